What follows belongs to an exercise in optimizing a design on an open flow for small area, a short achievable clock period and few clock cycles; a production flow would make more cautious choices.
Function was checked by simulation only, so behaviour that the tests miss may differ from the original.
Order is by start time. A run may have started before the one above it ended, and the first run may already hold edits.
Some runs may be left out. An edit can pass the tests and still lose a function that they never use.

--- flow/config.mk ---
export PLATFORM = sky130hd
export DESIGN_NAME = cpu_v32_5
export DESIGN_NICKNAME = cpu_v32_5
export VERILOG_FILES = /design/flow/design.v
export SDC_FILE = /design/flow/constraint.sdc
export NUM_CORES = 4
export LEC_CHECK = 0
export CAP_MARGIN = 40
export CORE_MARGIN = 2
export CORE_UTILIZATION = 32
export PLACE_DENSITY = 0.5
export SLEW_MARGIN = 30
--- flow/constraint.sdc ---
create_clock -name core_clock -period 70.0 [get_ports {wire_clock}]
set_input_delay 14.0000 -clock core_clock [delete_from_list [all_inputs] [get_ports {wire_clock}]]
set_output_delay 14.0000 -clock core_clock [all_outputs]
set_load 0.01 [all_outputs]
--- flow/design.v ---
module alu_v32_5(wire_clock, wire_reset, enable_alu, m2, m3, m4, opCode, FR_out,
                 useCarry, flagToShifthAndRot, dec, fr_load, fr_value);
   input  wire         wire_clock;
   input  wire         wire_reset;
   input  wire         enable_alu;
   output reg  [31:0]  m2;
   input  wire [31:0]  m3;
   input  wire [31:0]  m4;
   input  wire [5:0]   opCode;
   output reg  [15:0]  FR_out;
   input  wire         useCarry;
   input  wire [2:0]   flagToShifthAndRot;
   input  wire         dec;
   input  wire         fr_load;
   input  wire [15:0]  fr_value;
   wire        cin = useCarry & FR_out[11];
   wire [63:0] add_t = {32'h0, m3} + {32'h0, m4} + {63'h0, cin};
   wire [31:0] addInv = -m4;
   wire [63:0] sub_t = {32'h0, m3} + {32'h0, addInv} + {63'h0, cin};
   wire [31:0] sub_ref = m3 + {31'h0, cin};
   wire        sub_neg = (m4 > sub_ref);
   wire [63:0] mul_t = {32'h0, m3} * {32'h0, m4};
   wire        dz = (m4 == 32'h0);
   wire [31:0] div_q = m3 / m4;
   wire [31:0] div_r = m3 % m4;
   wire [31:0] div_res = dz ? m2 : div_q;
   wire [31:0] mod_res = dz ? m2 : div_r;
   wire [31:0] n = m4;
   reg  [31:0] sh_res;
   always @(*) begin
      casez (flagToShifthAndRot)
        3'b10?:  sh_res = ((m3 << n) & 32'h0000ffff) | (m3 >> (32'h0000000f - n));
        3'b11?:  sh_res = ((m3 >> (32'h00000010 - n)) | (m3 << n)) & 32'h0000ffff;
        3'b00?:  sh_res = m3 << n;
        default: sh_res = m3 >> n;
      endcase
   end
   always @(posedge wire_clock) begin
      if (wire_reset) begin
         m2     <= 32'h0;
         FR_out <= 16'h0;
      end else if (fr_load) begin
         FR_out <= fr_value;
      end else if (enable_alu) begin
         case (opCode)
           6'b100000: begin  
              m2         <= {16'h0, add_t[15:0]};
              FR_out[11] <= (add_t > 64'h000000000000ffff);
              FR_out[12] <= (add_t[15:0] == 16'h0);
           end
           6'b100001: begin  
              m2         <= sub_neg ? 32'h0 : {16'h0, sub_t[15:0]};
              FR_out[6]  <= sub_neg;
              FR_out[12] <= (sub_t[15:0] == 16'h0);
           end
           6'b100010: begin  
              m2         <= {16'h0, mul_t[15:0]};
              FR_out[10] <= (mul_t > 64'h000000000000ffff);
              FR_out[12] <= (mul_t[15:0] == 16'h0);
           end
           6'b100011: begin  
              m2         <= div_res;
              FR_out[9]  <= dz;
              FR_out[12] <= (div_res == 32'h0);
           end
           6'b100101: begin  
              m2         <= mod_res;
              FR_out[9]  <= dz;
              FR_out[12] <= (mod_res == 32'h0);
           end
           6'b100100: begin  
              m2 <= dec ? (m3 - 32'h1) : (m3 + 32'h1);
           end
           6'b010110: begin  
              if (m3 == m4)     FR_out[15:13] <= 3'b001;
              else if (m3 < m4) FR_out[15:13] <= 3'b010;
              else              FR_out[15:13] <= 3'b100;
           end
           6'b010010: begin  
              m2         <= m3 & m4;
              FR_out[12] <= ((m3 & m4) == 32'h0);
           end
           6'b010011: begin  
              m2         <= m3 | m4;
              FR_out[12] <= ((m3 | m4) == 32'h0);
           end
           6'b010100: begin  
              m2         <= m3 ^ m4;
              FR_out[12] <= ((m3 ^ m4) == 32'h0);
           end
           6'b010101: begin  
              m2         <= ~m3;
              FR_out[12] <= (~m3 == 32'h0);
           end
           6'b010000: begin  
              m2 <= sh_res;
           end
           default: ;
         endcase
      end
   end
endmodule
module control_unit_v(wire_clock, wire_reset, bus_RAM_DATA_IN, bus_RAM_DATA_OUT,
                      bus_RAM_ADDRESS, wire_RW, bus_keyboard, videoflag, bus_vga_pos,
                      bus_vga_char, enable_alu, FR_in_at_control, opcode, useCarry,
                      flagToShifthAndRot, useDec, m2, m3, m4, fr_load, fr_value);
   input  wire         wire_clock;
   input  wire         wire_reset;
   input  wire [31:0]  bus_RAM_DATA_IN;
   output reg  [31:0]  bus_RAM_DATA_OUT;
   output reg  [31:0]  bus_RAM_ADDRESS;
   output reg          wire_RW;
   input  wire [7:0]   bus_keyboard;
   output reg          videoflag;
   output reg  [15:0]  bus_vga_pos;
   output reg  [15:0]  bus_vga_char;
   output reg          enable_alu;
   input  wire [15:0]  FR_in_at_control;
   output reg  [5:0]   opcode;
   output reg          useCarry;
   output reg  [2:0]   flagToShifthAndRot;
   output reg          useDec;
   input  wire [31:0]  m2;
   output reg  [31:0]  m3;
   output reg  [31:0]  m4;
   output wire         fr_load;
   output wire [15:0]  fr_value;
   reg [7:0]   stage;
   reg         processing_instruction;
   reg [15:0]  IR;
   reg [15:0]  PC;
   reg [31:0]  Rn [0:7];
   reg [15:0]  END;
   reg [15:0]  SP;
   wire [15:0] FR = FR_in_at_control;
   wire [2:0]  rd = IR[9:7];
   wire [2:0]  rs = IR[6:4];
   wire [2:0]  rt = IR[3:1];
   reg cond;
   always @(*) begin
      case (IR[9:6])
        4'b0000: cond = 1'b1;
        4'b0001: cond = FR[13];
        4'b0010: cond = ~FR[13];
        4'b0011: cond = FR[12];
        4'b0100: cond = ~FR[12];
        4'b0101: cond = FR[11];
        4'b0110: cond = ~FR[11];
        4'b0111: cond = FR[15];
        4'b1000: cond = FR[14];
        4'b1001: cond = FR[15] | FR[13];
        4'b1010: cond = FR[14] | FR[13];
        4'b1011: cond = FR[10];
        4'b1100: cond = ~FR[10];
        4'b1101: cond = FR[6];
        4'b1110: cond = FR[9];
        default: cond = 1'b0;
      endcase
   end
   assign fr_load  = processing_instruction && (IR[15:10] == 6'b000110) && IR[6] && (stage == 8'h03);
   assign fr_value = bus_RAM_DATA_IN[15:0];
   wire [15:0] jmp_target = bus_RAM_DATA_IN[15:0] - 16'h0001;
   always @(posedge wire_clock) begin
      if (!wire_reset && processing_instruction) begin
         casez (IR[15:10])
           6'b110000: if (stage == 8'h04) Rn[rd] <= bus_RAM_DATA_IN;             
           6'b111100: if (stage == 8'h02) Rn[rd] <= bus_RAM_DATA_IN;             
           6'b111000: if (stage == 8'h02) Rn[rd] <= bus_RAM_DATA_IN;             
           6'b110011: if (stage == 8'h01) begin                                   
                         if (IR[0] == 1'b0)      Rn[rd] <= Rn[rs];
                         else if (IR[1] == 1'b0) Rn[rd] <= {16'h0, SP};
                      end
           6'b110101: if (stage == 8'h01) Rn[rd] <= {24'h0, bus_keyboard};      
           6'b000110: if (stage == 8'h03 && !IR[6]) Rn[rd] <= bus_RAM_DATA_IN;   
           6'b100000, 6'b100001, 6'b100010, 6'b100011, 6'b100101, 6'b100100,
           6'b010010, 6'b010011, 6'b010100, 6'b010101, 6'b010000:
                      if (stage == 8'h06) Rn[rd] <= m2;                           
           default: ;
         endcase
      end
   end
   always @(posedge wire_clock) begin
      if (wire_reset) begin
         stage                  <= 8'h01;
         processing_instruction <= 1'b0;
         PC                     <= 16'h0000;
         SP                     <= 16'h7ffc;
         bus_RAM_ADDRESS        <= 32'h0;
         wire_RW                <= 1'b0;
         videoflag              <= 1'b0;
         enable_alu             <= 1'b0;
      end else begin
         stage      <= stage + 8'h01;
         enable_alu <= 1'b0;
         if (!processing_instruction) begin
            case (stage)
              8'h01: bus_RAM_ADDRESS <= {16'h0, PC};
              8'h02: begin
                 IR                     <= bus_RAM_DATA_IN[15:0];
                 PC                     <= PC + 16'h0001;
                 processing_instruction <= 1'b1;
                 stage                  <= 8'h01;
              end
              default: ;
            endcase
         end else begin
            casez (IR[15:10])
              6'b110000: begin  
                 case (stage)
                   8'h01: bus_RAM_ADDRESS <= {16'h0, PC};
                   8'h02: END <= bus_RAM_DATA_IN[15:0];
                   8'h03: bus_RAM_ADDRESS <= {16'h0, END};
                   8'h04: begin
                      PC <= PC + 16'h0001;
                      processing_instruction <= 1'b0;
                      stage <= 8'h01;
                   end
                   default: ;
                 endcase
              end
              6'b110001: begin  
                 case (stage)
                   8'h01: bus_RAM_ADDRESS <= {16'h0, PC};
                   8'h02: END <= bus_RAM_DATA_IN[15:0];
                   8'h03: bus_RAM_ADDRESS <= {16'h0, END};
                   8'h04: begin
                      wire_RW <= 1'b1;
                      bus_RAM_DATA_OUT <= Rn[rd];
                   end
                   8'h05: begin
                      PC <= PC + 16'h0001;
                      wire_RW <= 1'b0;
                      processing_instruction <= 1'b0;
                      stage <= 8'h01;
                   end
                   default: ;
                 endcase
              end
              6'b111101: begin  
                 case (stage)
                   8'h01: bus_RAM_ADDRESS <= Rn[rd];
                   8'h02: begin
                      wire_RW <= 1'b1;
                      bus_RAM_DATA_OUT <= Rn[rs];
                   end
                   8'h03: begin
                      wire_RW <= 1'b0;
                      processing_instruction <= 1'b0;
                      stage <= 8'h01;
                   end
                   default: ;
                 endcase
              end
              6'b111100: begin  
                 case (stage)
                   8'h01: bus_RAM_ADDRESS <= Rn[rs];
                   8'h02: begin
                      processing_instruction <= 1'b0;
                      stage <= 8'h01;
                   end
                   default: ;
                 endcase
              end
              6'b111000: begin  
                 case (stage)
                   8'h01: bus_RAM_ADDRESS <= {16'h0, PC};
                   8'h02: begin
                      PC <= PC + 16'h0001;
                      processing_instruction <= 1'b0;
                      stage <= 8'h01;
                   end
                   default: ;
                 endcase
              end
              6'b110011: begin  
                 case (stage)
                   8'h01: if (IR[1:0] == 2'b11) SP <= Rn[rd][15:0];
                   8'h02: begin
                      processing_instruction <= 1'b0;
                      stage <= 8'h01;
                   end
                   default: ;
                 endcase
              end
              6'b110010: begin  
                 case (stage)
                   8'h01: begin
                      bus_vga_pos  <= Rn[rs][15:0];
                      bus_vga_char <= Rn[rd][15:0];
                   end
                   8'h02: begin
                      if (bus_vga_char[11:8] == 4'h0)
                        bus_vga_char <= Rn[rd][15:0] + 16'h0f00;
                      else if (bus_vga_char[11:8] == 4'hf)
                        bus_vga_char <= Rn[rd][15:0] - 16'h0f00;
                   end
                   8'h03: videoflag <= 1'b1;
                   8'h04: videoflag <= 1'b0;
                   8'h90: begin
                      processing_instruction <= 1'b0;
                      stage <= 8'h01;
                   end
                   default: ;
                 endcase
              end
              6'b110101: begin  
                 if (stage == 8'h02) begin
                    processing_instruction <= 1'b0;
                    stage <= 8'h01;
                 end
              end
              6'b000101: begin  
                 case (stage)
                   8'h01: bus_RAM_ADDRESS <= {16'h0, SP};
                   8'h02: begin
                      wire_RW <= 1'b1;
                      bus_RAM_DATA_OUT <= IR[6] ? {16'h0, FR} : Rn[rd];
                   end
                   8'h03: begin
                      wire_RW <= 1'b0;
                      SP <= SP - 16'h0001;
                      processing_instruction <= 1'b0;
                      stage <= 8'h01;
                   end
                   default: ;
                 endcase
              end
              6'b000110: begin  
                 case (stage)
                   8'h01: SP <= SP + 16'h0001;
                   8'h02: bus_RAM_ADDRESS <= {16'h0, SP};
                   8'h06: begin
                      processing_instruction <= 1'b0;
                      stage <= 8'h01;
                   end
                   default: ;
                 endcase
              end
              6'b000100: begin  
                 case (stage)
                   8'h01: SP <= SP + 16'h0001;
                   8'h02: bus_RAM_ADDRESS <= {16'h0, SP};
                   8'h03: PC <= bus_RAM_DATA_IN[15:0];
                   8'h04: begin
                      PC <= PC + 16'h0001;
                      processing_instruction <= 1'b0;
                      stage <= 8'h01;
                   end
                   default: ;
                 endcase
              end
              6'b100000, 6'b100001, 6'b100010, 6'b100011, 6'b100101,
              6'b010010, 6'b010011, 6'b010100: begin  
                 case (stage)
                   8'h01: begin
                      m3         <= Rn[rs];
                      m4         <= Rn[rt];
                      useCarry   <= IR[0];
                      opcode     <= IR[15:10];
                      enable_alu <= 1'b1;
                   end
                   8'h06: begin
                      processing_instruction <= 1'b0;
                      stage <= 8'h01;
                   end
                   default: ;
                 endcase
              end
              6'b100100: begin  
                 case (stage)
                   8'h01: begin
                      m3         <= Rn[rd];
                      useDec     <= IR[6];
                      opcode     <= IR[15:10];
                      enable_alu <= 1'b1;
                   end
                   8'h06: begin
                      processing_instruction <= 1'b0;
                      stage <= 8'h01;
                   end
                   default: ;
                 endcase
              end
              6'b010110: begin  
                 case (stage)
                   8'h01: begin
                      m3         <= Rn[rd];
                      m4         <= Rn[rs];
                      opcode     <= IR[15:10];
                      enable_alu <= 1'b1;
                   end
                   8'h06: begin
                      processing_instruction <= 1'b0;
                      stage <= 8'h01;
                   end
                   default: ;
                 endcase
              end
              6'b010101: begin  
                 case (stage)
                   8'h01: begin
                      m3         <= Rn[rs];
                      opcode     <= IR[15:10];
                      enable_alu <= 1'b1;
                   end
                   8'h06: begin
                      processing_instruction <= 1'b0;
                      stage <= 8'h01;
                   end
                   default: ;
                 endcase
              end
              6'b010000: begin  
                 case (stage)
                   8'h01: begin
                      m3                 <= Rn[rd];
                      m4                 <= {28'h0, IR[3:0]};
                      opcode             <= IR[15:10];
                      flagToShifthAndRot <= IR[6:4];
                      enable_alu         <= 1'b1;
                   end
                   8'h06: begin
                      processing_instruction <= 1'b0;
                      stage <= 8'h01;
                   end
                   default: ;
                 endcase
              end
              6'b000010: begin  
                 case (stage)
                   8'h01: bus_RAM_ADDRESS <= {16'h0, PC};
                   8'h02: if (cond) PC <= jmp_target;
                   8'h03: PC <= PC + 16'h0001;
                   8'h04: begin
                      processing_instruction <= 1'b0;
                      stage <= 8'h01;
                   end
                   default: ;
                 endcase
              end
              6'b000011: begin  
                 case (stage)
                   8'h01: bus_RAM_ADDRESS <= {16'h0, SP};
                   8'h02: begin
                      wire_RW <= 1'b1;
                      bus_RAM_DATA_OUT <= {16'h0, PC};
                   end
                   8'h03: wire_RW <= 1'b0;
                   8'h04: bus_RAM_ADDRESS <= {16'h0, PC};
                   8'h05: if (cond) begin
                      PC <= jmp_target;
                      SP <= SP - 16'h0001;
                   end
                   8'h06: PC <= PC + 16'h0001;
                   8'h07: begin
                      processing_instruction <= 1'b0;
                      stage <= 8'h01;
                   end
                   default: ;
                 endcase
              end
              default: begin  
                 if (stage == 8'h03) begin
                    processing_instruction <= 1'b0;
                    stage <= 8'h01;
                 end
              end
            endcase
         end
      end
   end
endmodule
module  cpu_v32_5(wire_clock, wire_reset, bus_RAM_DATA_IN, bus_RAM_DATA_OUT, bus_RAM_ADDRESS,
                  wire_RW, bus_keyboard, videoflag, bus_vga_pos, bus_vga_char);
   input  wire         wire_clock;
   input  wire         wire_reset;
   input  wire [31:0]  bus_RAM_DATA_IN;
   output wire [31:0]  bus_RAM_DATA_OUT;
   output wire [31:0]  bus_RAM_ADDRESS;
   output wire         wire_RW;
   input  wire [7:0]   bus_keyboard;
   output wire         videoflag;
   output wire [15:0]  bus_vga_pos;
   output wire [15:0]  bus_vga_char;
   wire [31:0]         m2;
   wire [31:0]         m3;
   wire [31:0]         m4;
   wire                enable_alu;
   wire [5:0]          opCode;
   wire                useCarry;
   wire                useDec;
   wire [15:0]         FR_in_at_control;
   wire [2:0]          flagToShifthAndRot;
   wire                fr_load;
   wire [15:0]         fr_value;
   alu_v32_5 alu_v_dut(wire_clock, wire_reset, enable_alu, m2, m3, m4, opCode, FR_in_at_control,
                       useCarry, flagToShifthAndRot, useDec, fr_load, fr_value);
   control_unit_v control_v_dut(wire_clock, wire_reset, bus_RAM_DATA_IN, bus_RAM_DATA_OUT,
                                bus_RAM_ADDRESS, wire_RW, bus_keyboard, videoflag, bus_vga_pos,
                                bus_vga_char, enable_alu, FR_in_at_control, opCode, useCarry,
                                flagToShifthAndRot, useDec, m2, m3, m4, fr_load, fr_value);
endmodule
--- flow/run.sh ---
#!/bin/bash
# synth_recipe.tcl (not shown) runs the flow's synth.tcl, then flattens the netlist and writes it again
# the make line also repeats each setting of config.mk as NAME=value (left out here)
make -C /OpenROAD-flow-scripts/flow DESIGN_CONFIG=/design/flow/config.mk WORK_HOME=/design/flow/orfs CLKGATE_MAP_FILE= SYNTH_SCRIPT=/design/flow/synth_recipe.tcl finish
==> impl_metrics.tcl, run 1 <==
set metrics [dict create \
    final_util_pct 37.5 \
    antenna_found_initial 38 \
    ys.warnings.count 2 \
    use_met3_pct 6.22 \
    fmaxAchievable_ghz 0.0148 \
    place.port_buffers 139 \
    finalWeightedCongestion 1.04 \
    cp_common_cell "ha_1" \
    viasPerCell 5.97 \
    netlist-cell-type-count 113 \
    skew_ns 0.102 \
    use_met1_pct 43.6 \
    synth_nets 15300 \
    drv_slew 0 \
    slowest_stage "a311oi_1" \
    numCtsBuffers 57 \
    synth_ff_type "edfxtp_1" \
    clk_latency_ns 0.71 \
    core_area_mm2 0.337 \
    synth_area_leader_cell "fa_1" \
    endpoint_kind "flip-flop" \
    die-area_mm2 0.343 \
    grt.busiest_layer "met2" \
    row_count 213 \
    grt.overflow.total 0 \
    hold_viol_final 0 \
    drv_cap 0 \
    tns_ns 0 \
    drtAntennaViolNets 0 \
    fin_area_mm2 0.126 \
    grt_pass1_wl_mm 803 \
    grt_usage_pct 32.5 \
    path_class "reg -> reg" \
    postPlaceCellArea_mm2 0.121 \
    layout.nets 16000 \
    clk_transition_reported_paths_ns 0.07 \
    syn_inst 13400 \
    firstDrtPassIters 8 \
    synth_top_area_share_pct 16.8 \
    max_stage_delay_ns 0.72 \
    worst_ep_required_time_ns 70.62 \
    post-route-drc-count 0 \
    async_flop_share_pct 0 \
    fin_crit_sh_pct 96.6 \
    drive_above_1_share_pct 15.1 \
    clock-sinks 559 \
    worstPathArrival_ns 68.24 \
    synth.area.top_cells "fa_1 17%, edfxtp_1 12%, ha_1 12%" \
    grt_use_met2_pct 50.3 \
    maxSlewHeadroom_pct 26.0 \
    place_ws_ns -3.75 \
    tightest_slew_ns 1.10 \
    io_pins 140 \
    min_period_ns 67.61 \
    cts_root_buf "clkbuf_16" \
    grt_pass1_vias 107000 \
    outcome "timing/DRC/antenna clean" \
    synth_edf_count 426 \
    vias 111000 \
    syn_to_final_growth_pct 16.7 \
    grt_max_degree 69 \
    clk_path_buf_depth 3 \
    seq_area_frac_synth_pct 14.3 \
    cts_tree "yes" \
    routedWlPerCell_um 30.8 \
    finalWorstSetupSlack_ns 2.39 \
    crit_fanout 20 \
    syn_area_mm2 0.108 \
    setup_viol 0 \
    initial_core_util_pct 32.1 \
    routed_wl_mm 572 \
    htreeDepth 2 \
    startpoint_type "flip-flop" \
    post-synth-top-count-cell "nand2_1" \
    synthTopCellsByCount "1692 x nand2_1, 1386 x nor2_1, 1268 x inv_1, 998 x ha_1, 910 x fa_1" \
    hpwl_mm 442 \
    detail_route.iter0.violations 12900 \
    min_path_type "reg -> reg" \
    die_h_um 585 \
    ys_seq_elements 559 \
    hold_buffers 0 \
    avgSynthCellArea_um2 8.10 \
    die_w_um 585 \
]
==> layout make-up <==
| class | instances | area (um^2) |
|---|---|---|
| Tap cell | 4515 | 5650 |
| Inverter | 1295 | 4870 |
| Clock inverter | 37 | 484 |
| Timing Repair Buffer | 1367 | 11000 |
| Antenna cell | 19 | 47.5 |
| Sequential cell | 559 | 15500 |
| Fill cell | 35000 | 210000 |
| Clock buffer | 71 | 1510 |
| Multi-Input combinational cell | 10700 | 87200 |
==> worst max-delay path, delay by kind of cell, from the launching register on <==
kind                     cells  cell delay (ns)
flip-flops                   1             0.53
XOR/XNOR                     2             0.61
AO/OA/AOI/OAI              156            34.54
AND/OR/NAND/NOR             75            15.16
buffers and inverters       37             6.03
adder cells (fa/ha/maj)     31             9.07
multiplexers                 6             1.48
==> cells by family (layout without fill, tap and decap cells) <==
group | after synthesis | count (layout) | synth area share (%)
flops | 559 | 559 | 14.3
compound gates | 3246 | 3247 | 19.7
fa+ha+maj | 1908 | 1908 | 28.4
simple gates | 4528 | 4528 | 18.7
buf+inv | 2056 | 2770 | 7.18
mux | 474 | 474 | 6.98
xor+xnor | 590 | 590 | 4.78
other cells | 0 | 19 | 0
==> layer usage <==
metal	wire length [um]	up-vias
met5	119	-
li1	-	48400
met2	248000	5958
met1	235000	55700
met3	56400	1146
met4	32600	12
==> final timing paths <==
kind	start	endpoint	slack (ns)	depth (start not counted)
setup / recovery	control_v_dut.m4[2]$_DFFE_PP_	alu_v_dut.FR_out[12]$_SDFFE_PP0P_	2.39	307
hold / removal	control_v_dut.IR[5]$_DFFE_PP_	control_v_dut.flagToShifthAndRot[1]$_DFFE_PP_	0.45	0
setup reg to reg	control_v_dut.m4[2]$_DFFE_PP_	alu_v_dut.FR_out[12]$_SDFFE_PP0P_	2.39	307
hold reg to reg	control_v_dut.IR[5]$_DFFE_PP_	control_v_dut.flagToShifthAndRot[1]$_DFFE_PP_	0.45	0
==> sequential cells by signal, indices dropped and copies added, names as in the netlist, 32 cells and up, named ones only <==
register and count:
control_v_dut.bus_RAM_DATA_OUT 32, control_v_dut.bus_RAM_ADDRESS 32, control_v_dut.m4 32, control_v_dut.Rn 256
control_v_dut.m3 32, alu_v_dut.m2 32
==> cell usage in the layout, fill, tap and decap left out, drive strengths merged, types with 51 or more instances in the layout <==
cell           synthesis  layout
nand2               1693    1693
nor2                1390    1390
inv                 1276    1278
buf                  200    1217
ha                   998     998
fa                   910     910
a21oi                873     873
o21ai                630     631
edfxtp               426     426
xnor2                395     395
nor3                 318     318
nand3                276     276
mux4                 219     219
a21o                 217     217
mux2i                206     206
xor2                 195     195
o21a                 163     163
clkdlybuf4s50          0     138
a31oi                137     137
o22ai                136     136
dfxtp                133     133
a211oi               125     125
nand4                123     123
o211ai               119     119
and3                 104     104
nor4                 102     102
a22oi                 87      87
nand2b                86      86
or3                   86      86
and2                  84      84
nor2b                 79      79
o21bai                78      78
clkbuf               561      78
or2                   66      66
a221oi                62      62
o31ai                 62      62
a2111oi               54      54
o221ai                53      53
a211o                 51      51
==> through the flow <==
stage	hold slack (ns)	instances
final	0.453	18600
after global routing	0.466	18600
after CTS	0.454	18500
after detailed placement	0.442	18400
after global placement	0.442	18300
after floorplan	0.422	13400
==> repair_timing <==
item | 4_1_cts | 5_1_grt
setup buffers | 17 | 97
pin swaps | 15 | 90
setup endpoints to repair | 33 | 33
resized for setup | 79 | 314
cloned | 1 | 3
Testbench counts, summed over its fixed seeds: cycles 320,860.
Power of run 1 is not shown: the default activity estimate is doubtful for this run.
==> run 2, diff against run 1 <==
==> flow/design.v (replaced) <==
module alu_v32_5(op, ir_lo, X, Y, FR, m2, W, div_active, cnt, kb, SP,
                 res, fr_new, wr_rd, wr_m2, div_stall, w_next, m2_next, cnt_next);
   input  wire [5:0]   op;           
   input  wire [9:0]   ir_lo;        
   input  wire [31:0]  X;
   input  wire [31:0]  Y;
   input  wire [15:0]  FR;
   input  wire [31:0]  m2;           
   input  wire [31:0]  W;            
   input  wire         div_active;
   input  wire [4:0]   cnt;
   input  wire [7:0]   kb;
   input  wire [15:0]  SP;
   output reg  [31:0]  res;          
   output reg  [15:0]  fr_new;
   output reg          wr_rd;        
   output reg          wr_m2;        
   output wire         div_stall;    
   output wire [31:0]  w_next;
   output wire [31:0]  m2_next;
   output wire [4:0]   cnt_next;
   localparam OP_ADD = 6'b100000, OP_SUB = 6'b100001, OP_MUL = 6'b100010,
              OP_DIV = 6'b100011, OP_MOD = 6'b100101, OP_INC = 6'b100100,
              OP_CMP = 6'b010110, OP_AND = 6'b010010, OP_OR  = 6'b010011,
              OP_XOR = 6'b010100, OP_NOT = 6'b010101, OP_SHF = 6'b010000,
              OP_MOV = 6'b110011, OP_INCH = 6'b110101;
   wire is_add = (op == OP_ADD);
   wire is_sub = (op == OP_SUB);
   wire is_cmp = (op == OP_CMP);
   wire is_inc = (op == OP_INC);
   wire is_div = (op == OP_DIV) | (op == OP_MOD);
   wire dec    = ir_lo[6];
   wire k      = ir_lo[0] & FR[11] & (is_add | is_sub);
   wire        b_inv = is_sub | is_cmp;
   wire [31:0] b_op  = is_inc ? {32{dec}} : (b_inv ? ~Y : Y);
   wire        c_in  = b_inv | (is_inc & ~dec);
   wire [33:0] sum   = {2'b0, X} + {2'b0, b_op} + {33'b0, c_in} + {33'b0, k};
   wire        x_ones  = &X;
   wire        sub_neg = ~(sum[32] | sum[33]) | (x_ones & k & (|Y));
   wire        add_c   = |sum[33:16];
   wire [16:0] p17 = X[15:0] * Y[15:0];
   wire [15:0] y_suf;    
   genvar gi;
   generate
      for (gi = 0; gi < 16; gi = gi + 1) begin : g_suf
         assign y_suf[gi] = |Y[15:gi];
      end
   endgenerate
   reg hipp;
   integer ii;
   always @(*) begin
      hipp = 1'b0;
      for (ii = 1; ii < 16; ii = ii + 1)
         hipp = hipp | (X[ii] & y_suf[16-ii]);
   end
   wire x_nz = |X;
   wire y_nz = |Y;
   wire mul_o = ((|X[31:16]) & y_nz) | ((|Y[31:16]) & x_nz) | hipp | p17[16];
   wire [3:0]  n    = ir_lo[3:0];
   wire [2:0]  mode = ir_lo[6:4];
   wire [4:0]  r_amt = (mode[2:1] == 2'b01) ? {1'b0, n} :
                       (mode[2:1] == 2'b10) ? (5'd15 - {1'b0, n}) : (5'd16 - {1'b0, n});
   wire [31:0] rsh = X >> r_amt;
   function [5:0] blen(input [31:0] v);
      integer j;
      begin
         blen = 6'd0;
         for (j = 0; j < 32; j = j + 1)
            if (v[j]) blen = j + 1;
      end
   endfunction
   wire [5:0]  bl_x  = blen(X);
   wire [5:0]  bl_y  = blen(Y);
   wire        q_any = (bl_x >= bl_y);           
   wire [5:0]  i0    = bl_x - bl_y;
   wire [4:0]  di    = div_active ? cnt : i0[4:0];
   wire        use_d = is_div;
   wire [31:0] l_in  = use_d ? Y : X;
   wire [4:0]  l_amt = use_d ? di : {1'b0, n};
   wire [31:0] lsh   = l_in << l_amt;
   reg [31:0] sh_res;
   always @(*) begin
      case (mode[2:1])
        2'b00: sh_res = lsh;
        2'b01: sh_res = rsh;
        2'b10: sh_res = {16'h0, lsh[15:0]} | rsh;
        default: sh_res = {16'h0, lsh[15:0] | rsh[15:0]};
      endcase
   end
   wire        dz    = ~y_nz;
   wire [31:0] r_cur = div_active ? W : X;
   wire [31:0] q_cur = div_active ? m2 : 32'h0;
   wire [32:0] dsub  = {1'b0, r_cur} - {1'b0, lsh};
   wire        q_bit = ~dsub[32];
   wire [31:0] r_nx  = q_bit ? dsub[31:0] : r_cur;
   wire [31:0] q_nx  = {q_cur[30:0], q_bit};
   wire        d_run = div_active | (~dz & q_any);    
   wire        d_last = (di == 5'd0);
   assign div_stall = is_div & d_run & ~d_last;
   assign w_next    = r_nx;
   assign m2_next   = q_nx;
   assign cnt_next  = di - 5'd1;
   wire [31:0] div_q = dz ? m2 : (d_run ? q_nx : 32'h0);
   wire [31:0] div_r = dz ? m2 : (d_run ? r_nx : X);
   reg [31:0] pre;
   always @(*) begin
      pre    = 32'h0;
      wr_rd  = 1'b0;
      wr_m2  = 1'b0;
      fr_new = FR;
      case (op)
        OP_ADD: begin pre = {16'h0, sum[15:0]}; wr_rd = 1'b1; wr_m2 = 1'b1; fr_new[11] = add_c; end
        OP_SUB: begin pre = {16'h0, sum[15:0]}; wr_rd = 1'b1; wr_m2 = 1'b1; fr_new[6] = sub_neg; end
        OP_MUL: begin pre = {16'h0, p17[15:0]}; wr_rd = 1'b1; wr_m2 = 1'b1; fr_new[10] = mul_o; end
        OP_DIV: begin pre = div_q; wr_rd = 1'b1; wr_m2 = 1'b1; fr_new[9] = dz; end
        OP_MOD: begin pre = div_r; wr_rd = 1'b1; wr_m2 = 1'b1; fr_new[9] = dz; end
        OP_INC: begin pre = sum[31:0]; wr_rd = 1'b1; wr_m2 = 1'b1; end
        OP_AND: begin pre = X & Y; wr_rd = 1'b1; wr_m2 = 1'b1; end
        OP_OR:  begin pre = X | Y; wr_rd = 1'b1; wr_m2 = 1'b1; end
        OP_XOR: begin pre = X ^ Y; wr_rd = 1'b1; wr_m2 = 1'b1; end
        OP_NOT: begin pre = ~X; wr_rd = 1'b1; wr_m2 = 1'b1; end
        OP_SHF: begin pre = sh_res; wr_rd = 1'b1; wr_m2 = 1'b1; end
        OP_CMP: begin
           fr_new[15:13] = (sum[31:0] == 32'h0) ? 3'b001 : (sum[32] ? 3'b100 : 3'b010);
        end
        OP_MOV: begin
           pre   = ir_lo[0] ? {16'h0, SP} : X;
           wr_rd = ~(ir_lo[0] & ir_lo[1]);
        end
        OP_INCH: begin pre = {24'h0, kb}; wr_rd = 1'b1; end
        default: ;
      endcase
      case (op)
        OP_ADD, OP_SUB, OP_MUL, OP_DIV, OP_MOD, OP_AND, OP_OR, OP_XOR, OP_NOT:
          fr_new[12] = (pre == 32'h0);
        default: ;
      endcase
      res = (is_sub & sub_neg) ? 32'h0 : pre;
   end
endmodule
module control_unit_v(wire_clock, wire_reset, bus_RAM_DATA_IN, bus_RAM_DATA_OUT,
                      bus_RAM_ADDRESS, wire_RW, bus_keyboard, videoflag, bus_vga_pos,
                      bus_vga_char);
   input  wire         wire_clock;
   input  wire         wire_reset;
   input  wire [31:0]  bus_RAM_DATA_IN;
   output reg  [31:0]  bus_RAM_DATA_OUT;
   output reg  [31:0]  bus_RAM_ADDRESS;
   output wire         wire_RW;
   input  wire [7:0]   bus_keyboard;
   output wire         videoflag;
   output wire [15:0]  bus_vga_pos;
   output wire [15:0]  bus_vga_char;
   localparam PH_F = 2'd0, PH_I = 2'd1, PH_D = 2'd2, PH_W = 2'd3;
   localparam OP_LOAD = 6'b110000, OP_STORE = 6'b110001, OP_LOADN = 6'b111000,
              OP_LOADI = 6'b111100, OP_STOREI = 6'b111101, OP_MOV = 6'b110011,
              OP_OUTC = 6'b110010, OP_PUSH = 6'b000101, OP_POP = 6'b000110,
              OP_JMP = 6'b000010, OP_CALL = 6'b000011, OP_RTS = 6'b000100;
   reg [1:0]   phase;
   reg         ex_valid;      
   reg [15:0]  IR;
   reg [15:0]  PC;
   reg [15:0]  SP;
   reg [15:0]  FR;
   reg [31:0]  m2;            
   reg [31:0]  W;             
   reg         div_active;
   reg [4:0]   cnt;
   reg [31:0]  Rn [0:7];
   wire [5:0]  op = IR[15:10];
   wire [2:0]  rd = IR[9:7];
   wire [2:0]  rs = IR[6:4];
   wire [2:0]  rt = IR[3:1];
   wire x_rd = (op == 6'b010110) | (op == 6'b100100) | (op == 6'b010000) |
               (op == OP_STORE) | (op == OP_PUSH) | ((op == OP_MOV) & IR[1] & IR[0]);
   wire alu2 = (op == 6'b100000) | (op == 6'b100001) | (op == 6'b100010) |
               (op == 6'b100011) | (op == 6'b100101) | (op == 6'b010010) |
               (op == 6'b010011) | (op == 6'b010100);
   wire [2:0]  xi = x_rd ? rd : rs;
   wire [2:0]  yi = alu2 ? rt : ((op == 6'b010110) ? rs : rd);
   wire [31:0] X = Rn[xi];
   wire [31:0] Y = Rn[yi];
   wire [31:0] res;
   wire [15:0] fr_new;
   wire        wr_rd, wr_m2, div_stall;
   wire [31:0] w_next, m2_next;
   wire [4:0]  cnt_next;
   alu_v32_5 alu(.op(op), .ir_lo(IR[9:0]), .X(X), .Y(Y), .FR(FR), .m2(m2), .W(W),
                 .div_active(div_active), .cnt(cnt), .kb(bus_keyboard), .SP(SP),
                 .res(res), .fr_new(fr_new), .wr_rd(wr_rd), .wr_m2(wr_m2),
                 .div_stall(div_stall), .w_next(w_next), .m2_next(m2_next),
                 .cnt_next(cnt_next));
   wire ex     = (phase == PH_F) & ex_valid;
   wire stall  = ex & div_stall;
   wire [15:0] fr_cur = ex ? fr_new : FR;    
   wire [15:0] din16 = bus_RAM_DATA_IN[15:0];
   function cond_f(input [3:0] c, input [15:0] f);
      case (c)
        4'b0000: cond_f = 1'b1;
        4'b0001: cond_f = f[13];
        4'b0010: cond_f = ~f[13];
        4'b0011: cond_f = f[12];
        4'b0100: cond_f = ~f[12];
        4'b0101: cond_f = f[11];
        4'b0110: cond_f = ~f[11];
        4'b0111: cond_f = f[15];
        4'b1000: cond_f = f[14];
        4'b1001: cond_f = f[15] | f[13];
        4'b1010: cond_f = f[14] | f[13];
        4'b1011: cond_f = f[10];
        4'b1100: cond_f = ~f[10];
        4'b1101: cond_f = f[6];
        4'b1110: cond_f = f[9];
        default: cond_f = 1'b0;
      endcase
   endfunction
   wire f_cond = cond_f(din16[9:6], fr_cur);
   wire c_cond = cond_f(IR[9:6], FR);
   wire [15:0] sp_inc = SP + 16'h0001;
   always @(*) begin
      case (phase)
        PH_D: case (op)
                 OP_LOAD:  bus_RAM_ADDRESS = {16'h0, W[15:0]};
                 OP_LOADI: bus_RAM_ADDRESS = X;
                 default:  bus_RAM_ADDRESS = {16'h0, sp_inc};
              endcase
        PH_W: case (op)
                 OP_STORE:  bus_RAM_ADDRESS = {16'h0, W[15:0]};
                 OP_STOREI: bus_RAM_ADDRESS = Y;
                 default:   bus_RAM_ADDRESS = {16'h0, SP};
              endcase
        default: bus_RAM_ADDRESS = {16'h0, PC};
      endcase
      case (op)
        OP_CALL: bus_RAM_DATA_OUT = {16'h0, PC};
        OP_PUSH: bus_RAM_DATA_OUT = IR[6] ? {16'h0, FR} : X;
        default: bus_RAM_DATA_OUT = X;
      endcase
   end
   assign wire_RW      = (phase == PH_W);
   assign videoflag    = ex & (op == OP_OUTC);
   assign bus_vga_pos  = X[15:0];
   assign bus_vga_char = {Y[15:12], Y[11:8] ^ {4{(Y[11:8] == 4'h0) | (Y[11:8] == 4'hf)}}, Y[7:0]};
   wire load_wr = ((phase == PH_I) & (op == OP_LOADN)) |
                  ((phase == PH_D) & ((op == OP_LOAD) | (op == OP_LOADI) |
                                      ((op == OP_POP) & ~IR[6])));
   always @(posedge wire_clock) begin
      if (!wire_reset) begin
         if (load_wr)                   Rn[rd] <= bus_RAM_DATA_IN;
         else if (ex & wr_rd & ~stall)  Rn[rd] <= res;
      end
   end
   wire [5:0] fop = din16[15:10];
   wire f_multi = (fop == OP_LOAD) | (fop == OP_STORE) | (fop == OP_LOADN) |
                  (fop == OP_LOADI) | (fop == OP_STOREI) | (fop == OP_PUSH) |
                  (fop == OP_POP) | (fop == OP_JMP) | (fop == OP_CALL) | (fop == OP_RTS);
   reg [1:0] f_phase;
   always @(*) begin
      case (fop)
        OP_LOAD, OP_STORE, OP_LOADN: f_phase = PH_I;
        OP_JMP:                      f_phase = f_cond ? PH_I : PH_F;
        OP_LOADI, OP_POP, OP_RTS:    f_phase = PH_D;
        OP_STOREI, OP_PUSH, OP_CALL: f_phase = PH_W;
        default:                     f_phase = PH_F;
      endcase
   end
   wire f_skip = (fop == OP_JMP) & ~f_cond;
   always @(posedge wire_clock) begin
      if (phase == PH_I) W <= bus_RAM_DATA_IN;
      else if (stall)    W <= w_next;
      if (stall) cnt <= cnt_next;
   end
   always @(posedge wire_clock) begin
      if (wire_reset) begin
         phase      <= PH_F;
         ex_valid   <= 1'b0;
         PC         <= 16'h0000;
         SP         <= 16'h7ffc;
         FR         <= 16'h0000;
         m2         <= 32'h0;
         div_active <= 1'b0;
      end else begin
         if (ex) begin
            FR <= fr_new;
            if (stall)      m2 <= m2_next;
            else if (wr_m2) m2 <= res;
            if (op == OP_MOV && IR[1] && IR[0]) SP <= X[15:0];
         end
         div_active <= stall;
         case (phase)
           PH_F: if (!stall) begin
              IR       <= din16;
              ex_valid <= ~f_multi;
              phase    <= f_phase;
              PC       <= PC + (f_skip ? 16'h0002 : 16'h0001);
           end
           PH_I: begin
              phase <= (op == OP_LOAD) ? PH_D : (op == OP_STORE) ? PH_W : PH_F;
              if (op == OP_JMP || op == OP_CALL) PC <= din16;
              else                                PC <= PC + 16'h0001;
           end
           PH_D: begin
              phase <= PH_F;
              if (op == OP_POP || op == OP_RTS) SP <= sp_inc;
              if (op == OP_POP && IR[6])        FR <= din16;
              if (op == OP_RTS)                 PC <= din16 + 16'h0001;
           end
           PH_W: begin
              phase <= PH_F;
              if (op == OP_PUSH) SP <= SP - 16'h0001;
              if (op == OP_CALL) begin
                 if (c_cond) begin
                    phase <= PH_I;
                    SP    <= SP - 16'h0001;
                 end else begin
                    PC <= PC + 16'h0001;
                 end
              end
           end
         endcase
      end
   end
endmodule
module  cpu_v32_5(wire_clock, wire_reset, bus_RAM_DATA_IN, bus_RAM_DATA_OUT, bus_RAM_ADDRESS,
                  wire_RW, bus_keyboard, videoflag, bus_vga_pos, bus_vga_char);
   input  wire         wire_clock;
   input  wire         wire_reset;
   input  wire [31:0]  bus_RAM_DATA_IN;
   output wire [31:0]  bus_RAM_DATA_OUT;
   output wire [31:0]  bus_RAM_ADDRESS;
   output wire         wire_RW;
   input  wire [7:0]   bus_keyboard;
   output wire         videoflag;
   output wire [15:0]  bus_vga_pos;
   output wire [15:0]  bus_vga_char;
   control_unit_v control_v_dut(wire_clock, wire_reset, bus_RAM_DATA_IN, bus_RAM_DATA_OUT,
                                bus_RAM_ADDRESS, wire_RW, bus_keyboard, videoflag, bus_vga_pos,
                                bus_vga_char);
endmodule
==> impl_metrics.tcl, run 2 <==
set metrics [dict create \
    outcome "timing/DRC/antenna clean" \
    cpLargestDelayFamily "buffers and inverters" \
    maxSlewHeadroom_pct 30.9 \
    async_flop_share_pct 0 \
    worst-path-buf-inv 4 \
    largest_reg_flops 256 \
    hold_buffers 0 \
    netlist-cell-type-count 116 \
    cts_tree "yes" \
    clk_path_buf_depth 3 \
    final_cell_mix "570 x nand2_1, 457 x nor2_1, 388 x o21ai_0, 309 x edfxtp_1, 285 x a21oi_1" \
    htreeDepth 2 \
    tns_ns 0 \
    syn_area_mm2 0.0423 \
    r2r_end "control_v_dut.PC[14]$_SDFFE_PP0P_" \
    numCtsBuffers 50 \
    io_pins 140 \
    row_count 133 \
    fmaxAchievable_ghz 0.0476 \
    synth_top_area_share_pct 21.9 \
    setup_viol 0 \
    synth_edf_count 309 \
    syn_inst 5221 \
    initial_core_util_pct 32.2 \
    die-area_mm2 0.135 \
    core_area_mm2 0.131 \
    top_regs "control_v_dut.Rn (256), control_v_dut.W (32), control_v_dut.m2 (32)" \
    synth.area.top_cells "edfxtp_1 22%, ha_1 6.6%, nand2_1 5.1%" \
    clk_latency_ns 0.69 \
    worstPathArrival_ns 7.00 \
    grt_max_degree 70 \
    post-route-drc-count 0 \
    vias 46600 \
    cp.depth 11 \
    place.port_buffers 139 \
    synthTopCellsByCount "571 x nand2_1, 465 x nor2_1, 408 x o21ai_0, 343 x clkbuf_1, 309 x edfxtp_1" \
    largest-register "control_v_dut.Rn" \
    avgSynthCellArea_um2 8.11 \
    drv_cap 0 \
    antenna_found_initial 17 \
    postCtsSetupBuffers 0 \
    grt_pass1_vias 42800 \
    hpwl_mm 189 \
    rsz0062_at_grt "no" \
    min_path_type "reg -> reg" \
    clk_transition_reported_paths_ns 0.06 \
    max_stage_delay_ns 0.84 \
    layout.nets 5594 \
    seq_area_frac_synth_pct 25.9 \
    detail_route.iter0.violations 7603 \
    rr_worst_depth 65 \
    synth_area_leader_cell "edfxtp_1" \
    grt_usage_pct 36.6 \
    ys_seq_elements 393 \
    hold_viol_final 0 \
    endpoint_kind "primary output" \
    ctsResizeCount 0 \
    crit_fanout 65 \
    skew_ns 0.0563 \
    grt.overflow.total 0 \
    crit_chain "xnor2_1, mux2i_1, nand4_4, nand3_4, buf_4, mux2i_1, a2111oi_4, buf_4, clkinv_1, o21ai_0, clkdlybuf4s50_1" \
    worst_ep_required_time_ns 56.00 \
    cts_root_buf "clkbuf_16" \
    drtAntennaViolNets 0 \
    clock-sinks 393 \
    fin_crit_sh_pct 30.0 \
    slowest_stage "nand3_4" \
    synth_nets 5586 \
    die_h_um 368 \
    routed_wl_mm 258 \
    routedWlPerCell_um 36.6 \
    die_w_um 368 \
    viasPerCell 6.63 \
    finalWeightedCongestion 1.07 \
    drv_slew 0 \
    post-synth-top-count-cell "nand2_1" \
    drive_above_1_share_pct 10.8 \
    mostFrequentLayoutCell "nand2_1" \
    rrSetupSlack_ns 50.21 \
    firstDrtPassIters 13 \
    synth_ff_type "edfxtp_1" \
    endpoint "bus_RAM_ADDRESS[15]" \
    grt_pass1_wl_mm 353 \
    min_period_ns 21.00 \
    ys.warnings.count 2 \
    tightest_slew_ns 1.03 \
    syn_to_final_growth_pct 14.0 \
    crit_path_start "control_v_dut.IR[10]$_DFFE_PP_" \
    path_class "reg -> out" \
    r2r_start "control_v_dut.IR[10]$_DFFE_PP_" \
    startpoint_type "flip-flop" \
]
run 2: how the worst min path moves through the flow:
stage	from	endpoint	depth (start not counted)	slack [ns]
4_1_cts	control_v_dut.FR[4]$_SDFFE_PP0P_	control_v_dut.FR[4]$_SDFFE_PP0P_	2	0.46
3_3_place_gp	control_v_dut.FR[7]$_SDFFE_PP0P_	control_v_dut.FR[7]$_SDFFE_PP0P_	2	0.44
2_1_floorplan	control_v_dut.FR[0]$_SDFFE_PP0P_	control_v_dut.FR[0]$_SDFFE_PP0P_	2	0.44
5_1_grt	control_v_dut.FR[5]$_SDFFE_PP0P_	control_v_dut.FR[5]$_SDFFE_PP0P_	2	0.48
3_5_place_dp	control_v_dut.FR[4]$_SDFFE_PP0P_	control_v_dut.FR[4]$_SDFFE_PP0P_	2	0.45
6_report	control_v_dut.FR[5]$_SDFFE_PP0P_	control_v_dut.FR[5]$_SDFFE_PP0P_	2	0.46
run 2: metal layers:
layer | up-vias | GRT usage [%] | part of all wire (%)
li1 | 19700 | - | -
met1 | 23100 | 49.4 | 41
met2 | 3245 | 52.6 | 41
met3 | 635 | 9.65 | 12
met4 | 8 | 20.7 | 6.7
met5 | - | 0 | 0.021
run 2: cell families (layout without fill, tap and decap cells):
kind of cell | count (synthesis) | in the layout | synth area share [%]
other cells | 0 | 5 | 0
buf+inv | 709 | 758 | 6.85
xor+xnor | 171 | 171 | 3.63
fa+ha+maj | 323 | 323 | 11.3
compound gates | 1684 | 1684 | 27.1
flops | 393 | 393 | 25.9
mux | 177 | 177 | 4.80
simple gates | 1764 | 1764 | 20.5
run 2: through the flow:
step | std cells | hold slack, ns | instance area (um^2) | utilization, % | setup WS [ns]
floorplan | 5221 | 0.437 | 42300 | - | 51.12
global placement | 6892 | 0.444 | 46100 | 35.1 | 49.34
detailed placement | 6919 | 0.449 | 46400 | 35.3 | 49.48
CTS | 7012 | 0.457 | 48100 | 36.6 | 49.02
global route | 7026 | 0.480 | 48200 | 36.7 | 48.77
finish | 7030 | 0.456 | 48300 | 36.7 | 49.00
run 2: final cells by class:
type                    instances  area, um^2
clock inverters                34         435
multi-input cells            4119       28900
repair buffers                407        3450
flip-flops and latches        393       11000
well taps                    1755        2200
inverters                     258         968
diodes                          5        12.5
clock buffers                  59        1280
fillers                     13700       83200
run 2: worst reg2reg max path, delay by kind of cell, from the launching register on:
kind | cells | cell delay (ns)
and+or+nand+nor | 19 | 6.34
adders and majority gates | 4 | 1.36
DFF | 1 | 0.74
AOI/OAI and AO/OA | 29 | 6.78
xor gates and xnor gates | 1 | 0.50
buffers and inverters | 8 | 2.65
muxes | 4 | 1.27
Testbench counts for the RTL of run 2, summed over its fixed seeds: cycles 68,759.
Power of run 2 is not shown: the default activity estimate is doubtful for this run.
==> run 3, diff against run 2 <==
--- a/flow/design.v
+++ b/flow/design.v
@@ -69,14 +69,18 @@
             if (v[j]) blen = j + 1;
       end
    endfunction
-   wire [5:0]  bl_x  = blen(X);
-   wire [5:0]  bl_y  = blen(Y);
-   wire        q_any = (bl_x >= bl_y);           
-   wire [5:0]  i0    = bl_x - bl_y;
-   wire [4:0]  di    = div_active ? cnt : i0[4:0];
+   reg [31:0] y_pre;    
+   integer jj;
+   always @(*) begin
+      y_pre[31] = Y[31];
+      for (jj = 30; jj >= 0; jj = jj - 1)
+         y_pre[jj] = y_pre[jj+1] | Y[jj];
+   end
+   wire        x_longer = |(X & ~y_pre);           
+   wire [5:0]  i0    = blen(X) - blen(Y);
    wire        use_d = is_div;
    wire [31:0] l_in  = use_d ? Y : X;
-   wire [4:0]  l_amt = use_d ? di : {1'b0, n};
+   wire [4:0]  l_amt = use_d ? cnt : {1'b0, n};
    wire [31:0] lsh   = l_in << l_amt;
    reg [31:0] sh_res;
    always @(*) begin
@@ -90,18 +94,17 @@
    wire        dz    = ~y_nz;
    wire [31:0] r_cur = div_active ? W : X;
    wire [31:0] q_cur = div_active ? m2 : 32'h0;
-   wire [32:0] dsub  = {1'b0, r_cur} - {1'b0, lsh};
+   wire [31:0] d_cur = div_active ? lsh : Y;
+   wire [32:0] dsub  = {1'b0, r_cur} - {1'b0, d_cur};
    wire        q_bit = ~dsub[32];
    wire [31:0] r_nx  = q_bit ? dsub[31:0] : r_cur;
    wire [31:0] q_nx  = {q_cur[30:0], q_bit};
-   wire        d_run = div_active | (~dz & q_any);    
-   wire        d_last = (di == 5'd0);
-   assign div_stall = is_div & d_run & ~d_last;
-   assign w_next    = r_nx;
-   assign m2_next   = q_nx;
-   assign cnt_next  = di - 5'd1;
-   wire [31:0] div_q = dz ? m2 : (d_run ? q_nx : 32'h0);
-   wire [31:0] div_r = dz ? m2 : (d_run ? r_nx : X);
+   assign div_stall = is_div & (div_active ? (cnt != 5'd0) : (~dz & x_longer));
+   assign w_next    = div_active ? r_nx : X;
+   assign m2_next   = div_active ? q_nx : 32'h0;
+   assign cnt_next  = div_active ? (cnt - 5'd1) : i0[4:0];
+   wire [31:0] div_q = dz ? m2 : q_nx;
+   wire [31:0] div_r = dz ? m2 : r_nx;
    reg [31:0] pre;
    always @(*) begin
       pre    = 32'h0;
@@ -171,13 +174,21 @@
    wire [2:0]  rd = IR[9:7];
    wire [2:0]  rs = IR[6:4];
    wire [2:0]  rt = IR[3:1];
-   wire x_rd = (op == 6'b010110) | (op == 6'b100100) | (op == 6'b010000) |
-               (op == OP_STORE) | (op == OP_PUSH) | ((op == OP_MOV) & IR[1] & IR[0]);
-   wire alu2 = (op == 6'b100000) | (op == 6'b100001) | (op == 6'b100010) |
-               (op == 6'b100011) | (op == 6'b100101) | (op == 6'b010010) |
-               (op == 6'b010011) | (op == 6'b010100);
-   wire [2:0]  xi = x_rd ? rd : rs;
-   wire [2:0]  yi = alu2 ? rt : ((op == 6'b010110) ? rs : rd);
+   function [5:0] port_sel(input [15:0] w);
+      reg [5:0] o;
+      reg x_rd, alu2;
+      begin
+         o = w[15:10];
+         x_rd = (o == 6'b010110) | (o == 6'b100100) | (o == 6'b010000) |
+                (o == OP_STORE) | (o == OP_PUSH) | ((o == OP_MOV) & w[1] & w[0]);
+         alu2 = (o == 6'b100000) | (o == 6'b100001) | (o == 6'b100010) |
+                (o == 6'b100011) | (o == 6'b100101) | (o == 6'b010010) |
+                (o == 6'b010011) | (o == 6'b010100);
+         port_sel[2:0] = x_rd ? w[9:7] : w[6:4];
+         port_sel[5:3] = alu2 ? w[3:1] : ((o == 6'b010110) ? w[6:4] : w[9:7]);
+      end
+   endfunction
+   reg  [2:0]  xi, yi;
    wire [31:0] X = Rn[xi];
    wire [31:0] Y = Rn[yi];
    wire [31:0] res;
@@ -192,7 +203,8 @@
                  .cnt_next(cnt_next));
    wire ex     = (phase == PH_F) & ex_valid;
    wire stall  = ex & div_stall;
-   wire [15:0] fr_cur = ex ? fr_new : FR;    
+   wire flags_late = ex & ((op == 6'b100010) | (op == 6'b100011) | (op == 6'b100101));
+   wire [15:0] fr_cur = ex ? fr_new : FR;
    wire [15:0] din16 = bus_RAM_DATA_IN[15:0];
    function cond_f(input [3:0] c, input [15:0] f);
       case (c)
@@ -258,13 +270,13 @@
    always @(*) begin
       case (fop)
         OP_LOAD, OP_STORE, OP_LOADN: f_phase = PH_I;
-        OP_JMP:                      f_phase = f_cond ? PH_I : PH_F;
+        OP_JMP:                      f_phase = (f_cond | flags_late) ? PH_I : PH_F;
         OP_LOADI, OP_POP, OP_RTS:    f_phase = PH_D;
         OP_STOREI, OP_PUSH, OP_CALL: f_phase = PH_W;
         default:                     f_phase = PH_F;
       endcase
    end
-   wire f_skip = (fop == OP_JMP) & ~f_cond;
+   wire f_skip = (fop == OP_JMP) & ~f_cond & ~flags_late;
    always @(posedge wire_clock) begin
       if (phase == PH_I) W <= bus_RAM_DATA_IN;
       else if (stall)    W <= w_next;
@@ -290,13 +302,14 @@
          case (phase)
            PH_F: if (!stall) begin
               IR       <= din16;
+              {yi, xi} <= port_sel(din16);
               ex_valid <= ~f_multi;
               phase    <= f_phase;
               PC       <= PC + (f_skip ? 16'h0002 : 16'h0001);
            end
            PH_I: begin
               phase <= (op == OP_LOAD) ? PH_D : (op == OP_STORE) ? PH_W : PH_F;
-              if (op == OP_JMP || op == OP_CALL) PC <= din16;
+              if (op == OP_CALL || (op == OP_JMP && c_cond)) PC <= din16;
               else                                PC <= PC + 16'h0001;
            end
            PH_D: begin
==> flow/config.mk (replaced) <==
export PLATFORM = sky130hd
export DESIGN_NAME = cpu_v32_5
export DESIGN_NICKNAME = cpu_v32_5
export VERILOG_FILES = /design/flow/design.v
export SDC_FILE = /design/flow/constraint.sdc
export NUM_CORES = 4
export LEC_CHECK = 0
export ABC_CLOCK_PERIOD_IN_PS = 14000
export CAP_MARGIN = 20
export CORE_MARGIN = 2
export CORE_UTILIZATION = 50
export PLACE_DENSITY = 0.6
export SLEW_MARGIN = 20
==> impl_metrics.tcl, run 3 <==
set metrics [dict create \
    synthTopCellsByCount "602 x nand2_1, 488 x nor2_1, 384 x a21oi_1, 340 x o21ai_0, 338 x clkbuf_1" \
    largest_reg_flops 256 \
    r2r_end "control_v_dut.PC[12]$_SDFFE_PP0P_" \
    skew_ns 0.0492 \
    drtAntennaViolNets 0 \
    slowest_stage "a2111oi_0" \
    synthSimpleGateAreaFrac_pct 17.7 \
    outcome "complete, but fails checks" \
    drv_cap 1 \
    drv_slew 3 \
    setup_viol 0 \
    synth_top_family_by_area "compound AO/OA/AOI/OAI gates" \
    synth_edf_count 314 \
    synth_area_leader_cell "edfxtp_1" \
    fin_crit_sh_pct 29.0 \
    clk_latency_ns 0.67 \
    hpwl_mm 175 \
    ys_seq_elements 404 \
    grt_pass1_wl_mm 329 \
    rrSetupSlack_ns 55.81 \
    tns_ns 0 \
    initial_core_util_pct 50.7 \
    ys.warnings.count 2 \
    core_area_mm2 0.0854 \
    synth_top_area_share_pct 21.8 \
    clk_path_buf_depth 3 \
    clk_transition_reported_paths_ns 0.06 \
    path_class "in -> reg" \
    die_h_um 298 \
    row_count 107 \
    rr_worst_depth 38 \
    synth.area.top_cells "edfxtp_1 22%, ha_1 6.4%, nand2_1 5.2%" \
    seq_area_frac_synth_pct 25.9 \
    grt.overflow.total 0 \
    numCtsBuffers 46 \
    async_flop_share_pct 0 \
    worstPathArrival_ns 20.88 \
    hold_buffers 0 \
    avgSynthCellArea_um2 8.25 \
    finalWeightedCongestion 1.14 \
    crit_chain "clkdlybuf4s50_1, a22oi_1, o211ai_1, a221o_1, a2111oi_0, and3_1, nor4b_1, and4b_1, nand4b_1, nor4_1, nand4_1, a2111oi_2, a311oi_2, nand2b_1, ha_1, inv_1, fa_1, or3_1, or2_2, nor2_1, a21oi_1, o311ai_0, a22oi_1, nor2_1" \
    io_pins 140 \
    final_cell_mix "601 x nand2_1, 479 x nor2_1, 379 x a21oi_1, 336 x o21ai_0, 314 x edfxtp_1" \
    firstDrtPassIters 12 \
    grt_usage_pct 51.8 \
    grt_max_degree 69 \
    worst-path-buf-inv 2 \
    maxSlewHeadroom_pct -2.98 \
    tightest_slew_ns 1.51 \
    largest-register "control_v_dut.Rn" \
    endpoint "control_v_dut.PC[12]$_SDFFE_PP0P_" \
    worst_ep_required_time_ns 70.58 \
    routedWlPerCell_um 37.1 \
    multi_input_area_mm2 0.0298 \
    rsz0062_at_grt "no" \
    yosys.area_share.adder_pct 11.1 \
    place.port_buffers 139 \
    syn_inst 5246 \
    so_faults "capacitance limit, slew limit" \
    die_w_um 298 \
    routed_wl_mm 238 \
    synth_mux_area_share_pct 11.3 \
    max_stage_delay_ns 1.17 \
    final_util_pct 56.3 \
    startpoint_type "input port" \
    syn_to_final_growth_pct 11.1 \
    fmaxAchievable_ghz 0.0493 \
    postCtsSetupBuffers 0 \
    vias 48200 \
    clock-sinks 404 \
    n_fill_cell 7846 \
    antenna_found_initial 23 \
    synth-xor-area-share_pct 3.63 \
    cp.depth 24 \
    endpoint_kind "flip-flop" \
    drive_above_1_share_pct 10.9 \
    top_regs "control_v_dut.Rn (256), control_v_dut.W (32), control_v_dut.m2 (32)" \
    synth_ff_type "edfxtp_1" \
    min_path_type "reg -> reg" \
    netlist-cell-type-count 100 \
    detail_route.iter0.violations 8881 \
    min_period_ns 20.30 \
    htreeDepth 2 \
    synth_compound_area_share_pct 24.2 \
    ctsResizeCount 0 \
    syn_area_mm2 0.0433 \
    post-route-drc-count 0 \
    cpLargestDelayFamily "simple AND/OR/NAND/NOR gates" \
    layout.nets 5584 \
    hold_viol_final 0 \
    crit_fanout 4 \
    post-synth-top-count-cell "nand2_1" \
    synth_nets 5610 \
    cts_root_buf "clkbuf_16" \
    crit_path_start "bus_keyboard[6]" \
    mostFrequentLayoutCell "nand2_1" \
    viasPerCell 7.50 \
    regArea_mm2 0.0113 \
    die-area_mm2 0.0889 \
    grt_pass1_vias 43200 \
    cts_tree "yes" \
]
## run 3: worst min-delay path by stage
stage	start	endpoint	slack (ns)	depth (start not counted)
floorplan	control_v_dut.FR[0]$_SDFFE_PP0P_	control_v_dut.FR[0]$_SDFFE_PP0P_	0.44	2
global placement	control_v_dut.FR[7]$_SDFFE_PP0P_	control_v_dut.FR[7]$_SDFFE_PP0P_	0.44	2
detailed placement	control_v_dut.FR[0]$_SDFFE_PP0P_	control_v_dut.FR[0]$_SDFFE_PP0P_	0.45	2
CTS	control_v_dut.FR[0]$_SDFFE_PP0P_	control_v_dut.FR[0]$_SDFFE_PP0P_	0.45	2
global route	control_v_dut.FR[8]$_SDFFE_PP0P_	control_v_dut.FR[8]$_SDFFE_PP0P_	0.48	2
finish	control_v_dut.FR[0]$_SDFFE_PP0P_	control_v_dut.FR[0]$_SDFFE_PP0P_	0.45	2
## run 3: metal layers
metal  routed length, um  vias to the layer above  share of wire (%)  track usage (%)
met1               86100                    23000                 36             65.9
met3               41300                     1111                 17             25.0
met2               91800                     4525                 38             69.3
met5                 163                        -              0.068            0.812
met4               19000                       10                8.0             32.6
li1                    -                    19500                  -                -
## run 3: cell type report
cell class	count	area share (%)
antenna	22	0.114
clock buffer	53	2.45
clock inverter	32	0.827
inverter	263	2.05
multi-input combinational	4153	62.0
sequential	404	23.4
tap	1144	2.98
timing repair buffer	352	6.21
## run 3: worst register-to-register path, delay by kind of cell, from the launching register on
kind	cells	cell delay, ns
AOI/OAI and AO/OA	13	4.69
buffers and inverters	6	2.69
muxes	3	1.41
adders and majority gates	3	1.06
and+or+nand+nor	13	3.79
DFF	1	0.50
## run 3: kinds of logic (layout without fill, tap and decap cells)
logic type               Yosys count  count (layout)
AO/OA/AOI/OAI                   1588            1588
XOR/XNOR                         178             178
adder cells (fa/ha/maj)          324             324
buffers and inverters            689             700
flip-flops                       404             404
multiplexers                     366             366
other                              0              22
AND/OR/NAND/NOR                 1697            1697
## run 3: stage by stage
step                setup WS, ns  std cells  hold WS [ns]  cell area, um^2
finish                     49.70       6423         0.453            48100
global route               49.73       6403         0.476            48100
CTS                        50.17       6401         0.454            48000
detailed placement         49.55       6316         0.446            46400
global placement           49.59       6316         0.442            46400
floorplan                  51.49       5246         0.436            43300
Testbench counts for the RTL of run 3, summed over its fixed seeds: cycles 69,166.
Power of run 3 is not shown: the default activity estimate is doubtful for this run.
==> run 4, diff against run 3 <==
--- a/flow/design.v
+++ b/flow/design.v
@@ -106,39 +106,36 @@
    wire [31:0] div_q = dz ? m2 : q_nx;
    wire [31:0] div_r = dz ? m2 : r_nx;
    reg [31:0] pre;
+   reg        zf;
    always @(*) begin
       pre    = 32'h0;
+      zf     = 1'b0;
       wr_rd  = 1'b0;
       wr_m2  = 1'b0;
       fr_new = FR;
       case (op)
-        OP_ADD: begin pre = {16'h0, sum[15:0]}; wr_rd = 1'b1; wr_m2 = 1'b1; fr_new[11] = add_c; end
-        OP_SUB: begin pre = {16'h0, sum[15:0]}; wr_rd = 1'b1; wr_m2 = 1'b1; fr_new[6] = sub_neg; end
-        OP_MUL: begin pre = {16'h0, p17[15:0]}; wr_rd = 1'b1; wr_m2 = 1'b1; fr_new[10] = mul_o; end
-        OP_DIV: begin pre = div_q; wr_rd = 1'b1; wr_m2 = 1'b1; fr_new[9] = dz; end
-        OP_MOD: begin pre = div_r; wr_rd = 1'b1; wr_m2 = 1'b1; fr_new[9] = dz; end
+        OP_ADD: begin pre = {16'h0, sum[15:0]}; wr_rd = 1'b1; wr_m2 = 1'b1; fr_new[11] = add_c; zf = 1'b1; end
+        OP_SUB: begin pre = {16'h0, sum[15:0]}; wr_rd = 1'b1; wr_m2 = 1'b1; fr_new[6] = sub_neg; zf = 1'b1; end
+        OP_MUL: begin pre = {16'h0, p17[15:0]}; wr_rd = 1'b1; wr_m2 = 1'b1; fr_new[10] = mul_o; zf = 1'b1; end
+        OP_DIV: begin pre = div_q; wr_rd = 1'b1; wr_m2 = 1'b1; fr_new[9] = dz; zf = 1'b1; end
+        OP_MOD: begin pre = div_r; wr_rd = 1'b1; wr_m2 = 1'b1; fr_new[9] = dz; zf = 1'b1; end
         OP_INC: begin pre = sum[31:0]; wr_rd = 1'b1; wr_m2 = 1'b1; end
-        OP_AND: begin pre = X & Y; wr_rd = 1'b1; wr_m2 = 1'b1; end
-        OP_OR:  begin pre = X | Y; wr_rd = 1'b1; wr_m2 = 1'b1; end
-        OP_XOR: begin pre = X ^ Y; wr_rd = 1'b1; wr_m2 = 1'b1; end
-        OP_NOT: begin pre = ~X; wr_rd = 1'b1; wr_m2 = 1'b1; end
+        OP_AND: begin pre = X & Y; wr_rd = 1'b1; wr_m2 = 1'b1; zf = 1'b1; end
+        OP_OR:  begin pre = X | Y; wr_rd = 1'b1; wr_m2 = 1'b1; zf = 1'b1; end
+        OP_XOR: begin pre = X ^ Y; wr_rd = 1'b1; wr_m2 = 1'b1; zf = 1'b1; end
+        OP_NOT: begin pre = ~X; wr_rd = 1'b1; wr_m2 = 1'b1; zf = 1'b1; end
         OP_SHF: begin pre = sh_res; wr_rd = 1'b1; wr_m2 = 1'b1; end
         OP_CMP: begin
            fr_new[15:13] = (sum[31:0] == 32'h0) ? 3'b001 : (sum[32] ? 3'b100 : 3'b010);
         end
-        OP_MOV: begin
-           pre   = ir_lo[0] ? {16'h0, SP} : X;
-           wr_rd = ~(ir_lo[0] & ir_lo[1]);
-        end
-        OP_INCH: begin pre = {24'h0, kb}; wr_rd = 1'b1; end
-        default: ;
-      endcase
-      case (op)
-        OP_ADD, OP_SUB, OP_MUL, OP_DIV, OP_MOD, OP_AND, OP_OR, OP_XOR, OP_NOT:
-          fr_new[12] = (pre == 32'h0);
+        OP_MOV: wr_rd = ~(ir_lo[0] & ir_lo[1]);
+        OP_INCH: wr_rd = 1'b1;
         default: ;
       endcase
-      res = (is_sub & sub_neg) ? 32'h0 : pre;
+      if (zf) fr_new[12] = (pre == 32'h0);
+      if (op == OP_MOV)       res = ir_lo[0] ? {16'h0, SP} : X;
+      else if (op == OP_INCH) res = {24'h0, kb};
+      else                    res = (is_sub & sub_neg) ? 32'h0 : pre;
    end
 endmodule
 module control_unit_v(wire_clock, wire_reset, bus_RAM_DATA_IN, bus_RAM_DATA_OUT,
@@ -147,33 +144,40 @@
    input  wire         wire_clock;
    input  wire         wire_reset;
    input  wire [31:0]  bus_RAM_DATA_IN;
-   output reg  [31:0]  bus_RAM_DATA_OUT;
-   output reg  [31:0]  bus_RAM_ADDRESS;
+   output wire [31:0]  bus_RAM_DATA_OUT;
+   output wire [31:0]  bus_RAM_ADDRESS;
    output wire         wire_RW;
    input  wire [7:0]   bus_keyboard;
    output wire         videoflag;
    output wire [15:0]  bus_vga_pos;
    output wire [15:0]  bus_vga_char;
-   localparam PH_F = 2'd0, PH_I = 2'd1, PH_D = 2'd2, PH_W = 2'd3;
+   localparam PH_F = 3'd0, PH_I = 3'd1, PH_D = 3'd2, PH_W = 3'd3, PH_A = 3'd4;
    localparam OP_LOAD = 6'b110000, OP_STORE = 6'b110001, OP_LOADN = 6'b111000,
               OP_LOADI = 6'b111100, OP_STOREI = 6'b111101, OP_MOV = 6'b110011,
               OP_OUTC = 6'b110010, OP_PUSH = 6'b000101, OP_POP = 6'b000110,
               OP_JMP = 6'b000010, OP_CALL = 6'b000011, OP_RTS = 6'b000100;
-   reg [1:0]   phase;
+   reg [2:0]   phase;
    reg         ex_valid;      
    reg [15:0]  IR;
-   reg [15:0]  PC;
+   reg [15:0]  PC;            
    reg [15:0]  SP;
    reg [15:0]  FR;
    reg [31:0]  m2;            
-   reg [31:0]  W;             
+   reg [31:0]  ADDR;
+   reg [31:0]  DOUT;          
+   reg         RW;
+   reg         VF;
    reg         div_active;
    reg [4:0]   cnt;
    reg [31:0]  Rn [0:7];
+   assign bus_RAM_ADDRESS  = ADDR;
+   assign bus_RAM_DATA_OUT = DOUT;
+   assign wire_RW          = RW;
+   assign videoflag        = VF;
+   assign bus_vga_pos      = DOUT[15:0];
+   assign bus_vga_char     = DOUT[31:16];
    wire [5:0]  op = IR[15:10];
    wire [2:0]  rd = IR[9:7];
-   wire [2:0]  rs = IR[6:4];
-   wire [2:0]  rt = IR[3:1];
    function [5:0] port_sel(input [15:0] w);
       reg [5:0] o;
       reg x_rd, alu2;
@@ -196,16 +200,17 @@
    wire        wr_rd, wr_m2, div_stall;
    wire [31:0] w_next, m2_next;
    wire [4:0]  cnt_next;
-   alu_v32_5 alu(.op(op), .ir_lo(IR[9:0]), .X(X), .Y(Y), .FR(FR), .m2(m2), .W(W),
+   alu_v32_5 alu(.op(op), .ir_lo(IR[9:0]), .X(X), .Y(Y), .FR(FR), .m2(m2), .W(DOUT),
                  .div_active(div_active), .cnt(cnt), .kb(bus_keyboard), .SP(SP),
                  .res(res), .fr_new(fr_new), .wr_rd(wr_rd), .wr_m2(wr_m2),
                  .div_stall(div_stall), .w_next(w_next), .m2_next(m2_next),
                  .cnt_next(cnt_next));
    wire ex     = (phase == PH_F) & ex_valid;
    wire stall  = ex & div_stall;
+   wire ex_outc  = ex & (op == OP_OUTC);
+   wire ex_movsp = ex & (op == OP_MOV) & IR[1] & IR[0];
    wire flags_late = ex & ((op == 6'b100010) | (op == 6'b100011) | (op == 6'b100101));
    wire [15:0] fr_cur = ex ? fr_new : FR;
-   wire [15:0] din16 = bus_RAM_DATA_IN[15:0];
    function cond_f(input [3:0] c, input [15:0] f);
       case (c)
         4'b0000: cond_f = 1'b1;
@@ -226,61 +231,38 @@
         default: cond_f = 1'b0;
       endcase
    endfunction
+   wire [15:0] din16 = bus_RAM_DATA_IN[15:0];
+   wire [5:0]  fop   = din16[15:10];
    wire f_cond = cond_f(din16[9:6], fr_cur);
    wire c_cond = cond_f(IR[9:6], FR);
-   wire [15:0] sp_inc = SP + 16'h0001;
-   always @(*) begin
-      case (phase)
-        PH_D: case (op)
-                 OP_LOAD:  bus_RAM_ADDRESS = {16'h0, W[15:0]};
-                 OP_LOADI: bus_RAM_ADDRESS = X;
-                 default:  bus_RAM_ADDRESS = {16'h0, sp_inc};
-              endcase
-        PH_W: case (op)
-                 OP_STORE:  bus_RAM_ADDRESS = {16'h0, W[15:0]};
-                 OP_STOREI: bus_RAM_ADDRESS = Y;
-                 default:   bus_RAM_ADDRESS = {16'h0, SP};
-              endcase
-        default: bus_RAM_ADDRESS = {16'h0, PC};
-      endcase
-      case (op)
-        OP_CALL: bus_RAM_DATA_OUT = {16'h0, PC};
-        OP_PUSH: bus_RAM_DATA_OUT = IR[6] ? {16'h0, FR} : X;
-        default: bus_RAM_DATA_OUT = X;
-      endcase
-   end
-   assign wire_RW      = (phase == PH_W);
-   assign videoflag    = ex & (op == OP_OUTC);
-   assign bus_vga_pos  = X[15:0];
-   assign bus_vga_char = {Y[15:12], Y[11:8] ^ {4{(Y[11:8] == 4'h0) | (Y[11:8] == 4'hf)}}, Y[7:0]};
+   wire [15:0] pc_inc  = PC + 16'h0001;
+   wire [15:0] pc_inc2 = PC + 16'h0002;
+   wire [15:0] sp_inc  = SP + 16'h0001;
+   wire [15:0] sp_dec  = SP - 16'h0001;
+   wire [15:0] sp_now     = ex_movsp ? X[15:0] : SP;
+   wire [15:0] sp_now_inc = ex_movsp ? (X[15:0] + 16'h0001) : sp_inc;
    wire load_wr = ((phase == PH_I) & (op == OP_LOADN)) |
                   ((phase == PH_D) & ((op == OP_LOAD) | (op == OP_LOADI) |
                                       ((op == OP_POP) & ~IR[6])));
    always @(posedge wire_clock) begin
-      if (!wire_reset) begin
-         if (load_wr)                   Rn[rd] <= bus_RAM_DATA_IN;
-         else if (ex & wr_rd & ~stall)  Rn[rd] <= res;
-      end
-   end
-   wire [5:0] fop = din16[15:10];
-   wire f_multi = (fop == OP_LOAD) | (fop == OP_STORE) | (fop == OP_LOADN) |
-                  (fop == OP_LOADI) | (fop == OP_STOREI) | (fop == OP_PUSH) |
-                  (fop == OP_POP) | (fop == OP_JMP) | (fop == OP_CALL) | (fop == OP_RTS);
-   reg [1:0] f_phase;
-   always @(*) begin
-      case (fop)
-        OP_LOAD, OP_STORE, OP_LOADN: f_phase = PH_I;
-        OP_JMP:                      f_phase = (f_cond | flags_late) ? PH_I : PH_F;
-        OP_LOADI, OP_POP, OP_RTS:    f_phase = PH_D;
-        OP_STOREI, OP_PUSH, OP_CALL: f_phase = PH_W;
-        default:                     f_phase = PH_F;
-      endcase
+      if (load_wr)                   Rn[rd] <= bus_RAM_DATA_IN;
+      else if (ex & wr_rd & ~stall)  Rn[rd] <= res;
    end
-   wire f_skip = (fop == OP_JMP) & ~f_cond & ~flags_late;
+   wire [15:0] ch = Y[15:0];
+   wire [15:0] ch_adj = {ch[15:12], ch[11:8] ^ {4{(ch[11:8] == 4'h0) | (ch[11:8] == 4'hf)}}, ch[7:0]};
    always @(posedge wire_clock) begin
-      if (phase == PH_I) W <= bus_RAM_DATA_IN;
-      else if (stall)    W <= w_next;
       if (stall) cnt <= cnt_next;
+      if (ex_outc)
+         DOUT <= {ch_adj, X[15:0]};
+      else if (stall)
+         DOUT <= w_next;
+      else if (phase == PH_F)
+         DOUT <= {16'h0, pc_inc};                         
+      else if (phase == PH_A)
+         DOUT <= (op == OP_CALL) ? {16'h0, PC} :
+                 (op == OP_PUSH && IR[6]) ? {16'h0, FR} : X;
+      else if (phase == PH_I)
+         DOUT <= X;                                        
    end
    always @(posedge wire_clock) begin
       if (wire_reset) begin
@@ -291,45 +273,113 @@
          FR         <= 16'h0000;
          m2         <= 32'h0;
          div_active <= 1'b0;
+         ADDR       <= 32'h0;
+         RW         <= 1'b0;
+         VF         <= 1'b0;
       end else begin
          if (ex) begin
             FR <= fr_new;
             if (stall)      m2 <= m2_next;
             else if (wr_m2) m2 <= res;
-            if (op == OP_MOV && IR[1] && IR[0]) SP <= X[15:0];
+            if (ex_movsp)   SP <= X[15:0];
          end
          div_active <= stall;
+         VF <= ex_outc;
+         RW <= 1'b0;
          case (phase)
            PH_F: if (!stall) begin
               IR       <= din16;
               {yi, xi} <= port_sel(din16);
-              ex_valid <= ~f_multi;
-              phase    <= f_phase;
-              PC       <= PC + (f_skip ? 16'h0002 : 16'h0001);
+              ex_valid <= 1'b0;
+              PC       <= pc_inc;
+              ADDR     <= {16'h0, pc_inc};
+              case (fop)
+                OP_LOAD, OP_STORE, OP_LOADN: phase <= PH_I;
+                OP_JMP:
+                   if (f_cond | flags_late) phase <= PH_I;
+                   else begin
+                      PC   <= pc_inc2;
+                      ADDR <= {16'h0, pc_inc2};
+                   end
+                OP_LOADI, OP_STOREI, OP_PUSH: phase <= PH_A;
+                OP_POP, OP_RTS: begin
+                   phase <= PH_D;
+                   ADDR  <= {16'h0, sp_now_inc};
+                end
+                OP_CALL:
+                   if (ex_outc) phase <= PH_A;      
+                   else begin
+                      phase <= PH_W;
+                      ADDR  <= {16'h0, sp_now};
+                      RW    <= 1'b1;
+                   end
+                default: ex_valid <= 1'b1;
+              endcase
            end
            PH_I: begin
-              phase <= (op == OP_LOAD) ? PH_D : (op == OP_STORE) ? PH_W : PH_F;
-              if (op == OP_CALL || (op == OP_JMP && c_cond)) PC <= din16;
-              else                                PC <= PC + 16'h0001;
+              phase <= PH_F;
+              PC    <= pc_inc;
+              ADDR  <= {16'h0, pc_inc};
+              case (op)
+                OP_LOAD: begin
+                   phase <= PH_D;
+                   ADDR  <= {16'h0, din16};
+                end
+                OP_STORE: begin
+                   phase <= PH_W;
+                   ADDR  <= {16'h0, din16};
+                   RW    <= 1'b1;
+                end
+                OP_JMP, OP_CALL:
+                   if (op == OP_CALL || c_cond) begin
+                      PC   <= din16;
+                      ADDR <= {16'h0, din16};
+                   end
+                default: ;
+              endcase
            end
            PH_D: begin
               phase <= PH_F;
+              ADDR  <= {16'h0, PC};
               if (op == OP_POP || op == OP_RTS) SP <= sp_inc;
               if (op == OP_POP && IR[6])        FR <= din16;
-              if (op == OP_RTS)                 PC <= din16 + 16'h0001;
+              if (op == OP_RTS) begin
+                 PC   <= din16 + 16'h0001;
+                 ADDR <= {16'h0, din16 + 16'h0001};
+              end
            end
            PH_W: begin
               phase <= PH_F;
-              if (op == OP_PUSH) SP <= SP - 16'h0001;
+              ADDR  <= {16'h0, PC};
+              if (op == OP_PUSH) SP <= sp_dec;
               if (op == OP_CALL) begin
                  if (c_cond) begin
                     phase <= PH_I;
-                    SP    <= SP - 16'h0001;
+                    SP    <= sp_dec;
                  end else begin
-                    PC <= PC + 16'h0001;
+                    PC   <= pc_inc;
+                    ADDR <= {16'h0, pc_inc};
                  end
               end
            end
+           default: begin  
+              case (op)
+                OP_LOADI: begin
+                   phase <= PH_D;
+                   ADDR  <= X;
+                end
+                OP_STOREI: begin
+                   phase <= PH_W;
+                   ADDR  <= Y;
+                   RW    <= 1'b1;
+                end
+                default: begin  
+                   phase <= PH_W;
+                   ADDR  <= {16'h0, SP};
+                   RW    <= 1'b1;
+                end
+              endcase
+           end
          endcase
       end
    end
==> impl_metrics.tcl, run 4 <==
set metrics [dict create \
    die-area_mm2 0.0946 \
    clk_path_buf_depth 3 \
    hpwl_mm 187 \
    vias 51700 \
    setup_viol 0 \
    largest-register "control_v_dut.Rn" \
    ys.warnings.count 2 \
    synth_edf_count 314 \
    postPlaceCellArea_mm2 0.0488 \
    antenna_found_initial 21 \
    path_class "in -> reg" \
    rsz0062_at_grt "no" \
    avgSynthCellArea_um2 8.22 \
    worst_ep_required_time_ns 70.58 \
    detail_route.iter0.violations 10400 \
    seq_area_frac_synth_pct 25.9 \
    endpoint_kind "flip-flop" \
    syn_inst 5602 \
    crit_path_start "bus_RAM_DATA_IN[7]" \
    async_flop_share_pct 0 \
    rrSetupSlack_ns 56.11 \
    drv_slew 0 \
    grt_pass1_wl_mm 363 \
    syn_area_mm2 0.0461 \
    largest_reg_flops 256 \
    drive_above_1_share_pct 10.8 \
    fin_crit_sh_pct 25.7 \
    synth.area.top_cells "edfxtp_1 20%, ha_1 6.1%, dfxtp_1 5.4%" \
    grt_pass1_vias 47400 \
    worstPathArrival_ns 18.57 \
    post-route-drc-count 0 \
    die_h_um 308 \
    initial_core_util_pct 50.3 \
    synth_ff_type "edfxtp_1" \
    n_fill_cell 8361 \
    cts_root_buf "clkbuf_16" \
    netlist-cell-type-count 106 \
    routed_wl_mm 264 \
    hold_buffers 0 \
    rr_worst_depth 36 \
    synthTopCellsByCount "646 x nand2_1, 485 x nor2_1, 474 x a21oi_1, 392 x o21ai_0, 389 x clkbuf_1" \
    firstDrtPassIters 13 \
    final_util_pct 55.2 \
    synth_nets 5965 \
    clk_transition_reported_paths_ns 0.06 \
    layout.nets 5863 \
    min_period_ns 18.00 \
    ys_seq_elements 439 \
    hold_viol_final 0 \
    hp-start "control_v_dut.xi[2]$_DFFE_PP_" \
    ctsResizeCount 0 \
    synth_top_area_share_pct 20.5 \
    htreeDepth 2 \
    viasPerCell 7.67 \
    clock-sinks 439 \
    synth_area_leader_cell "edfxtp_1" \
    tightest_slew_ns 1.38 \
    drtAntennaViolNets 0 \
    place.port_buffers 139 \
    grt_max_degree 68 \
    outcome "timing/DRC/antenna clean" \
    crit_fanout 22 \
    fmaxAchievable_ghz 0.0556 \
    io_pins 140 \
    postCtsSetupBuffers 0 \
    die_w_um 308 \
    min_path_type "reg -> reg" \
    clk_latency_ns 0.68 \
    regArea_mm2 0.0119 \
    grt_usage_pct 54.2 \
    r2r_end "control_v_dut.PC[6]$_SDFFE_PP0P_" \
    routedWlPerCell_um 39.1 \
    fin_area_mm2 0.0505 \
    numCtsBuffers 50 \
    maxSlewHeadroom_pct 7.56 \
    mostFrequentLayoutCell "nand2_1" \
    multi_input_area_mm2 0.0315 \
    core_area_mm2 0.0915 \
    cts_tree "yes" \
    finalWeightedCongestion 1.13 \
    min_path_cells 2 \
    syn_to_final_growth_pct 9.73 \
    tns_ns 0 \
    post-synth-top-count-cell "nand2_1" \
    grt.overflow.total 0 \
    final_cell_mix "646 x nand2_1, 472 x nor2_1, 471 x a21oi_1, 390 x o21ai_0, 314 x edfxtp_1" \
    drv_cap 0 \
    row_count 111 \
    startpoint_type "input port" \
    skew_ns 0.0213 \
]
## run 4: changes by cell type in the layout (fill, tap and decap cells not counted), moves of 17 or more
cell	delta
a311oi_1	-19
dfxtp_1	+38
a21oi_1	+92
nand3_1	-54
o22ai_1	+40
xnor2_1	+35
o21ai_0	+54
inv_1	-17
nand2_1	+45
## run 4: critical path: stages
cell,delay (ns)
clkdlybuf4s50_1,0.94
or3_1,0.21
a21oi_1,0.07
nor3_1,0.20
nand2_1,0.08
a31oi_1,0.14
o311ai_1,0.13
a211o_1,0.29
a211oi_1,0.56
nand2_2,0.56
nor2_4,0.44
mux2_1,0.39
a32o_1,0.27
a221oi_1,0.28
## run 4: layout make-up
cell class              count  share of cell area [%]
multi-input cells        4407                    62.2
flip-flops and latches    439                    23.6
repair buffers            351                    5.89
well taps                1186                    2.94
clock buffers              61                    2.56
inverters                 251                    1.86
clock inverters            32                   0.804
diodes                     17                  0.0842
## run 4: cell families (layout without fill, tap and decap cells)
family / count (synthesis) / in the layout / synth area share, %
multiplexers: 370 / 370 / 11.1
AO/OA/AOI/OAI: 1792 / 1792 / 25.1
adder cells (fa/ha/maj): 322 / 322 / 10.3
buffers and inverters: 756 / 695 / 6.69
other: 0 / 17 / 0
AND/OR/NAND/NOR: 1708 / 1708 / 16.8
flip-flops: 439 / 439 / 25.9
XOR/XNOR: 215 / 215 / 4.09
## run 4: per-layer routing
layer / part of all wire, % / wire length (um) / global-route usage [%]
met3: 17 / 44000 / 23.9
met2: 39 / 102000 / 73.9
met1: 35 / 92700 / 68.0
met5: 0.093 / 246 / 1.03
met4: 9.3 / 24500 / 38.1
## run 4: through the flow
step / setup slack (ns) / std cells / hold slack (ns)
after detailed placement: 51.39 / 6634 / 0.436
after global placement: 51.53 / 6633 / 0.428
after global routing: 51.85 / 6729 / 0.479
final: 52.00 / 6744 / 0.447
after CTS: 52.12 / 6727 / 0.448
after floorplan: 53.21 / 5602 / 0.415
## run 4: how the worst max path moves through the flow
stage,end,slack [ns],cells after the start
5_1_grt,control_v_dut.PC[6]$_SDFFE_PP0P_,51.85,14
4_1_cts,control_v_dut.PC[6]$_SDFFE_PP0P_,52.12,14
3_5_place_dp,control_v_dut.PC[6]$_SDFFE_PP0P_,51.39,14
6_report,control_v_dut.PC[6]$_SDFFE_PP0P_,52.00,14
3_3_place_gp,control_v_dut.PC[6]$_SDFFE_PP0P_,51.53,14
2_1_floorplan,control_v_dut.PC[6]$_SDFFE_PP0P_,53.21,14
Testbench counts for the RTL of run 4, summed over its fixed seeds: cycles 72,207.
Power of run 4 is not shown: the default activity estimate is doubtful for this run.
==> run 5, diff against run 4 <==
--- a/flow/design.v
+++ b/flow/design.v
@@ -31,10 +31,13 @@
    wire is_div = (op == OP_DIV) | (op == OP_MOD);
    wire dec    = ir_lo[6];
    wire k      = ir_lo[0] & FR[11] & (is_add | is_sub);
-   wire        b_inv = is_sub | is_cmp;
-   wire [31:0] b_op  = is_inc ? {32{dec}} : (b_inv ? ~Y : Y);
+   wire        d_it  = is_div & div_active;           
+   wire [31:0] lsh;
+   wire        b_inv = is_sub | is_cmp | is_div;
+   wire [31:0] a_op  = d_it ? W : X;
+   wire [31:0] b_op  = is_inc ? {32{dec}} : (b_inv ? ~(d_it ? lsh : Y) : Y);
    wire        c_in  = b_inv | (is_inc & ~dec);
-   wire [33:0] sum   = {2'b0, X} + {2'b0, b_op} + {33'b0, c_in} + {33'b0, k};
+   wire [33:0] sum   = {2'b0, a_op} + {2'b0, b_op} + {33'b0, c_in} + {33'b0, k};
    wire        x_ones  = &X;
    wire        sub_neg = ~(sum[32] | sum[33]) | (x_ones & k & (|Y));
    wire        add_c   = |sum[33:16];
@@ -81,7 +84,7 @@
    wire        use_d = is_div;
    wire [31:0] l_in  = use_d ? Y : X;
    wire [4:0]  l_amt = use_d ? cnt : {1'b0, n};
-   wire [31:0] lsh   = l_in << l_amt;
+   assign      lsh   = l_in << l_amt;
    reg [31:0] sh_res;
    always @(*) begin
       case (mode[2:1])
@@ -92,12 +95,9 @@
       endcase
    end
    wire        dz    = ~y_nz;
-   wire [31:0] r_cur = div_active ? W : X;
    wire [31:0] q_cur = div_active ? m2 : 32'h0;
-   wire [31:0] d_cur = div_active ? lsh : Y;
-   wire [32:0] dsub  = {1'b0, r_cur} - {1'b0, d_cur};
-   wire        q_bit = ~dsub[32];
-   wire [31:0] r_nx  = q_bit ? dsub[31:0] : r_cur;
+   wire        q_bit = sum[32];                          
+   wire [31:0] r_nx  = q_bit ? sum[31:0] : a_op;
    wire [31:0] q_nx  = {q_cur[30:0], q_bit};
    assign div_stall = is_div & (div_active ? (cnt != 5'd0) : (~dz & x_longer));
    assign w_next    = div_active ? r_nx : X;
@@ -151,7 +151,8 @@
    output wire         videoflag;
    output wire [15:0]  bus_vga_pos;
    output wire [15:0]  bus_vga_char;
-   localparam PH_F = 3'd0, PH_I = 3'd1, PH_D = 3'd2, PH_W = 3'd3, PH_A = 3'd4;
+   localparam PH_F = 3'd0, PH_I = 3'd1, PH_D = 3'd2, PH_W = 3'd3, PH_A = 3'd4,
+              PH_FA = 3'd5, PH_DA = 3'd6, PH_WA = 3'd7;
    localparam OP_LOAD = 6'b110000, OP_STORE = 6'b110001, OP_LOADN = 6'b111000,
               OP_LOADI = 6'b111100, OP_STOREI = 6'b111101, OP_MOV = 6'b110011,
               OP_OUTC = 6'b110010, OP_PUSH = 6'b000101, OP_POP = 6'b000110,
@@ -168,6 +169,8 @@
    reg         RW;
    reg         VF;
    reg         div_active;
+   reg [2:0]   pend;          
+   reg [2:0]   ld_rd;         
    reg [4:0]   cnt;
    reg [31:0]  Rn [0:7];
    assign bus_RAM_ADDRESS  = ADDR;
@@ -192,9 +195,17 @@
          port_sel[5:3] = alu2 ? w[3:1] : ((o == 6'b010110) ? w[6:4] : w[9:7]);
       end
    endfunction
-   reg  [2:0]  xi, yi;
-   wire [31:0] X = Rn[xi];
-   wire [31:0] Y = Rn[yi];
+   reg  [7:0]  xs, ys;        
+   reg  [31:0] X, Y;
+   integer ri;
+   always @(*) begin
+      X = 32'h0;
+      Y = 32'h0;
+      for (ri = 0; ri < 8; ri = ri + 1) begin
+         X = X | (Rn[ri] & {32{xs[ri]}});
+         Y = Y | (Rn[ri] & {32{ys[ri]}});
+      end
+   end
    wire [31:0] res;
    wire [15:0] fr_new;
    wire        wr_rd, wr_m2, div_stall;
@@ -233,7 +244,13 @@
    endfunction
    wire [15:0] din16 = bus_RAM_DATA_IN[15:0];
    wire [5:0]  fop   = din16[15:10];
-   wire f_cond = cond_f(din16[9:6], fr_cur);
+   wire [5:0]  psel  = port_sel(din16);
+   reg [15:0] cv;
+   integer ci;
+   always @(*)
+      for (ci = 0; ci < 16; ci = ci + 1)
+         cv[ci] = cond_f(ci[3:0], fr_cur) | flags_late;
+   wire f_cond = cv[din16[9:6]];
    wire c_cond = cond_f(IR[9:6], FR);
    wire [15:0] pc_inc  = PC + 16'h0001;
    wire [15:0] pc_inc2 = PC + 16'h0002;
@@ -241,39 +258,119 @@
    wire [15:0] sp_dec  = SP - 16'h0001;
    wire [15:0] sp_now     = ex_movsp ? X[15:0] : SP;
    wire [15:0] sp_now_inc = ex_movsp ? (X[15:0] + 16'h0001) : sp_inc;
+   wire ph_f  = (phase == PH_F);
+   wire ph_fa = (phase == PH_FA);
+   wire ph_da = (phase == PH_DA);
+   wire ph_wa = (phase == PH_WA);
+   wire ph_ax = ph_da | ph_wa;
+   wire fa_hazard = ((op == OP_PUSH) & (SP == PC)) |
+                    ((op == OP_STOREI) & (Y == {16'h0, PC}));
+   wire f_go  = ph_f & ~stall;                  
+   wire fa_go = ph_fa & ~fa_hazard;             
+   wire fetch = f_go | fa_go;
    wire load_wr = ((phase == PH_I) & (op == OP_LOADN)) |
-                  ((phase == PH_D) & ((op == OP_LOAD) | (op == OP_LOADI) |
-                                      ((op == OP_POP) & ~IR[6])));
+                  ((phase == PH_D) & ((op == OP_LOAD) | ((op == OP_POP) & ~IR[6]))) |
+                  ph_da;
+   wire [2:0] wr_idx = ph_da ? ld_rd : rd;
    always @(posedge wire_clock) begin
-      if (load_wr)                   Rn[rd] <= bus_RAM_DATA_IN;
+      if (load_wr)                   Rn[wr_idx] <= bus_RAM_DATA_IN;
       else if (ex & wr_rd & ~stall)  Rn[rd] <= res;
    end
    wire [15:0] ch = Y[15:0];
    wire [15:0] ch_adj = {ch[15:12], ch[11:8] ^ {4{(ch[11:8] == 4'h0) | (ch[11:8] == 4'hf)}}, ch[7:0]};
+   wire d_jmp     = (fop == OP_JMP);
+   wire d_poprts  = (fop == OP_POP) | (fop == OP_RTS);
+   wire d_call    = (fop == OP_CALL);
+   wire d_ahead   = (fop == OP_LOADI) | (fop == OP_STOREI) | (fop == OP_PUSH);
+   wire d_callw   = d_call & ~ex_outc;                 
+   wire f_skip    = d_jmp & ~f_cond;
+   reg  [2:0] f_phase;                                  
+   always @(*) begin
+      case (fop)
+        OP_LOAD, OP_STORE, OP_LOADN: f_phase = PH_I;
+        OP_JMP:                      f_phase = f_skip ? PH_F : PH_I;
+        OP_LOADI, OP_STOREI, OP_PUSH: f_phase = PH_FA;
+        OP_POP, OP_RTS:              f_phase = PH_D;
+        OP_CALL:                     f_phase = ex_outc ? PH_A : PH_W;
+        default:                     f_phase = PH_F;
+      endcase
+   end
+   wire f_multi = (fop == OP_LOAD) | (fop == OP_STORE) | (fop == OP_LOADN) | d_jmp |
+                  d_ahead | d_poprts | d_call;
    always @(posedge wire_clock) begin
       if (stall) cnt <= cnt_next;
+      if (fetch) begin
+         IR       <= din16;
+         {ys, xs} <= {8'h1 << psel[5:3], 8'h1 << psel[2:0]};
+      end
+      if (ph_fa) ld_rd <= rd;
       if (ex_outc)
          DOUT <= {ch_adj, X[15:0]};
       else if (stall)
          DOUT <= w_next;
-      else if (phase == PH_F)
+      else if (ph_f)
          DOUT <= {16'h0, pc_inc};                         
-      else if (phase == PH_A)
-         DOUT <= (op == OP_CALL) ? {16'h0, PC} :
-                 (op == OP_PUSH && IR[6]) ? {16'h0, FR} : X;
+      else if (ph_fa)
+         DOUT <= (op == OP_PUSH && IR[6]) ? {16'h0, FR} : X;
+      else if (phase == PH_A || ph_ax)
+         DOUT <= {16'h0, PC};                             
       else if (phase == PH_I)
          DOUT <= X;                                        
    end
+   wire i_din     = (op == OP_LOAD) | (op == OP_STORE) | (op == OP_CALL) | ((op == OP_JMP) & c_cond);
+   wire [15:0] din_inc = din16 + 16'h0001;
+   reg  [31:0] addr_slow;
+   reg  [15:0] pc_slow;
+   always @(*) begin
+      addr_slow = {16'h0, PC};
+      pc_slow   = PC;
+      case (phase)
+        PH_I: begin
+           addr_slow = {16'h0, i_din ? din16 : pc_inc};
+           pc_slow   = ((op == OP_CALL) | ((op == OP_JMP) & c_cond)) ? din16 : pc_inc;
+        end
+        PH_D:
+           if (op == OP_RTS) begin
+              addr_slow = {16'h0, din_inc};
+              pc_slow   = din_inc;
+           end
+        PH_W:
+           if (op == OP_CALL && !c_cond) begin
+              addr_slow = {16'h0, pc_inc};
+              pc_slow   = pc_inc;
+           end
+        PH_A:
+           addr_slow = {16'h0, SP};
+        PH_FA:
+           addr_slow = (op == OP_LOADI) ? X : (op == OP_STOREI) ? Y : {16'h0, SP};
+        PH_DA, PH_WA:
+           addr_slow = {16'h0, (pend == PH_D) ? sp_inc : (pend == PH_W) ? SP : PC};
+        default: ;
+      endcase
+   end
+   wire [15:0] a_base = d_poprts ? sp_now_inc : (d_callw ? sp_now : pc_inc);
+   wire [15:0] a_jmp  = f_cond ? pc_inc : pc_inc2;
+   wire [15:0] a_f    = d_jmp ? a_jmp : a_base;
+   wire [31:0] addr_next = f_go ? {16'h0, a_f} : addr_slow;
+   wire [15:0] pc_f      = d_jmp ? a_jmp : pc_inc;
+   wire [15:0] pc_next   = fetch ? pc_f : pc_slow;
+   always @(posedge wire_clock) begin
+      if (wire_reset) begin
+         ADDR <= 32'h0;
+         PC   <= 16'h0000;
+      end else begin
+         ADDR <= addr_next;
+         PC   <= pc_next;
+      end
+   end
    always @(posedge wire_clock) begin
       if (wire_reset) begin
          phase      <= PH_F;
          ex_valid   <= 1'b0;
-         PC         <= 16'h0000;
          SP         <= 16'h7ffc;
          FR         <= 16'h0000;
          m2         <= 32'h0;
          div_active <= 1'b0;
-         ADDR       <= 32'h0;
          RW         <= 1'b0;
          VF         <= 1'b0;
       end else begin
@@ -286,99 +383,47 @@
          div_active <= stall;
          VF <= ex_outc;
          RW <= 1'b0;
+         if (fetch) ex_valid <= ~f_multi;
          case (phase)
            PH_F: if (!stall) begin
-              IR       <= din16;
-              {yi, xi} <= port_sel(din16);
-              ex_valid <= 1'b0;
-              PC       <= pc_inc;
-              ADDR     <= {16'h0, pc_inc};
-              case (fop)
-                OP_LOAD, OP_STORE, OP_LOADN: phase <= PH_I;
-                OP_JMP:
-                   if (f_cond | flags_late) phase <= PH_I;
-                   else begin
-                      PC   <= pc_inc2;
-                      ADDR <= {16'h0, pc_inc2};
-                   end
-                OP_LOADI, OP_STOREI, OP_PUSH: phase <= PH_A;
-                OP_POP, OP_RTS: begin
-                   phase <= PH_D;
-                   ADDR  <= {16'h0, sp_now_inc};
-                end
-                OP_CALL:
-                   if (ex_outc) phase <= PH_A;      
-                   else begin
-                      phase <= PH_W;
-                      ADDR  <= {16'h0, sp_now};
-                      RW    <= 1'b1;
-                   end
-                default: ex_valid <= 1'b1;
-              endcase
+              phase <= f_phase;
+              RW    <= d_callw;
            end
            PH_I: begin
               phase <= PH_F;
-              PC    <= pc_inc;
-              ADDR  <= {16'h0, pc_inc};
-              case (op)
-                OP_LOAD: begin
-                   phase <= PH_D;
-                   ADDR  <= {16'h0, din16};
-                end
-                OP_STORE: begin
-                   phase <= PH_W;
-                   ADDR  <= {16'h0, din16};
-                   RW    <= 1'b1;
-                end
-                OP_JMP, OP_CALL:
-                   if (op == OP_CALL || c_cond) begin
-                      PC   <= din16;
-                      ADDR <= {16'h0, din16};
-                   end
-                default: ;
-              endcase
+              if (op == OP_LOAD) phase <= PH_D;
+              if (op == OP_STORE) begin
+                 phase <= PH_W;
+                 RW    <= 1'b1;
+              end
            end
            PH_D: begin
               phase <= PH_F;
-              ADDR  <= {16'h0, PC};
               if (op == OP_POP || op == OP_RTS) SP <= sp_inc;
               if (op == OP_POP && IR[6])        FR <= din16;
-              if (op == OP_RTS) begin
-                 PC   <= din16 + 16'h0001;
-                 ADDR <= {16'h0, din16 + 16'h0001};
-              end
            end
            PH_W: begin
               phase <= PH_F;
-              ADDR  <= {16'h0, PC};
               if (op == OP_PUSH) SP <= sp_dec;
-              if (op == OP_CALL) begin
-                 if (c_cond) begin
-                    phase <= PH_I;
-                    SP    <= sp_dec;
-                 end else begin
-                    PC   <= pc_inc;
-                    ADDR <= {16'h0, pc_inc};
-                 end
+              if (op == OP_CALL && c_cond) begin
+                 phase <= PH_I;
+                 SP    <= sp_dec;
               end
            end
+           PH_A: begin  
+              phase <= PH_W;
+              RW    <= 1'b1;
+           end
+           PH_FA: begin
+              phase <= (op == OP_LOADI) ? PH_DA : PH_WA;
+              RW    <= (op != OP_LOADI);
+              pend  <= fa_hazard ? PH_F : ((f_phase == PH_A) ? PH_W : f_phase);
+              if (fa_hazard) ex_valid <= 1'b0;
+              if (op == OP_PUSH) SP <= sp_dec;
+           end
            default: begin  
-              case (op)
-                OP_LOADI: begin
-                   phase <= PH_D;
-                   ADDR  <= X;
-                end
-                OP_STOREI: begin
-                   phase <= PH_W;
-                   ADDR  <= Y;
-                   RW    <= 1'b1;
-                end
-                default: begin  
-                   phase <= PH_W;
-                   ADDR  <= {16'h0, SP};
-                   RW    <= 1'b1;
-                end
-              endcase
+              phase <= pend;
+              RW    <= (pend == PH_W);
            end
          endcase
       end
==> flow/flow/run.sh (new file) <==
#!/bin/bash
# Layout: the standard flow (standard.sh, unchanged synthesis), with
# repair_timing asked to keep a setup margin so that it also shortens the
# paths that already meet the 70 ns clock; the I/O ports keep their buffers.
set -euo pipefail
cd "$(dirname "$0")/.."
bash standard.sh SETUP_SLACK_MARGIN=54.5 finish > orfs_make.log 2>&1
==> flow/standard.sh (new file) <==
#!/bin/bash
# synth_recipe.tcl (not shown) runs the flow's synth.tcl, then flattens the netlist and writes it again
# the make line also repeats each setting of config.mk as NAME=value (left out here)
make -C /OpenROAD-flow-scripts/flow DESIGN_CONFIG=/design/flow/config.mk WORK_HOME=/design/flow/orfs CLKGATE_MAP_FILE= SYNTH_SCRIPT=/design/flow/synth_recipe.tcl "${@:-finish}"
==> flow/config.mk (replaced) <==
export PLATFORM = sky130hd
export DESIGN_NAME = cpu_v32_5
export DESIGN_NICKNAME = cpu_v32_5
export VERILOG_FILES = /design/flow/design.v
export SDC_FILE = /design/flow/constraint.sdc
export NUM_CORES = 4
export LEC_CHECK = 0
export CAP_MARGIN = 40
export CORE_MARGIN = 2
export CORE_UTILIZATION = 35
export PLACE_DENSITY = 0.5
export SLEW_MARGIN = 30
removed: flow/run.sh
==> impl_metrics.tcl, run 5 <==
set metrics [dict create \
    outcome "timing/DRC/antenna clean" \
    fin_crit_sh_pct 22.4 \
    viasPerCell 6.95 \
    routedWlPerCell_um 37.8 \
    tightest_slew_ns 1.14 \
    initial_core_util_pct 35.4 \
    rsz0062_at_grt "yes" \
    grt_max_degree 66 \
    die_w_um 355 \
    rrSetupSlack_ns 58.34 \
    worst_ep_required_time_ns 70.58 \
    min_period_ns 15.68 \
    die_h_um 355 \
    dp_cells 6824 \
    yosys.area_share.adder_pct 10.1 \
    grt_pass1_wl_mm 364 \
    largest_reg_flops 256 \
    synth_compound_area_share_pct 29.4 \
    drv_cap 0 \
    synthSimpleGateAreaFrac_pct 18.0 \
    async_flop_share_pct 0 \
    startpoint_type "input port" \
    clk_latency_ns 0.70 \
    grt_usage_pct 40.5 \
    layout.cells.non_filler 7036 \
    ys.warnings.count 2 \
    vias 48900 \
    netlist-cell-type-count 118 \
    min_path_cells 2 \
    maxSlewHeadroom_pct 24.1 \
    tns_ns 0 \
    mostFrequentLayoutCell "nor2_1" \
    cts_root_buf "clkbuf_16" \
    grt.overflow.total 0 \
    row_count 128 \
    finalWeightedCongestion 1.08 \
    synth_nets 5619 \
    ys_seq_elements 449 \
    crit_fanout 8 \
    max_stage_delay_ns 0.36 \
    crit_chain "buf_12, nand2b_4, buf_4, buf_4, nor4b_2, or3b_4, o211ai_4, buf_12, a21oi_4, buf_6, a221oi_2, a21boi_2, a211oi_2" \
    fmaxAchievable_ghz 0.0638 \
    syn_area_mm2 0.0432 \
    skew_ns 0.0555 \
    drive_above_1_share_pct 14.7 \
    cts_tree "yes" \
    synth_top_area_share_pct 22.9 \
    min_path_type "reg -> reg" \
    io_pins 140 \
    synth-xor-area-share_pct 3.55 \
    hold_viol_final 0 \
    routed_wl_mm 266 \
    layout.nets 5691 \
    endpoint_kind "flip-flop" \
    numCtsBuffers 54 \
    firstDrtPassIters 9 \
    clock-sinks 449 \
    avgSynthCellArea_um2 8.17 \
    synth.area.top_cells "edfxtp_1 23%, a22oi_1 5.6%, ha_1 5.6%" \
    slowest_stage "a211oi_2" \
    drv_slew 0 \
    seq_area_frac_synth_pct 28.4 \
    cpLargestDelayFamily "compound AO/OA/AOI/OAI gates" \
    setup_viol 0 \
    hpwl_mm 188 \
    synthTopCellsByCount "576 x nor2_1, 433 x nand2_1, 364 x o21ai_0, 348 x a21oi_1, 336 x clkbuf_1" \
    htreeDepth 2 \
    hold_buffers 0 \
    core_area_mm2 0.122 \
    clk_transition_reported_paths_ns 0.06 \
    place.port_buffers 139 \
    die-area_mm2 0.126 \
    worst-path-buf-inv 5 \
    largest-register "control_v_dut.Rn" \
    rr_worst_depth 30 \
    synth_edf_count 330 \
    drtAntennaViolNets 0 \
    hp-start "control_v_dut.FR[3]$_SDFFE_PP0P_" \
    r2r_end "control_v_dut.PC[14]$_SDFFE_PP0P_" \
    synth_top_family_by_area "compound AO/OA/AOI/OAI gates" \
    grt_pass1_vias 45000 \
    r2r_start "control_v_dut.IR[14]$_DFFE_PN_" \
    syn_to_final_growth_pct 16.3 \
    post-synth-top-count-cell "nor2_1" \
    detail_route.iter0.violations 8775 \
    syn_inst 5287 \
    clk_path_buf_depth 3 \
    synth_mux_area_share_pct 3.15 \
    final_cell_mix "556 x nor2_1, 429 x nand2_1, 350 x o21ai_0, 336 x a21oi_1, 331 x buf_4" \
    min_to "control_v_dut.FR[3]$_SDFFE_PP0P_" \
    post-route-drc-count 0 \
    path_class "in -> reg" \
    antenna_found_initial 16 \
    synth_ff_type "edfxtp_1" \
    synth_area_leader_cell "edfxtp_1" \
    worstPathArrival_ns 16.26 \
]
## run 5: cell count changes in the layout (fill, tap and decap cells not counted), sizes merged, moves of 83 or more
cell | before | now
mux4 | 98 | 15
clkdlybuf4s50 | 138 | 24
mux2i | 216 | 41
nor2 | 487 | 578
a21oi | 474 | 354
nand2 | 648 | 435
a22oi | 135 | 337
buf | 213 | 391
## run 5: kinds of logic (layout without fill, tap and decap cells)
group,after synthesis,after routing
mux,110,110
buf+inv,758,873
simple gates,1641,1641
xor+xnor,175,175
fa+ha+maj,291,291
other cells,0,9
flops,449,449
compound gates,1863,1863
## run 5: how the worst max path moves through the flow
stage | start | to | slack (ns) | depth (start not counted)
6_report | bus_RAM_DATA_IN[8] | control_v_dut.ADDR[0]$_SDFF_PP0_ | 54.32 | 13
2_1_floorplan | bus_RAM_DATA_IN[8] | control_v_dut.ADDR[8]$_SDFF_PP0_ | 53.97 | 11
3_5_place_dp | bus_RAM_DATA_IN[0] | control_v_dut.ADDR[14]$_SDFF_PP0_ | 52.49 | 14
3_3_place_gp | bus_RAM_DATA_IN[0] | control_v_dut.ADDR[10]$_SDFF_PP0_ | 52.58 | 12
4_1_cts | bus_RAM_DATA_IN[5] | control_v_dut.ADDR[14]$_SDFF_PP0_ | 54.29 | 14
5_1_grt | bus_RAM_DATA_IN[7] | control_v_dut.ADDR[14]$_SDFF_PP0_ | 54.26 | 11
## run 5: per-stage QoR
step                      instance area [um^2]  worst slack [ns]  hold slack (ns)  util (%)
after floorplan                          43500             53.97            0.424         -
after global placement                   46700             52.58            0.473      38.2
after detailed placement                 47000             52.49            0.472      38.4
after CTS                                49500             54.29            0.480      40.5
after global routing                     50200             54.26            0.504      41.1
final                                    50300             54.32            0.485      41.1
## run 5: metal layers
layer | up-vias | track usage, % | routed length (um)
met5 | - | 0.0377 | 61
met4 | 10 | 22.6 | 17600
met3 | 947 | 14.1 | 35900
met2 | 3895 | 57.7 | 108000
met1 | 24000 | 53.2 | 104000
li1 | 20100 | - | -
## run 5: layout make-up
class / instances / area, um^2
clock inverter: 31 / 370
multi-input combinational: 4080 / 28700
sequential: 449 / 12300
tap: 1625 / 2030
timing repair buffer: 516 / 4290
fill: 12400 / 71900
inverter: 258 / 973
antenna: 9 / 22.5
clock buffer: 68 / 1530
## run 5: what timing repair did
action | in CTS | in global routing
buffers inserted | 52 | 36
gates resized for setup | 296 | 81
endpoints found under the setup margin | 151 | 59
gates cloned | 1 | 1
pin swaps | 30 | 48
## run 5: worst register-to-register path, delay by kind of cell (launching register included)
kind            cells  cell delay, ns
simple gates       11            5.03
compound gates     13            4.01
fa+ha+maj           2            0.71
mux                 2            0.66
flops               1            0.61
buf+inv             2            0.55
Testbench counts for the RTL of run 5, summed over its fixed seeds: cycles 69,172.
Power of run 5 is not shown: the default activity estimate is doubtful for this run.
==> run 6, diff against run 5 <==
==> flow/flow/run.sh (replaced) <==
#!/bin/bash
# Layout: the standard flow (standard.sh, unchanged synthesis), with
# repair_timing asked to keep a setup margin so that it also shortens the
# paths that already meet the 70 ns clock. The I/O ports keep their
# buffers (a plain buffer cell instead of the default delay cell).
set -euo pipefail
cd "$(dirname "$0")/.."
bash standard.sh SETUP_SLACK_MARGIN=55 "BUFFER_PORTS_ARGS=-buffer_cell sky130_fd_sc_hd__buf_2" finish > orfs_make.log 2>&1
--- a/flow/config.mk
+++ b/flow/config.mk
@@ -8,5 +8,6 @@
 export CAP_MARGIN = 40
 export CORE_MARGIN = 2
 export CORE_UTILIZATION = 35
+export CTS_BUF_LIST = sky130_fd_sc_hd__clkbuf_4 sky130_fd_sc_hd__clkbuf_8
 export PLACE_DENSITY = 0.5
 export SLEW_MARGIN = 30
==> impl_metrics.tcl, run 6 <==
set metrics [dict create \
    outcome "timing/DRC/antenna clean" \
    synthTopCellsByCount "576 x nor2_1, 433 x nand2_1, 364 x o21ai_0, 348 x a21oi_1, 336 x clkbuf_1" \
    drtAntennaViolNets 0 \
    mostFrequentLayoutCell "nor2_1" \
    synth.area.top_cells "edfxtp_1 23%, a22oi_1 5.6%, ha_1 5.6%" \
    fmaxAchievable_ghz 0.0642 \
    largest-register "control_v_dut.Rn" \
    netlist-cell-type-count 118 \
    grt_usage_pct 39.3 \
    drv_cap 0 \
    vias 49200 \
    io_pins 140 \
    maxSlewHeadroom_pct 25.7 \
    place.port_buffers 139 \
    cts_tree "yes" \
    largest_reg_flops 256 \
    cpLargestDelayFamily "flip-flops" \
    drv_slew 0 \
    layout.cells.non_filler 7035 \
    die-area_mm2 0.126 \
    synth_top_area_share_pct 22.9 \
    numCtsBuffers 86 \
    whs_ns 0.496 \
    route.met3.wl_mm 36.1 \
    min_path_type "reg -> reg" \
    synth_edf_count 330 \
    hold_viol_final 0 \
    clock-sinks 449 \
    hold_buffers 0 \
    worstPathArrival_ns 1.58 \
    layout.nets 5669 \
    crit_fanout 3 \
    slowest_stage "edfxtp_1" \
    r2r_start "control_v_dut.IR[14]$_DFFE_PN_" \
    crit_path_start "control_v_dut.DOUT[31]$_DFFE_PP_" \
    hpwl_mm 181 \
    cts_root_buf "clkbuf_8" \
    routed_wl_mm 258 \
    drive_above_1_share_pct 17.7 \
    dr_wl_met2_mm 103 \
    final_cell_mix "555 x nor2_1, 426 x nand2_1, 353 x o21ai_0, 335 x a21oi_1, 330 x edfxtp_1" \
    clk_path_buf_depth 3 \
    max_stage_delay_ns 0.52 \
    grt_pass1_vias 45300 \
    detail_route.iter0.violations 8257 \
    skew_ns 0.0880 \
    min_period_ns 15.58 \
    seq_area_frac_synth_pct 28.4 \
    viasPerCell 6.99 \
    ys.warnings.count 2 \
    htreeDepth 3 \
    routedWlPerCell_um 36.7 \
    antenna_found_initial 13 \
    syn_inst 5287 \
    firstDrtPassIters 10 \
    core_area_mm2 0.122 \
    grt_pass1_wl_mm 355 \
    initial_core_util_pct 35.4 \
    grt_max_degree 51 \
    synth_area_leader_cell "edfxtp_1" \
    fin_crit_sh_pct 22.3 \
    clk_latency_ns 0.86 \
    setup_viol 0 \
    grt.overflow.total 0 \
    clk_transition_reported_paths_ns 0.08 \
    path_class "reg -> out" \
    tns_ns 0 \
    syn_area_mm2 0.0432 \
    post-synth-top-count-cell "nor2_1" \
    die_h_um 355 \
    top_layer "met5" \
    worst_ep_required_time_ns 56.00 \
    tightest_slew_ns 1.12 \
    startpoint_type "flip-flop" \
    hp-start "control_v_dut.FR[2]$_SDFFE_PP0P_" \
    async_flop_share_pct 0 \
    rsz0062_at_grt "yes" \
    wl_met1_mm 99.9 \
    synth_ff_type "edfxtp_1" \
    worst-path-buf-inv 1 \
    crit_chain "buf_2" \
    finalWeightedCongestion 1.11 \
    dp_cells 6802 \
    avgSynthCellArea_um2 8.17 \
    row_count 128 \
    post-route-drc-count 0 \
    die_w_um 355 \
    ys_seq_elements 449 \
    endpoint_kind "primary output" \
    synth_nets 5619 \
    syn_to_final_growth_pct 14.6 \
]
[run 6: cell counts after synthesis]
Identical to the previous run, type by type.
[run 6: cell families after synthesis]
group | count (synthesis) | share of synthesized area, %
multiplexers | 110 | 3.15
buffers and inverters | 758 | 7.29
AO/OA/AOI/OAI | 1863 | 29.4
XOR/XNOR | 175 | 3.55
adder cells (fa/ha/maj) | 291 | 10.1
flip-flops | 449 | 28.4
AND/OR/NAND/NOR | 1641 | 18.0
[run 6: cell type report]
class                           count  area, um^2
Inverter                          258         985
Sequential cell                   449       12300
Fill cell                       12500       72600
Clock inverter                     36         400
Multi-Input combinational cell   4080       28800
Clock buffer                      119        1470
Antenna cell                        6        15.0
Timing Repair Buffer              462        3550
Tap cell                         1625        2030
[run 6: final timing paths]
kind | end | slack [ns] | depth (start not counted)
setup / recovery | bus_RAM_DATA_OUT[31] | 54.42 | 1
hold / removal | control_v_dut.FR[2]$_SDFFE_PP0P_ | 0.50 | 2
setup reg to reg | control_v_dut.PC[13]$_SDFFE_PP0P_ | 58.31 | 32
hold reg to reg | control_v_dut.FR[2]$_SDFFE_PP0P_ | 0.50 | 2
[run 6: metrics by stage]
stage,util (%),area (um^2),worst slack [ns]
after floorplan,-,43700,53.97
final,40.5,49500,54.42
after global placement,37.6,46000,53.25
after detailed placement,37.8,46200,53.23
after global routing,40.5,49500,54.39
after CTS,40.0,48900,54.37
[run 6: worst min-delay path: cells and delay by family, from the launching register on]
family	cells	cell delay, ns
compound gates	1	0.05
flops	1	0.33
simple gates	1	0.06
[run 6: repair_timing]
action	4_1_cts	5_1_grt
hold endpoints to repair	0	0
pin swaps	46	43
cloned	1	0
setup buffers	43	15
gates resized for setup	118	84
endpoints found under the setup margin	140	149
[run 6: layer usage]
layer / GRT usage, % / vias to the layer above
li1: - / 20000
met3: 13.4 / 1044
met5: 0 / -
met2: 55.0 / 4095
met1: 51.7 / 24000
met4: 24.5 / 10
Power of run 6 is not shown: the default activity estimate is doubtful for this run.
==> run 7, diff against run 6 <==
--- a/flow/flow/run.sh
+++ b/flow/flow/run.sh
@@ -5,4 +5,4 @@
 # buffers (a plain buffer cell instead of the default delay cell).
 set -euo pipefail
 cd "$(dirname "$0")/.."
-bash standard.sh SETUP_SLACK_MARGIN=55 "BUFFER_PORTS_ARGS=-buffer_cell sky130_fd_sc_hd__buf_2" finish > orfs_make.log 2>&1
+bash standard.sh SETUP_SLACK_MARGIN=54.5 "BUFFER_PORTS_ARGS=-buffer_cell sky130_fd_sc_hd__buf_2" finish > orfs_make.log 2>&1
==> impl_metrics.tcl, run 7 <==
set metrics [dict create \
    outcome "timing/DRC/antenna clean" \
    rsz0062_at_grt "yes" \
    row_count 128 \
    synth_area_leader_cell "edfxtp_1" \
    drtAntennaViolNets 0 \
    hp-start "control_v_dut.FR[8]$_SDFFE_PP0P_" \
    clk_path_buf_depth 3 \
    skew_ns 0.0712 \
    drv_slew 0 \
    r2r_start "control_v_dut.xs[5]$_SDFFCE_PN0N_" \
    synth_mux_area_share_pct 3.15 \
    syn_inst 5287 \
    synth_nets 5619 \
    mostFrequentLayoutCell "nor2_1" \
    firstDrtPassIters 9 \
    post-route-drc-count 0 \
    hold_buffers 0 \
    min_path_cells 2 \
    clk_latency_ns 0.85 \
    min_to "control_v_dut.FR[8]$_SDFFE_PP0P_" \
    path_class "in -> reg" \
    routedWlPerCell_um 37.3 \
    grt.overflow.total 0 \
    n_fill_cell 12600 \
    crit_fanout 10 \
    clock-sinks 449 \
    synth.area.top_cells "edfxtp_1 23%, a22oi_1 5.6%, ha_1 5.6%" \
    antenna_found_initial 16 \
    synthTopCellsByCount "576 x nor2_1, 433 x nand2_1, 364 x o21ai_0, 348 x a21oi_1, 336 x clkbuf_1" \
    async_flop_share_pct 0 \
    initial_core_util_pct 35.4 \
    final_util_pct 39.6 \
    layout.nets 5640 \
    grt_usage_pct 39.9 \
    fmaxAchievable_ghz 0.0641 \
    avgSynthCellArea_um2 8.17 \
    min_period_ns 15.60 \
    finalWeightedCongestion 1.10 \
    ys.warnings.count 2 \
    die_h_um 355 \
    syn_to_final_growth_pct 12.1 \
    hpwl_mm 184 \
    fin_crit_sh_pct 22.3 \
    netlist-cell-type-count 118 \
    worst_ep_required_time_ns 70.69 \
    r2r_end "control_v_dut.PC[13]$_SDFFE_PP0P_" \
    tightest_slew_ns 1.25 \
    synth_top_family_by_area "compound AO/OA/AOI/OAI gates" \
    synth-xor-area-share_pct 3.55 \
    grt_pass1_vias 44900 \
    htreeDepth 3 \
    setup_viol 0 \
    grt_max_degree 65 \
    die-area_mm2 0.126 \
    rr_worst_depth 35 \
    vias 49200 \
    hold_viol_final 0 \
    seq_area_frac_synth_pct 28.4 \
    drv_cap 0 \
    rrSetupSlack_ns 58.06 \
    cts_root_buf "clkbuf_8" \
    viasPerCell 7.02 \
    synth_ff_type "edfxtp_1" \
    routed_wl_mm 262 \
    clk_transition_reported_paths_ns 0.07 \
    io_pins 140 \
    min_path_type "reg -> reg" \
    detail_route.iter0.violations 8528 \
    synthSimpleGateAreaFrac_pct 18.0 \
    drive_above_1_share_pct 15.7 \
    yosys.area_share.adder_pct 10.1 \
    maxSlewHeadroom_pct 16.4 \
    syn_area_mm2 0.0432 \
    final_cell_mix "555 x nor2_1, 429 x nand2_1, 354 x o21ai_0, 339 x a21oi_1, 330 x edfxtp_1" \
    numCtsBuffers 85 \
    largest_reg_flops 256 \
    whs_ns 0.498 \
    synth_compound_area_share_pct 29.4 \
    largest-register "control_v_dut.Rn" \
    endpoint_kind "flip-flop" \
    synth_edf_count 330 \
    synth_top_area_share_pct 22.9 \
    worstPathArrival_ns 16.29 \
    grt_pass1_wl_mm 359 \
    startpoint_type "input port" \
    place.port_buffers 139 \
    cts_tree "yes" \
    ys_seq_elements 449 \
    die_w_um 355 \
    tns_ns 0 \
    post-synth-top-count-cell "nor2_1" \
    core_area_mm2 0.122 \
]
run 7: routing by layer:
metal | vias up | share of wire, % | GRT usage [%]
li1 | 20000 | - | -
met1 | 24000 | 38 | 51.9
met2 | 4123 | 40 | 56.7
met3 | 1022 | 14 | 13.9
met4 | 20 | 7.4 | 23.7
met5 | - | 0.053 | 0
run 7: what timing repair did:
item	in CTS	in global routing
pin swaps	11	17
hold endpoints to repair	0	0
endpoints found under the setup margin	64	34
resized for setup	44	34
setup buffers	19	14
run 7: logic make-up after synthesis:
kind of cell | after synthesis
AOI/OAI and AO/OA | 1863
xor gates and xnor gates | 175
adders and majority gates | 291
buffers and inverters | 758
DFF | 449
muxes | 110
and+or+nand+nor | 1641
run 7: how the worst max path moves through the flow:
stage	to	slack, ns	cells after the start	start
finish	control_v_dut.ADDR[10]$_SDFF_PP0_	54.40	13	bus_RAM_DATA_IN[0]
global route	control_v_dut.PC[10]$_SDFFE_PP0P_	54.34	12	bus_RAM_DATA_IN[8]
floorplan	control_v_dut.ADDR[8]$_SDFF_PP0_	53.97	11	bus_RAM_DATA_IN[8]
detailed placement	control_v_dut.ADDR[5]$_SDFF_PP0_	53.15	12	bus_RAM_DATA_IN[8]
CTS	bus_vga_char[14]	54.43	1	control_v_dut.DOUT[30]$_DFFE_PP_
global placement	control_v_dut.ADDR[5]$_SDFF_PP0_	53.24	12	bus_RAM_DATA_IN[8]
run 7: final cells by class:
| cell class | instances | area (um^2) | share of cell area, % |
|---|---|---|---|
| antenna | 11 | 27.5 | 0.0568 |
| tap | 1625 | 2030 | 4.20 |
| clock buffer | 111 | 1380 | 2.86 |
| sequential | 449 | 12300 | 25.4 |
| clock inverter | 40 | 260 | 0.537 |
| multi-input combinational | 4080 | 28400 | 58.7 |
| timing repair buffer | 434 | 3040 | 6.28 |
| inverter | 258 | 976 | 2.02 |
run 7: metrics by stage:
| step | instance area (um^2) | worst slack (ns) | cells |
|---|---|---|---|
| 4_1_cts | 48100 | 54.43 | 6973 |
| 6_report | 48400 | 54.40 | 7008 |
| 5_1_grt | 48400 | 54.34 | 6998 |
| 3_3_place_gp | 45900 | 53.24 | 6786 |
| 3_5_place_dp | 46100 | 53.15 | 6803 |
| 2_1_floorplan | 43500 | 53.97 | 5287 |
run 7: worst max-delay path, cell delays in order:
cell      delay [ns]
buf_8           0.13
ha_4            0.17
and3_4          0.17
and3_4          0.18
buf_4           0.14
xnor2_2         0.15
a32oi_2         0.29
o221ai_2        0.15
a221oi_2        0.33
a21oi_2         0.13
nand3b_1        0.20
nor4_2          0.15
nor3_1          0.08
Power of run 7 is not shown: the default activity estimate is doubtful for this run.
==> run 8, diff against run 7 <==
--- a/flow/config.mk
+++ b/flow/config.mk
@@ -7,7 +7,7 @@
 export LEC_CHECK = 0
 export CAP_MARGIN = 40
 export CORE_MARGIN = 2
-export CORE_UTILIZATION = 35
+export CORE_UTILIZATION = 50
 export CTS_BUF_LIST = sky130_fd_sc_hd__clkbuf_4 sky130_fd_sc_hd__clkbuf_8
-export PLACE_DENSITY = 0.5
+export PLACE_DENSITY = 0.6
 export SLEW_MARGIN = 30
==> impl_metrics.tcl, run 8 <==
set metrics [dict create \
    crit_path_start "bus_RAM_DATA_IN[6]" \
    firstDrtPassIters 10 \
    synthTopCellsByCount "576 x nor2_1, 433 x nand2_1, 364 x o21ai_0, 348 x a21oi_1, 336 x clkbuf_1" \
    drtAntennaViolNets 0 \
    row_count 107 \
    worst_ep_required_time_ns 70.64 \
    path_class "in -> reg" \
    clk_latency_ns 0.81 \
    setup_viol 0 \
    synth_nets 5619 \
    mostFrequentLayoutCell "nor2_1" \
    die_w_um 298 \
    clk_transition_reported_paths_ns 0.06 \
    post-route-drc-count 0 \
    outcome "timing/DRC/antenna clean" \
    routed_wl_mm 246 \
    largest_reg_flops 256 \
    avgSynthCellArea_um2 8.17 \
    fmaxAchievable_ghz 0.0643 \
    cts_root_buf "clkbuf_8" \
    detail_route.iter0.violations 10100 \
    grt_max_degree 72 \
    final_cell_mix "556 x nor2_1, 429 x nand2_1, 356 x o21ai_0, 337 x a21oi_1, 330 x edfxtp_1" \
    tightest_slew_ns 1.06 \
    synth_edf_count 330 \
    netlist-cell-type-count 118 \
    grt_pass1_wl_mm 341 \
    tns_ns 0 \
    hold_buffers 0 \
    drv_slew 0 \
    worstPathArrival_ns 16.20 \
    place.port_buffers 139 \
    endpoint_kind "flip-flop" \
    die_h_um 298 \
    rsz0062_at_grt "yes" \
    synth_top_area_share_pct 22.9 \
    seq_area_frac_synth_pct 28.4 \
    drv_cap 0 \
    htreeDepth 3 \
    min_path_type "reg -> reg" \
    startpoint_type "input port" \
    initial_core_util_pct 50.6 \
    maxSlewHeadroom_pct 28.8 \
    fin_crit_sh_pct 22.2 \
    post-synth-top-count-cell "nor2_1" \
    r2r_start "control_v_dut.IR[10]$_DFFE_PN_" \
    skew_ns 0.0647 \
    vias 50000 \
    viasPerCell 7.66 \
    routedWlPerCell_um 37.6 \
    core_area_mm2 0.0854 \
    die-area_mm2 0.0888 \
    async_flop_share_pct 0 \
    largest-register "control_v_dut.Rn" \
    finalWeightedCongestion 1.13 \
    grt.overflow.total 0 \
    syn_area_mm2 0.0432 \
    hpwl_mm 174 \
    cts_tree "yes" \
    numCtsBuffers 81 \
    syn_inst 5287 \
    antenna_found_initial 13 \
    clock-sinks 449 \
    crit_fanout 8 \
    ys_seq_elements 449 \
    clk_path_buf_depth 3 \
    hp-start "control_v_dut.FR[3]$_SDFFE_PP0P_" \
    min_period_ns 15.56 \
    layout.nets 5643 \
    syn_to_final_growth_pct 11.1 \
    grt_pass1_vias 45600 \
    ys.warnings.count 2 \
    drive_above_1_share_pct 15.8 \
    io_pins 140 \
    grt_usage_pct 53.3 \
    hold_viol_final 0 \
    synth_area_leader_cell "edfxtp_1" \
    synth.area.top_cells "edfxtp_1 23%, a22oi_1 5.6%, ha_1 5.6%" \
    synth_ff_type "edfxtp_1" \
]
-- run 8: worst paths after layout --
kind | end | slack [ns] | depth (start not counted)
worst max register to register | control_v_dut.PC[10]$_SDFFE_PP0P_ | 58.04 | 30
worst min-delay path | control_v_dut.FR[3]$_SDFFE_PP0P_ | 0.50 | 2
worst max-delay path | control_v_dut.ADDR[14]$_SDFF_PP0_ | 54.44 | 14
worst min register to register | control_v_dut.FR[3]$_SDFFE_PP0P_ | 0.50 | 2
-- run 8: area by class of cell --
type | instances | area [um^2]
Multi-Input combinational cell | 4081 | 28400
Timing Repair Buffer | 440 | 3120
Clock buffer | 111 | 1380
Inverter | 258 | 973
Antenna cell | 9 | 22.5
Sequential cell | 449 | 12300
Tap cell | 1144 | 1430
Clock inverter | 41 | 389
Fill cell | 8036 | 37400
-- run 8: worst max-delay path, cell delays in order --
cell       delay [ns]
buf_12           0.10
and3_4           0.17
and3_4           0.17
and3_4           0.21
nand3_2          0.09
xor2_2           0.17
a21oi_1          0.09
o21ai_1          0.10
o211ai_1         0.23
nor3_1           0.28
and3_4           0.24
nand3_1          0.09
nor4_2           0.18
a2111oi_2        0.06
-- run 8: kinds of logic (layout without fill, tap and decap cells) --
family	Yosys count	after routing	synth area share, %
compound gates	1863	1863	29.4
simple gates	1641	1642	18.0
buf+inv	758	850	7.29
flops	449	449	28.4
fa+ha+maj	291	291	10.1
xor+xnor	175	175	3.55
mux	110	110	3.15
other cells	0	9	0
-- run 8: through the flow --
step | cell area (um^2) | utilization [%] | hold WS, ns | setup WS [ns] | instances
2_1_floorplan | 43500 | - | 0.424 | 53.97 | 5287
3_3_place_gp | 45200 | 52.9 | 0.463 | 53.13 | 6290
3_5_place_dp | 45400 | 53.2 | 0.481 | 53.10 | 6314
4_1_cts | 47500 | 55.6 | 0.488 | 54.46 | 6483
5_1_grt | 48000 | 56.2 | 0.495 | 54.34 | 6527
6_report | 48000 | 56.2 | 0.499 | 54.44 | 6533
-- run 8: repair_timing --
item / 4_1_cts / 5_1_grt
resized for setup: 42 / 37
buffers inserted: 17 / 19
cloned: 0 / 1
pin swaps: 14 / 22
endpoints found under the setup margin: 35 / 30
-- run 8: metal layers --
layer  routed length (um)  track usage (%)  vias up
li1                     -                -    20000
met1                84300             64.9    23700
met3                43900             27.3     1313
met2                95200             72.7     4985
met5                  433             1.08        -
met4                22000             35.6       18
Power of run 8 is not shown: the default activity estimate is doubtful for this run.

afterwards: timing with drivers on the ports:
Ports are ideal in the flow. The routed layouts listed here were re-timed in OpenROAD. Step 1 assumes that a clkbuf_16 drives the clock port and a buf_2 every other input. Step 2 times the ports against the registers' clock, not the clock port: input delays grow and output delays shrink by t, the midpoint of the rising clock arrivals with the driver on. Slacks: ideal ports / drivers / drivers and shift; pairs: ideal ports / drivers.
run | t (ns) | setup slack, ns | hold slack, ns | latest minus earliest clock arrival (ns) | pins driven straight from the clock port
run 1 | 0.722 | 2.387 / 2.387 / 2.387 | 0.453 / 0.453 / 0.453 | 0.106 / 0.106 | 1
run 2 | 0.736 | 48.997 / 48.919 / 49.291 | 0.456 / 0.456 / 0.456 | 0.056 / 0.056 | 1
run 3 | 0.722 | 49.696 / 49.750 / 49.027 | 0.453 / 0.453 / 0.453 | 0.050 / 0.049 | 1
run 4 | 0.745 | 52.005 / 52.054 / 51.309 | 0.447 / 0.447 / 0.447 | 0.022 / 0.022 | 1
run 5 | 0.761 | 54.319 / 54.357 / 53.596 | 0.485 / 0.485 / 0.485 | 0.059 / 0.058 | 1
run 6 | 0.887 | 54.420 / 54.351 / 53.521 | 0.496 / 0.496 / 0.496 | 0.091 / 0.092 | 1
run 7 | 0.889 | 54.399 / 54.339 / 53.539 | 0.498 / 0.498 / 0.498 | 0.072 / 0.071 | 1
run 8 | 0.848 | 54.437 / 54.408 / 53.600 | 0.499 / 0.499 / 0.499 | 0.065 / 0.064 | 1
The setup slack of run 6, which loses most, moves by -0.069 ns with the drivers and by -0.899 ns with both steps.
